This is an optimization exercise on Yosys and OpenROAD, whose aim is small area, not a production implementation. The RTL was checked by simulation tests, not by an equivalence proof against the original design. Runs are listed by start time; runs that overlapped did not see each other's results, and the first one shown may already differ from the original design. Not every run is shown, and edits may drop behaviour that the tests do not exercise. The clock cells of runs 7 to 15 come from the design's own scripts or RTL, not from TritonCTS. The clock input has no modelled driver; a real chip could not lean on it and would need a root buffer or a full tree. Power and IR drop assume default switching activity.

`config.mk`:
```
export PLATFORM = sky130hd
export DESIGN_NAME = newspaper_vending_machine
export DESIGN_NICKNAME = newspaper_vending_machine
export VERILOG_FILES = /design/flow/design.v
export SDC_FILE = /design/flow/constraint.sdc
export NUM_CORES = 4
export LEC_CHECK = 0
export CAP_MARGIN = 20
export CORE_MARGIN = 2
export CORE_UTILIZATION = 40
export SLEW_MARGIN = 20
```
`constraint.sdc`:
```
create_clock -name core_clock -period 10.0 [get_ports {clk}]
set_input_delay 2.0000 -clock core_clock [delete_from_list [all_inputs] [get_ports {clk}]]
set_output_delay 2.0000 -clock core_clock [all_outputs]
set_load 0.01 [all_outputs]
```
`design.v`:
```
module newspaper_vending_machine(
    input wire clk,              
    input wire reset,            
    input wire coin5,             
    input wire coin10,            
    input wire coin15,            
    output reg newspaper,         
    output reg [4:0] led_amount   
);
    parameter S0  = 3'b000;    
    parameter S5  = 3'b001;    
    parameter S10 = 3'b010;    
    parameter S15 = 3'b011;    
    parameter S20 = 3'b100;    
    parameter S25 = 3'b101;    
    reg [2:0] state, next_state;
    parameter DEBOUNCE_TIME = 1_000;
    reg [9:0] debounce_counter5, debounce_counter10, debounce_counter15;
    reg coin5_sync1, coin5_sync2;
    reg coin10_sync1, coin10_sync2;
    reg coin15_sync1, coin15_sync2;
    reg reset_sync1, reset_sync2;
    reg coin5_prev, coin10_prev, coin15_prev;
    wire coin5_edge, coin10_edge, coin15_edge;
    reg coin5_stable, coin10_stable, coin15_stable;
    reg coin5_last, coin10_last, coin15_last;
    parameter DISPLAY_TIME = 20_000;
    reg [14:0] display_counter;
    reg displaying;
    always @(posedge clk) begin
        coin5_sync1  <= coin5;
        coin5_sync2  <= coin5_sync1;
        coin10_sync1 <= coin10;
        coin10_sync2 <= coin10_sync1;
        coin15_sync1 <= coin15;
        coin15_sync2 <= coin15_sync1;
        reset_sync1  <= reset;
        reset_sync2  <= reset_sync1;
    end
    always @(posedge clk) begin
        if (reset_sync2) begin
            debounce_counter5 <= 0;
            coin5_stable <= 0;
            coin5_last <= 0;
        end else begin
            if (coin5_sync2 != coin5_last) begin
                debounce_counter5 <= 0;
                coin5_last <= coin5_sync2;
            end else if (debounce_counter5 < DEBOUNCE_TIME) begin
                debounce_counter5 <= debounce_counter5 + 1;
            end else begin
                coin5_stable <= coin5_last;
            end
        end
    end
    always @(posedge clk) begin
        if (reset_sync2) begin
            debounce_counter10 <= 0;
            coin10_stable <= 0;
            coin10_last <= 0;
        end else begin
            if (coin10_sync2 != coin10_last) begin
                debounce_counter10 <= 0;
                coin10_last <= coin10_sync2;
            end else if (debounce_counter10 < DEBOUNCE_TIME) begin
                debounce_counter10 <= debounce_counter10 + 1;
            end else begin
                coin10_stable <= coin10_last;
            end
        end
    end
    always @(posedge clk) begin
        if (reset_sync2) begin
            debounce_counter15 <= 0;
            coin15_stable <= 0;
            coin15_last <= 0;
        end else begin
            if (coin15_sync2 != coin15_last) begin
                debounce_counter15 <= 0;
                coin15_last <= coin15_sync2;
            end else if (debounce_counter15 < DEBOUNCE_TIME) begin
                debounce_counter15 <= debounce_counter15 + 1;
            end else begin
                coin15_stable <= coin15_last;
            end
        end
    end
    always @(posedge clk) begin
        if (reset_sync2) begin
            coin5_prev  <= 0;
            coin10_prev <= 0;
            coin15_prev <= 0;
        end else begin
            coin5_prev  <= coin5_stable;
            coin10_prev <= coin10_stable;
            coin15_prev <= coin15_stable;
        end
    end
    assign coin5_edge  = coin5_stable  & ~coin5_prev;
    assign coin10_edge = coin10_stable & ~coin10_prev;
    assign coin15_edge = coin15_stable & ~coin15_prev;
    always @(posedge clk) begin
        if (reset_sync2)
            state <= S0;
        else
            state <= next_state;
    end
    always @(*) begin
        next_state = state;
        case (state)
            S0:  if (coin5_edge) next_state = S5;
                 else if (coin10_edge) next_state = S10;
                 else if (coin15_edge) next_state = S15;
            S5:  if (coin5_edge) next_state = S10;
                 else if (coin10_edge) next_state = S15;
                 else if (coin15_edge) next_state = S20;
            S10: if (coin5_edge) next_state = S15;
                 else if (coin10_edge) next_state = S20;
                 else if (coin15_edge) next_state = S25;
            S15, S20, S25:
                 if (!displaying) next_state = S0;
            default: next_state = S0;
        endcase
    end
    always @(posedge clk) begin
        if (reset_sync2) begin
            display_counter <= 0;
            displaying <= 0;
        end else begin
            if ((state == S15 || state == S20 || state == S25) && !displaying) begin
                displaying <= 1;
                display_counter <= 0;
            end else if (displaying) begin
                if (display_counter < DISPLAY_TIME)
                    display_counter <= display_counter + 1;
                else begin
                    displaying <= 0;
                    display_counter <= 0;
                end
            end
        end
    end
    always @(posedge clk) begin
        if (reset_sync2)
            newspaper <= 0;
        else
            newspaper <= displaying;
    end
    always @(*) begin
        case (state)
            S0:  led_amount = 5'b00000;
            S5:  led_amount = 5'b00001;
            S10: led_amount = 5'b00011;
            S15: led_amount = 5'b00111;
            S20: led_amount = 5'b01111;
            S25: led_amount = 5'b11111;
            default: led_amount = 5'b00000;
        endcase
    end
endmodule
```
`run.sh`:
```
#!/bin/bash
# synth_recipe.tcl (not shown) runs the flow's synth.tcl, then flattens the netlist and writes it again
# the make line also repeats each setting of config.mk as NAME=value (left out here)
make -C /OpenROAD-flow-scripts/flow DESIGN_CONFIG=/design/flow/config.mk WORK_HOME=/design/flow/orfs CLKGATE_MAP_FILE= SYNTH_SCRIPT=/design/flow/synth_recipe.tcl finish
```
==> results.txt, run 1 <==
core area=~6800 um2; slowest stage delay, CP=between 500 and 600 ps; Site Rows=30; min Tclk post-route=~3800 ps; post-synthesis net count=320; clock latency (worst-skew pair)=approximately 340 ps; worst vdd ir=approximately 0.080 mV; Routed Antenna Nets=0; port buffer count=10; H-tree levels=3; crit path max fanout=11; Power Dens Cells=between 150 and 200 nW/um2; Max Clock Freq=about 0.26 GHz; Syn Std Cell Area=2810 um2; Syn Area/Cell=~9.1 um2; number of buffers created by CTS=9; vias in the first global route=around 1,700; root buf cell=clkbuf_8; critical path's slowest cell=clkdlybuf4s50_1; post-synthesis sequential area ratio=a little under half; max-capacitance violation count=0; die area=between 7000 and 8000 um2; GR Overflow Total=0; static leakage=between 1 and 1.5 nW; Final Hold Viols=0; CP delay by family, top=buffers and inverters; RSZ-0062 raised after global routing=false; top cells by area, synth=dfxtp_1, nor2_1, xnor2_1, xor2_1, a21oi_1; Crit path required time=around 8000 ps; post-cts sizing count=0; initial antenna violation count=0; largest area contributor in the netlist=dfxtp_1; CP Class=register to output port; synth-to-layout area growth=10.9%; first-pass GRT wire length=between 7000 and 8000 um; Via Count=approximately 2,000; worst clock skew=roughly 8.3 ps; Initial DRC Count=79; Worst setup SP type=register; WP data arrival=1840 ps; final instance area=between 3000 and 4000 um2; CTS Hold Bufs=0; DRC=0; fillers=~670; drt first pass iters=6; hold crit path type=register to register; reg2reg path depth=5; pin count of the biggest net entering global routing=20; TNS Setup=0 ps; crit path buf inv count=1; clk sinks=67; clk buf depth=2; Initial Util=about 41%; Die Wd=87.9 um; Mapped Cells=between 300 and 400; Worst slew margin=59.7%; Clock Pin Slew Worst Setup and Hold Paths=roughly 70 ps; hold path depth=0; Die Ht=a little under 90 um; crit end category=output port; DP Area=2950 um2; Yosys top cell area share=a little under half; routability cong.=about 0.8; outcome=timing/DRC/antenna clean; WL final=between 4000 and 5000 um; crit-path cells=nand2_1 -> o21bai_2 -> clkdlybuf4s50_1; fin. max-slew vios=0; Ports=11; Crit path depth=3; post-synthesis cell type count=38; Worst Tran Pin Value=603 ps; diodes inserted=0; hpwl dp=a little under 3000 um; total track usage=about an eighth; Setup Buffers After CTS=0; Post-synth EDFFs=0; Top FF cell, synth=dfxtp_1; Ys Warns=1; CTS tree=yes; layout cells sized above 1=around 7.4%; drt wl/cell=between 10 and 15 um; Layout Nets=around 330; ys async rst share=0%; setup violators final=0; vias per inst=roughly 4.8; Tcrit/Tclk final=approximately two fifths; Seq cells post-synth=67
through the flow:
| step | hold WS [ps] | util, % | power, mW | setup slack [ps] | instances |
|---|---|---|---|---|---|
| final | 329 | 45.9 | 0.479 | 6160 | 419 |
| after global routing | 336 | 45.9 | 0.502 | 6020 | 419 |
| after CTS | 330 | 45.9 | 0.489 | 6140 | 419 |
| after detailed placement | 312 | 43.4 | 0.293 | 6520 | 403 |
| after global placement | 312 | 43.4 | 0.292 | 6560 | 403 |
| after floorplan | 310 | - | 0.290 | 7160 | 310 |
cell usage after synthesis, drive strengths merged (2+ instances only):
| cell type | n |
|---|---|
| a21boi | 3 |
| a21oi | 20 |
| a32oi | 2 |
| and3 | 7 |
| and4 | 2 |
| buf | 8 |
| clkbuf | 5 |
| dfxtp | 67 |
| ha | 5 |
| inv | 6 |
| mux2i | 5 |
| nand2 | 19 |
| nand2b | 7 |
| nand3 | 12 |
| nand4 | 11 |
| nor2 | 59 |
| nor2b | 5 |
| nor3 | 6 |
| o21ai | 10 |
| or2 | 2 |
| xnor2 | 21 |
| xor2 | 19 |
metal layers:
layer  share of wire, %  wire [um]  global-route usage, %
met1                 51       2250                   16.8
met2                 43       1910                   19.0
met3                4.6        206                   5.75
met4                1.6         72                   5.17
met5                  0          0                      0
power breakdown:
group	internal, mW	leakage (nW)	switching [mW]
Combinational	0.00525	0.465	0.00592
Sequential	0.271	0.544	0.00405
Clock	0.0888	0.0887	0.104
area by class of cell:
class / count / area, um2 / share of cell area, %
timing repair buffer: 10 / 100 / 3.21
inverter: 6 / 22.5 / 0.722
multi-input combinational: 224 / 1370 / 43.8
clock buffer: 9 / 124 / 3.97
clock inverter: 7 / 45.0 / 1.44
sequential: 67 / 1340 / 43.0
tap: 96 / 120 / 3.85
state kept, by name, indices dropped and copies added, names as in the netlist, 3 cells and up:
register	cells
debounce_counter10	10
debounce_counter5	10
debounce_counter15	10
display_counter	15
state	3
path summary, 6_finish.rpt:
check	start	slack [ps]	to
max	state[1]	6160	led_amount[2]
min	coin15_sync1	330	coin15_sync2
max reg2reg	state[1]	8410	state[0]
min reg2reg	coin15_sync1	330	coin15_sync2
layout by cell type, fill, tap and decap left out:
cell,netlist,layout
nand3b_1,1,1
o22a_1,1,1
nor2_1,59,59
a32oi_1,1,1
nand2b_1,7,7
nand4_1,11,11
clkinvlp_4,0,1
o21ai_0,9,9
clkbuf_8,1,9
or2_2,2,2
mux2i_1,5,5
clkdlybuf4s50_1,0,10
nand3_1,12,12
ha_1,5,5
nor2b_4,1,1
a21boi_0,3,3
o31ai_4,1,1
and4_2,1,1
o211ai_1,1,1
nor3_1,6,6
inv_1,6,6
clkinv_4,0,2
and2_1,1,1
xor2_1,19,19
o21ai_2,1,1
xnor2_1,21,21
o21bai_2,1,1
and4_1,1,1
nor4b_1,1,1
nor2b_1,4,4
o41a_1,1,1
o32ai_1,1,1
nand2_1,19,19
and3_1,7,7
a21oi_1,20,20
clkinv_2,0,4
a32oi_2,1,1
dfxtp_1,67,67
cells by family after synthesis:
group | synth area share, %
flip-flops | 47.7
adder cells (fa/ha/maj) | 2.22
buffers and inverters | 3.78
XOR/XNOR | 12.5
multiplexers | 1.78
AO/OA/AOI/OAI | 9.61
AND/OR/NAND/NOR | 22.5
==> inputs of run 2 (changes only) <==
==> design.v (replaced) <==
module newspaper_vending_machine(
    input wire clk,              
    input wire reset,            
    input wire coin5,             
    input wire coin10,            
    input wire coin15,            
    output reg newspaper,         
    output reg [4:0] led_amount   
);
    localparam [9:0]  DB_LOAD = 10'h2f9;
    localparam [9:0]  DB_INV  = 10'h2aa;
    localparam [14:0] DP_LOAD = 15'h2ecf;
    localparam [14:0] DP_INV  = 15'h2aaa;
    reg coin5_sync1, coin5_sync2;
    reg coin10_sync1, coin10_sync2;
    reg coin15_sync1, coin15_sync2;
    reg reset_sync1, reset_sync2;
    always @(posedge clk) begin
        coin5_sync1  <= coin5;
        coin5_sync2  <= coin5_sync1;
        coin10_sync1 <= coin10;
        coin10_sync2 <= coin10_sync1;
        coin15_sync1 <= coin15;
        coin15_sync2 <= coin15_sync1;
        reset_sync1  <= reset;
        reset_sync2  <= reset_sync1;
    end
    reg coin5_last, coin10_last, coin15_last;
    reg coin5_prev, coin10_prev, coin15_prev;
    reg [9:0] debounce_counter5, debounce_counter10, debounce_counter15;
    wire [9:0] q5  = debounce_counter5  ^ DB_INV;
    wire [9:0] q10 = debounce_counter10 ^ DB_INV;
    wire [9:0] q15 = debounce_counter15 ^ DB_INV;
    wire coin5_full  = &q5;
    wire coin10_full = &q10;
    wire coin15_full = &q15;
    wire [9:0] q5_next  = {q5[8:0],  ~(q5[9]  ^ q5[6])  | (&q5[8:0])};
    wire [9:0] q10_next = {q10[8:0], ~(q10[9] ^ q10[6]) | (&q10[8:0])};
    wire [9:0] q15_next = {q15[8:0], ~(q15[9] ^ q15[6]) | (&q15[8:0])};
    wire coin5_stable  = coin5_full  ? coin5_last  : coin5_prev;
    wire coin10_stable = coin10_full ? coin10_last : coin10_prev;
    wire coin15_stable = coin15_full ? coin15_last : coin15_prev;
    always @(posedge clk) begin
        if (reset_sync2 || (coin5_sync2 != coin5_last))
            debounce_counter5 <= DB_LOAD ^ DB_INV;
        else
            debounce_counter5 <= q5_next ^ DB_INV;
        if (reset_sync2 || (coin10_sync2 != coin10_last))
            debounce_counter10 <= DB_LOAD ^ DB_INV;
        else
            debounce_counter10 <= q10_next ^ DB_INV;
        if (reset_sync2 || (coin15_sync2 != coin15_last))
            debounce_counter15 <= DB_LOAD ^ DB_INV;
        else
            debounce_counter15 <= q15_next ^ DB_INV;
        if (reset_sync2) begin
            coin5_last  <= 1'b0;
            coin10_last <= 1'b0;
            coin15_last <= 1'b0;
            coin5_prev  <= 1'b0;
            coin10_prev <= 1'b0;
            coin15_prev <= 1'b0;
        end else begin
            coin5_last  <= coin5_sync2;
            coin10_last <= coin10_sync2;
            coin15_last <= coin15_sync2;
            coin5_prev  <= coin5_stable;
            coin10_prev <= coin10_stable;
            coin15_prev <= coin15_stable;
        end
    end
    wire coin5_edge  = coin5_full  & coin5_last  & ~coin5_prev;
    wire coin10_edge = coin10_full & coin10_last & ~coin10_prev;
    wire coin15_edge = coin15_full & coin15_last & ~coin15_prev;
    reg [2:0] state;
    reg [14:0] display_counter;
    wire [14:0] qd = display_counter ^ DP_INV;
    wire dp_a = &qd[13:1];
    wire displaying = ~(qd[14] & dp_a);
    wire [14:0] qd_next = {qd[13:0], ~(qd[14] ^ qd[13]) | dp_a};
    wire high = state[2] | (state[1] & state[0]);    
    wire [2:0] coin = coin5_edge ? 3'd1 : coin10_edge ? 3'd2 : coin15_edge ? 3'd3 : 3'd0;
    always @(posedge clk) begin
        if (reset_sync2)
            state <= 3'd0;
        else if (high) begin
            if (!displaying) state <= 3'd0;
        end else
            state <= state + coin;
    end
    always @(posedge clk) begin
        if (reset_sync2)
            display_counter <= {15{1'b1}} ^ DP_INV;
        else if (high && !displaying)
            display_counter <= DP_LOAD ^ DP_INV;
        else
            display_counter <= qd_next ^ DP_INV;
        if (reset_sync2)
            newspaper <= 1'b0;
        else
            newspaper <= displaying;
    end
    always @(*) begin
        case (state)
            3'd0: led_amount = 5'b00000;
            3'd1: led_amount = 5'b00001;
            3'd2: led_amount = 5'b00011;
            3'd3: led_amount = 5'b00111;
            3'd4: led_amount = 5'b01111;
            default: led_amount = 5'b11111;
        endcase
    end
endmodule
--- a/config.mk
+++ b/config.mk
@@ -5,6 +5,7 @@
 export SDC_FILE = /design/flow/constraint.sdc
 export NUM_CORES = 4
 export LEC_CHECK = 0
+export ABC_AREA = 1
 export CAP_MARGIN = 20
 export CORE_MARGIN = 2
 export CORE_UTILIZATION = 40
==> run 2 against run 1 <==
  * Final cell count decreased by 21%
  * Combinational power is 21% higher
  * Setup slack better by 250 ps
==> results.txt, run 2 <==
Top cell by count, worst path=nand2_1; Initial DRC Count=64; hold path depth=0; count leader, synth=dfxtp_1; r2r setup slk=8070 ps; GR Overflow Total=0; Post-synth EDFFs=0; most frequent cells in the layout=dfxtp_1, nor2_1, nand2_1, inv_1, nand3_1; Max Clock Freq=approximately 0.28 GHz; first-pass GRT wire length=just under 6000 um; diodes inserted=0; Seq cells post-synth=between 60 and 70; Syn Area/Cell=between 8 and 9 um2; crit path max fanout=5; Initial Util=roughly two fifths; core area=5110 um2; Power Dens Cells=around 210 nW/um2; number of buffers created by CTS=9; Layout Nets=around 270; H-tree levels=3; outcome=timing/DRC/antenna clean; fin cells=between 300 and 400; CTS Hold Bufs=0; top cells by count, synth=dfxtp_1, nor2_1, nand2_1, inv_1, nand3_1; routability cong.=slightly below 0.8; Seq. cell area=between 1000 and 1500 um2; setup violators final=0; crit path buf inv count=1; top cells by area, synth=dfxtp_1, nor2_1, nand2_1, inv_1, nand3_1; final instance area=around 2500 um2; max-capacitance violation count=0; CP delay by family, top=buffers and inverters; clk sinks=63; reg2reg path depth=10; Clock Pin Slew Worst Setup and Hold Paths=60 ps; Routed Antenna Nets=0; static leakage=about 1.1 nW; Worst setup SP type=register; RSZ-0062 raised after global routing=false; footprint of the multi-input gates=slightly above 700 um2; synth-to-layout area growth=19.6%; Syn Std Cell Area=2110 um2; clock latency (worst-skew pair)=approximately 340 ps; crit-path cells=nand2_1 -> nand2_1 -> clkdlybuf4s50_1; CTS tree=yes; worst vdd ir=around 0.096 mV; pin count of the biggest net entering global routing=14; Tcrit/Tclk final=35.9%; DRC=0; WL final=3210 um; RR Startpoint=debounce_counter10[6]; Via Count=roughly 1,400; worst clock skew=roughly 9 ps; critical path's slowest cell=clkdlybuf4s50_1; Worst Tran Pin Value=slightly below 600 ps; slowest stage delay, CP=slightly below 600 ps; largest area contributor in the netlist=dfxtp_1; initial antenna violation count=0; layout cells sized above 1=a little over a tenth; hold endpoint=coin5_sync2; Die Wd=about 77 um; most flop-heavy register=display_counter; fin. max-slew vios=0; die area=~5900 um2; Site Rows=26; fin worst setup slack=between 6000 and 7000 ps; Post-Place Cells=around 320; most common cell after layout, fill and taps aside=dfxtp_1; drt first pass iters=4; Setup Buffers After CTS=0; TNS Setup=0 ps; drt wl/cell=between 9 and 10 um; Top FF cell, synth=dfxtp_1; post-synthesis sequential area ratio=roughly three fifths; root buf cell=clkbuf_8; pre-CTS WS=about 6800 ps; Worst slew margin=between 60 and 70%; CP Class=register to output port; vias in the first global route=about 1,400; Die Ht=~77 um; post-cts sizing count=0; total track usage=a little over an eighth; ys async rst share=0%; port buffer count=10; Ys Warns=1; max reg flops=15; DP Area=between 2000 and 2500 um2; Final Hold Viols=0; WP data arrival=1590 ps; clk buf depth=2; Mapped Cells=240; post-synthesis cell type count=26; fillers=495; vias per inst=4.28; hold crit path type=register to register; Yosys top cell area share=59.8%; Ports=11; crit end category=output port; launch point of the worst hold path=coin5_sync1; min Tclk post-route=3590 ps; R2R Path End=state[1]; post-synthesis net count=247; Crit path required time=about 8000 ps; hpwl dp=around 2300 um
run 2: cell count changes after synthesis, moves of 5 or more:
cell      delta
inv_1       +25
mux2i_1      -5
nand4_1      -7
nor3_1       -6
nor2_1       -7
nand2b_1     -7
a21oi_1     -13
xnor2_1     -18
xor2_1      -18
o21ai_0      -6
and3_1       -7
nand2_1     +20
run 2: per-layer routing:
metal,vias up,part of all wire (%),GRT usage (%)
met5,-,0,0
met4,0,2.7,9.27
li1,773,-,-
met3,6,4.9,6.04
met2,23,42,18.3
met1,624,50,15.9
run 2: cell families (layout without fill, tap and decap cells):
| family | Yosys count | after routing | share of synthesized area (%) |
|---|---|---|---|
| adders and majority gates | 2 | 2 | 1.54 |
| and+or+nand+nor | 123 | 123 | 27.2 |
| DFF | 63 | 63 | 59.8 |
| buffers and inverters | 36 | 59 | 6.65 |
| xor gates and xnor gates | 4 | 4 | 1.66 |
| AOI/OAI and AO/OA | 12 | 12 | 3.15 |
run 2: worst reg2reg max path: cells and delay by family (launching register included):
| family | cells | cell delay [ps] |
|---|---|---|
| DFF | 1 | 370 |
| and+or+nand+nor | 7 | 700 |
| AOI/OAI and AO/OA | 1 | 130 |
| adders and majority gates | 2 | 650 |
run 2: cell type report:
cell class	count	area share, %
clock buffers	12	6.55
flip-flops and latches	63	50.0
repair buffers	10	3.97
clock inverters	4	3.03
well taps	70	3.47
inverters	33	4.91
multi-input cells	141	28.0
run 2: worst max-delay path by stage:
stage | start | to | slack (ps) | cells past startpoint
2_1_floorplan | state[1] | led_amount[2] | 7360 | 2
3_3_place_gp | state[1] | led_amount[2] | 6790 | 3
3_5_place_dp | state[1] | led_amount[2] | 6760 | 3
4_1_cts | state[1] | led_amount[2] | 6370 | 3
5_1_grt | state[1] | led_amount[2] | 6300 | 3
6_report | state[1] | led_amount[2] | 6410 | 3
run 2: metrics by stage:
step           hold slack [ps]  utilization, %  total power [mW]
6_report                   327            49.4             0.534
5_1_grt                    341            49.4             0.557
4_1_cts                    330            49.4             0.542
3_5_place_dp               312            44.6             0.283
3_3_place_gp               311            44.6             0.283
2_1_floorplan              310               -             0.279
run 2: where the power goes:
| group | switching [mW] | internal (mW) |
|---|---|---|
| Sequential | 0.00482 | 0.259 |
| Clock | 0.0957 | 0.161 |
| Combinational | 0.00781 | 0.00570 |
| Total | 0.108 | 0.425 |
==> inputs of run 3 (changes only) <==
--- a/config.mk
+++ b/config.mk
@@ -5,7 +5,6 @@
 export SDC_FILE = /design/flow/constraint.sdc
 export NUM_CORES = 4
 export LEC_CHECK = 0
-export ABC_AREA = 1
 export CAP_MARGIN = 20
 export CORE_MARGIN = 2
 export CORE_UTILIZATION = 40
==> run 3 against run 2 <==
  * Sequential cell count unchanged
  * Global-route usage up 0.82 points
  * Setup slack worse by 150 ps
  * Power down 7.1%
  * Cell area down 3.5%
  * First-iteration DRC count down 58%
  * Sequential share of layout area up 1.8 points
  * Routed wire length down 0.12%
  * Clock skew down 3.5 ps
  * Largest cell class unchanged
  * Sequential power about the same
  * Critical path type unchanged
  * Synthesized cell count down 20%
==> results.txt, run 3 <==
clock latency (worst-skew pair)=around 340 ps; largest area contributor in the netlist=dfxtp_1; WP data arrival=about 1700 ps; CTS tree=yes; Die Ht=~76 um; Final Hold Viols=0; RSZ-0062 raised after global routing=false; max-capacitance violation count=0; clk sinks=63; Worst setup SP type=register; Ports=11; hold crit path type=register to register; drt wl/cell=approximately 11 um; critical path's slowest cell=clkdlybuf4s50_1; post-synthesis cell type count=38; Max Clock Freq=~0.27 GHz; drt first pass iters=4; Site Rows=26; Routed Antenna Nets=0; total track usage=14.0%; launch point of the worst hold path=coin5_sync1; GR Overflow Total=0; diodes inserted=0; vias in the first global route=approximately 1,300; min Tclk post-route=~3700 ps; RR Startpoint=debounce_counter10[3]; die area=between 5000 and 6000 um2; H-tree levels=3; hpwl dp=around 2200 um; most frequent cells in the layout=dfxtp_1, nor2_1, nor2b_1, nand2b_1, nand2_1; Tcrit/Tclk final=between 30% and 40%; CP Class=register to output port; Setup Buffers After CTS=0; core area=~5000 um2; Post-synth EDFFs=0; Worst slew margin=between 60% and 70%; CTS Hold Bufs=0; R2R Path End=state[1]; outcome=timing/DRC/antenna clean; pre-CTS WS=~6600 ps; synth-to-layout area growth=18.2%; r2r setup slk=7670 ps; reg2reg path depth=6; Via Count=1,342; layout cells sized above 1=between 10% and 20%; crit-path cells=a21oi_1 -> inv_1 -> clkdlybuf4s50_1; Final Power=around 500 uW; fillers=roughly 470; crit path buf inv count=2; Clock Pin Slew Worst Setup and Hold Paths=~70 ps; crit path max fanout=6; routability cong.=0.718; TNS Setup=0 ps; clk buf depth=2; first-pass GRT wire length=5690 um; WL final=around 3200 um; Yosys top cell area share=61.3%; post-synthesis sequential area ratio=61.3%; Mapped Cells=between 150 and 200; number of buffers created by CTS=9; Ys Warns=1; hold slack=around 330 ps; fin. max-slew vios=0; ys async rst share=0%; DRC=0; fin worst setup slack=6260 ps; initial antenna violation count=0; worst vdd ir=about 0.12 mV; slowest stage delay, CP=520 ps; Seq cells post-synth=63; worst clock skew=between 5 and 6 ps; most flop-heavy register=display_counter; crit end category=output port; Syn Area/Cell=about 11 um2; Power Dens Cells=204 nW/um2; root buf cell=clkbuf_8; Initial Util=between 40% and 50%; Crit path required time=~8000 ps; hold path depth=0; hold endpoint=coin5_sync2; Worst Tran Pin Value=~570 ps; most common cell after layout, fill and taps aside=dfxtp_1; post-synthesis net count=roughly 200; setup violators final=0; static leakage=between 0.9 and 1 nW; post-cts sizing count=0; vias per inst=4.73; CP delay by family, top=buffers and inverters; Layout Nets=about 220; count leader, synth=dfxtp_1; Die Wd=about 76 um; top cells by count, synth=dfxtp_1, nor2_1, nor2b_1, nand2_1, nand2b_1; Top FF cell, synth=dfxtp_1; Syn Std Cell Area=between 2000 and 2500 um2; pin count of the biggest net entering global routing=22; Initial DRC Count=27; max reg flops=15; top cells by area, synth=dfxtp_1, nor2_1, nor2b_1, nand2b_1, nand2_1; port buffer count=10
[run 3: layout make-up]
| cell class | count | area [um2] | area share, % |
|---|---|---|---|
| multi-input cells | 121 | 767 | 31.5 |
| repair buffers | 11 | 108 | 4.42 |
| clock inverters | 6 | 60.1 | 2.47 |
| clock buffers | 10 | 138 | 5.66 |
| flip-flops and latches | 63 | 1260 | 51.9 |
| well taps | 70 | 87.6 | 3.60 |
| inverters | 3 | 11.3 | 0.463 |
[run 3: where the power goes]
part           internal (mW)  switching, mW
logic                0.00800        0.00858
clock network          0.120         0.0943
registers              0.259        0.00543
total                  0.387          0.108
[run 3: worst max path at each step]
stage | end | slack (ps) | cells past startpoint | startpoint
finish | led_amount[2] | 6260 | 3 | state[1]
global route | led_amount[2] | 6130 | 3 | state[1]
CTS | led_amount[2] | 6230 | 3 | state[1]
detailed placement | led_amount[2] | 6610 | 3 | state[1]
global placement | led_amount[2] | 6680 | 3 | state[1]
floorplan | led_amount[2] | 7230 | 2 | state[1]
[run 3: logic make-up (layout without fill, tap and decap cells)]
kind of cell	count (synthesis)	after routing	synth area share [%]
flip-flops	63	63	61.3
XOR/XNOR	7	7	2.98
buffers and inverters	8	30	1.46
AND/OR/NAND/NOR	92	92	25.7
AO/OA/AOI/OAI	19	19	6.51
multiplexers	1	1	0.486
adder cells (fa/ha/maj)	2	2	1.58
[run 3: per-stage QoR]
step	area [um2]	utilization (%)	std cells
6_report	2430	48.2	284
5_1_grt	2430	48.2	284
4_1_cts	2430	48.2	284
3_5_place_dp	2230	44.3	268
3_3_place_gp	2230	44.3	268
2_1_floorplan	2060	-	192
[run 3: metal layers]
| layer | share of wire, % | global-route usage (%) | vias up |
|---|---|---|---|
| met4 | 1.8 | 6.04 | 0 |
| met5 | 0 | 0 | - |
| met3 | 4.9 | 8.47 | 6 |
| li1 | - | - | 695 |
| met1 | 47 | 16.6 | 624 |
| met2 | 46 | 20.3 | 17 |
==> inputs of run 4 (changes only) <==
==> flow/run.sh (new file) <==
#!/bin/bash
# Standard ORFS layout, with a single-level clock tree (no dummy loads)
# and the smallest buffer on every input and output port.
set -e
export CTS_ARGS="-sink_clustering_enable -repair_clock_nets -dont_use_dummy_load -sink_clustering_size 100 -sink_clustering_max_diameter 500 -buf_list sky130_fd_sc_hd__clkbuf_16"
export BUFFER_PORTS_ARGS="-buffer_cell sky130_fd_sc_hd__buf_1"
bash standard.sh > standard.log 2>&1
==> standard.sh (new file) <==
#!/bin/bash
# synth_recipe.tcl (not shown) runs the flow's synth.tcl, then flattens the netlist and writes it again
# the make line also repeats each setting of config.mk as NAME=value (left out here)
make -C /OpenROAD-flow-scripts/flow DESIGN_CONFIG=/design/flow/config.mk WORK_HOME=/design/flow/orfs CLKGATE_MAP_FILE= SYNTH_SCRIPT=/design/flow/synth_recipe.tcl "${@:-finish}"
removed: run.sh
==> run 4 against run 3 <==
  * Power up 6.4%
  * Global-route usage up 0.70 points
  * Clock power up 14%
  * Utilization down 0.69 points
  * Via count up 0.45%
  * Critical endpoint unchanged
==> results.txt, run 4 <==
Ys Warns=1; setup violators final=0; clock latency (worst-skew pair)=320 ps; P_sw=between 100 and 150 uW; pin count of the biggest net entering global routing=38; Via Count=between 1,000 and 1,500; max-capacitance violation count=0; critical path's slowest cell=dfxtp_1; drt wl/cell=~12 um; hold crit path type=register to register; switching portion of total power=19.7%; Seq cells post-synth=63; Tcrit/Tclk final=about a third; total track usage=between 10% and 20%; diodes inserted=0; hpwl dp=2230 um; Initial DRC Count=43; static leakage=slightly above 0.9 nW; GR Overflow Total=0; top cells by count, synth=dfxtp_1, nor2_1, nor2b_1, nand2_1, nand2b_1; slowest stage delay, CP=roughly 360 ps; Worst slew margin=63.6%; min Tclk post-route=approximately 3300 ps; Setup Buffers After CTS=0; routability cong.=about 0.7; vias per inst=between 4 and 5; Routed Antenna Nets=0; Initial Util=between 40 and 50%; die area=around 5700 um2; Post-Place Cells=between 200 and 300; first-pass GRT wire length=about 5800 um; Layout Nets=216; fillers=between 400 and 500; Clock Pin Slew Worst Setup and Hold Paths=approximately 50 ps; met1 WL=1540 um; Worst Tran Pin Value=542 ps; Syn Std Cell Area=2060 um2; CP Class=register to output port; Seq pwr share=between 50% and 60%; crit path max fanout=6; largest area contributor in the netlist=dfxtp_1; core area=between 5000 and 6000 um2; TNS Setup=0 ps; Final Hold Viols=0; post-synthesis cell type count=38; DR WL met3=between 150 and 200 um; CTS tree=yes; number of buffers created by CTS=9; WP data arrival=~1300 ps; CP delay by family, top=flip-flops; Die Ht=around 76 um; Site Rows=26; layout cells sized above 1=under 10%; H-tree levels=3; Core Util, Final=47.5%; Crit path required time=roughly 8000 ps; final instance area=2400 um2; top cells by area, synth=dfxtp_1, nor2_1, nor2b_1, nand2b_1, nand2_1; hold slack=~320 ps; clk buf depth=2; port buffer count=10; crit-path cells=a21oi_1 -> inv_1 -> buf_1; RSZ-0062 raised after global routing=false; highest routed layer=met4; Max Clock Freq=between 0.2 and 0.3 GHz; Power Dens Cells=~220 nW/um2; max reg flops=15; Syn Area/Cell=between 10 and 15 um2; count leader, synth=dfxtp_1; initial antenna violation count=0; most flop-heavy register=display_counter; clk sinks=between 60 and 70; DRC=0; CTS Hold Bufs=0; DP Area=about 2200 um2; met2 wire length=around 1400 um; Die Wd=roughly 76 um; crit end category=output port; most frequent cells in the layout=dfxtp_1, nor2_1, nor2b_1, nand2b_1, nand2_1; worst clock skew=between 10 and 15 ps; worst vdd ir=0.161 mV; fin cells=277; Yosys top cell area share=between 60% and 70%; Mapped Cells=192; Ports=11; clock share of power=46.7%; synth-to-layout area growth=16.5%; post-cts sizing count=0; outcome=timing/DRC/antenna clean; Post-synth EDFFs=0; root buf cell=clkbuf_16; WL final=around 3300 um; vias in the first global route=between 1,000 and 1,500; ys async rst share=0%; Comb pwr share=3.1%; drt first pass iters=4; internal power=between 400 and 500 uW; Top FF cell, synth=dfxtp_1; Worst setup SP type=register; fin. max-slew vios=0; post-synthesis net count=between 150 and 200; crit path buf inv count=2; most common cell after layout, fill and taps aside=dfxtp_1; post-synthesis sequential area ratio=about three fifths
## run 4: cell counts after synthesis
Identical to the previous run, type by type.
## run 4: area by class of cell
class	instances	area, um2	share of cell area [%]
clock buffers	9	225	9.39
multi-input cells	121	767	32.0
flip-flops and latches	63	1260	52.6
inverters	3	11.3	0.470
repair buffers	11	45.0	1.88
well taps	70	87.6	3.65
## run 4: power by group through the flow
stage                     Combinational, mW  Sequential, mW  Clock, mW
after floorplan                      0.0134           0.268          0
after global placement               0.0165           0.269          0
after detailed placement             0.0167           0.269          0
after CTS                            0.0167           0.265      0.256
after global routing                 0.0188           0.265      0.265
final                                0.0165           0.265      0.246
## run 4: final timing paths
kind                         startpoint            end  slack (ps)  depth (start not counted)
setup / recovery               state[1]  led_amount[2]        6670                          3
hold / removal              coin5_sync1    coin5_sync2         320                          0
setup reg to reg  debounce_counter10[3]       state[1]        7700                          6
hold reg to reg             coin5_sync1    coin5_sync2         320                          0
## run 4: logic make-up after synthesis
group,after synthesis,share of synthesized area [%]
flops,63,61.3
simple gates,92,25.7
mux,1,0.486
compound gates,19,6.51
fa+ha+maj,2,1.58
xor+xnor,7,2.98
buf+inv,8,1.46
## run 4: through the flow
step                worst slack [ps]  power, mW
floorplan                       7230      0.282
global placement                7030      0.286
detailed placement              7010      0.286
CTS                             6660      0.537
global route                    6480      0.549
finish                          6670      0.527
## run 4: metal layers
layer,GRT usage [%],up-vias
met5,0,-
met4,9.94,0
met3,7.94,10
met2,20.6,25
met1,17.1,629
li1,-,684
==> inputs of run 5 (changes only) <==
==> flow/run.sh (replaced) <==
#!/bin/bash
# Standard ORFS layout, except: the clock is buffered by a single clock
# buffer (flow/cts_hook.tcl, run before CTS) and every input and output port
# gets the smallest buffer.  ORFS writes each step's log under orfs/logs.
set -e
export FLOW_CLKBUF=${FLOW_CLKBUF:-sky130_fd_sc_hd__clkbuf_8}
export PRE_CTS_TCL=$PWD/flow/cts_hook.tcl
export BUFFER_PORTS_ARGS="-buffer_cell sky130_fd_sc_hd__buf_1"
bash standard.sh > standard.log 2>&1
==> flow/cts_hook.tcl (new file) <==
# Clock tree: one clock buffer, placed at the centre of the registers,
# drives every clock pin.  Replaces TritonCTS's H-tree.
set block [ord::get_db_block]
set sx 0.0
set sy 0.0
set n 0
foreach it [[$block findNet clk] getITerms] {
  set b [[$it getInst] getBBox]
  set sx [expr {$sx + ([$b xMin] + [$b xMax]) / 2.0}]
  set sy [expr {$sy + ([$b yMin] + [$b yMax]) / 2.0}]
  incr n
}
set dbu [$block getDbUnitsPerMicron]
set x [expr {$sx / $n / $dbu}]
set y [expr {$sy / $n / $dbu}]
puts "clock buffer $::env(FLOW_CLKBUF) for $n sinks at ($x, $y)"
insert_buffer -buffer_cell $::env(FLOW_CLKBUF) -net clk -location [list $x $y] \
  -buffer_name clkbuf_root -net_name clknet_root
[$block findNet clknet_root] setSigType CLOCK
set_propagated_clock [all_clocks]
rename clock_tree_synthesis _tritoncts
proc clock_tree_synthesis {args} {
  puts "clock_tree_synthesis skipped: single clock buffer inserted"
}
==> run 5 against run 4 <==
  * The run now fails in clock tree synthesis
  * Area after synthesis did not move
  * Synthesized cell count unchanged
==> results.txt, run 5 <==
Die Ht=roughly 76 um; Seq cells post-synth=63; top cells by area, synth=dfxtp_1, nor2_1, nor2b_1, nand2b_1, nand2_1; count leader, synth=dfxtp_1; Post-synth EDFFs=0; top cells by count, synth=dfxtp_1, nor2_1, nor2b_1, nand2_1, nand2b_1; hpwl dp=between 2000 and 2500 um; Syn Area/Cell=about 11 um2; Ys Warns=1; ys async rst share=0%; outcome=did not finish; Error Message=Error: cts.tcl, 6 invalid command name "NULL"; Initial Util=40.8%; post-synthesis sequential area ratio=between 60% and 70%; routability cong.=between 0.6 and 0.7; Halt Stage=clock tree synthesis; port buffer count=10; largest area contributor in the netlist=dfxtp_1; DP Area=~2200 um2; post-synthesis cell type count=38; Mapped Cells=approximately 190; Site Rows=26; Ports=11; Syn Std Cell Area=roughly 2000 um2; Yosys top cell area share=roughly three fifths; Die Wd=75.7 um; post-synthesis net count=199; Top FF cell, synth=dfxtp_1
==> run 5: cell counts after synthesis <==
Identical to the previous run, type by type.
==> run 5: stage by stage <==
| stage | setup WS (ps) | cells | hold WS [ps] |
|---|---|---|---|
| after floorplan | 7230 | 192 | 310 |
| after global placement | 7030 | 268 | 313 |
| after detailed placement | 7010 | 268 | 314 |
==> run 5: worst max path at each step <==
stage | startpoint | end | slack (ps)
floorplan | state[1] | led_amount[2] | 7230
global placement | state[1] | led_amount[2] | 7030
detailed placement | state[1] | led_amount[2] | 7010
==> run 5: cell families after synthesis <==
kind of cell | count (synthesis) | share of synthesized area (%)
AOI/OAI and AO/OA | 19 | 6.51
xor gates and xnor gates | 7 | 2.98
adders and majority gates | 2 | 1.58
buffers and inverters | 8 | 1.46
DFF | 63 | 61.3
muxes | 1 | 0.486
and+or+nand+nor | 92 | 25.7
==> run 5: power groups by stage <==
stage,logic [mW],clock network (mW),registers [mW]
3_3_place_gp,0.0165,0,0.269
2_1_floorplan,0.0134,0,0.268
3_5_place_dp,0.0167,0,0.269
==> inputs of run 6 (changes only) <==
==> flow/run.sh (replaced) <==
#!/bin/bash
# Standard ORFS layout, except: the clock is buffered by a single clock
# buffer (flow/cts_hook.tcl, run before CTS) and every input and output port
# gets the smallest buffer.  ORFS writes each step's log under orfs/logs.
set -e
export FLOW_CLKBUF=${FLOW_CLKBUF:-sky130_fd_sc_hd__clkbuf_16}
export PRE_CTS_TCL=$PWD/flow/cts_hook.tcl
export BUFFER_PORTS_ARGS="-buffer_cell sky130_fd_sc_hd__buf_1"
bash standard.sh > standard.log 2>&1
==> run 6 against run 5 <==
  * Area after synthesis unchanged
  * Synthesized cell count unchanged
  * The flow again stops in clock tree synthesis
==> results.txt, run 6 <==
Post-synth EDFFs=0; Top FF cell, synth=dfxtp_1; Ports=11; Site Rows=26; Die Wd=approximately 76 um; Initial Util=about 41%; Mapped Cells=192; Syn Std Cell Area=slightly above 2000 um2; Halt Stage=clock tree synthesis; Ys Warns=1; hpwl dp=between 2000 and 2500 um; routability cong.=0.697; Error Message=Error: cts.tcl, 6 invalid command name "NULL"; largest area contributor in the netlist=dfxtp_1; outcome=did not finish; post-synthesis net count=a little under 200; post-synthesis sequential area ratio=around three fifths; ys async rst share=0%; count leader, synth=dfxtp_1; Die Ht=between 70 and 80 um; Yosys top cell area share=61.3%; top cells by count, synth=dfxtp_1, nor2_1, nor2b_1, nand2_1, nand2b_1; post-synthesis cell type count=38; port buffer count=10; Seq cells post-synth=63; Syn Area/Cell=10.7 um2; top cells by area, synth=dfxtp_1, nor2_1, nor2b_1, nand2b_1, nand2_1
-- run 6: cell counts after synthesis --
No cell type changed its count.
-- run 6: kinds of logic after synthesis --
kind of cell / Yosys count / share of synthesized area, %
XOR/XNOR: 7 / 2.98
AND/OR/NAND/NOR: 92 / 25.7
AO/OA/AOI/OAI: 19 / 6.51
adder cells (fa/ha/maj): 2 / 1.58
flip-flops: 63 / 61.3
buffers and inverters: 8 / 1.46
multiplexers: 1 / 0.486
-- run 6: worst min-delay path by stage --
stage	end	slack, ps	start
after floorplan	coin10_sync2	310	coin10_sync1
after global placement	coin5_sync2	310	coin5_sync1
after detailed placement	coin10_sync2	310	coin10_sync1
-- run 6: power groups by stage --
stage / clock [mW] / combinational, mW / sequential, mW
3_3_place_gp: 0 / 0.0165 / 0.269
2_1_floorplan: 0 / 0.0134 / 0.268
3_5_place_dp: 0 / 0.0167 / 0.269
-- run 6: stage by stage --
step	std cells	cell area (um2)	setup slack (ps)	utilization [%]	power, mW
3_3_place_gp	268	2170	7030	43.1	0.286
3_5_place_dp	268	2170	7010	43.1	0.286
2_1_floorplan	192	2060	7230	-	0.282
==> inputs of run 7 (changes only) <==
==> flow/run.sh (replaced) <==
#!/bin/bash
# Standard ORFS layout, except: the clock port drives a few clock buffers,
# one per cluster of registers (flow/cts_hook.tcl, run before CTS), and
# every input and output port gets the smallest buffer.  ORFS writes each step's log under orfs/logs.
set -e
export FLOW_CLKBUF=${FLOW_CLKBUF:-sky130_fd_sc_hd__clkbuf_16}
export FLOW_NCLK=${FLOW_NCLK:-2}
export PRE_CTS_TCL=$PWD/flow/cts_hook.tcl
export BUFFER_PORTS_ARGS="-buffer_cell sky130_fd_sc_hd__buf_1"
bash standard.sh > standard.log 2>&1
==> flow/cts_hook.tcl (replaced) <==
set block [ord::get_db_block]
set clknet [$block findNet clk]
set k $::env(FLOW_NCLK)
set pts {}
set its {}
foreach it [$clknet getITerms] {
  set b [[$it getInst] getBBox]
  lappend pts [list [expr {([$b xMin] + [$b xMax]) / 2.0}] [expr {([$b yMin] + [$b yMax]) / 2.0}]]
  lappend its $it
}
set n [llength $pts]
# initial centres: sinks sorted by x+y, evenly spaced
set order [lsort -real -indices [lmap p $pts {expr {[lindex $p 0] + [lindex $p 1]}}]]
set cen {}
for {set c 0} {$c < $k} {incr c} {
  lappend cen [lindex $pts [lindex $order [expr {int(($c + 0.5) * $n / $k)}]]]
}
# balanced k-means: each cluster takes at most ceil(n/k) sinks
set cap [expr {($n + $k - 1) / $k}]
for {set iter 0} {$iter < 30} {incr iter} {
  set pairs {}
  for {set i 0} {$i < $n} {incr i} {
    set p [lindex $pts $i]
    for {set c 0} {$c < $k} {incr c} {
      set q [lindex $cen $c]
      lappend pairs [list [expr {abs([lindex $p 0] - [lindex $q 0]) + abs([lindex $p 1] - [lindex $q 1])}] $i $c]
    }
  }
  set pairs [lsort -real -index 0 $pairs]
  set asg [lrepeat $n -1]
  set cnt [lrepeat $k 0]
  foreach pr $pairs {
    lassign $pr d i c
    if {[lindex $asg $i] >= 0 || [lindex $cnt $c] >= $cap} { continue }
    lset asg $i $c
    lset cnt $c [expr {[lindex $cnt $c] + 1}]
  }
  set new {}
  for {set c 0} {$c < $k} {incr c} {
    set sx 0.0; set sy 0.0; set m 0
    for {set i 0} {$i < $n} {incr i} {
      if {[lindex $asg $i] == $c} {
        set sx [expr {$sx + [lindex $pts $i 0]}]
        set sy [expr {$sy + [lindex $pts $i 1]}]
        incr m
      }
    }
    lappend new [list [expr {$sx / max($m, 1)}] [expr {$sy / max($m, 1)}]]
  }
  set cen $new
}
set master [[ord::get_db] findMaster $::env(FLOW_CLKBUF)]
for {set c 0} {$c < $k} {incr c} {
  set inst [odb::dbInst_create $block $master clkbuf_$c]
  set net [odb::dbNet_create $block clknet_$c]
  $net setSigType CLOCK
  for {set i 0} {$i < $n} {incr i} {
    if {[lindex $asg $i] == $c} {
      set it [lindex $its $i]
      $it disconnect
      $it connect $net
    }
  }
  [$inst findITerm A] connect $clknet
  [$inst findITerm X] connect $net
  $inst setLocation [expr {int([lindex $cen $c 0])}] [expr {int([lindex $cen $c 1])}]
  $inst setPlacementStatus PLACED
  puts "clock buffer clkbuf_$c ($::env(FLOW_CLKBUF)): [lindex $cnt $c] sinks at [lindex $cen $c]"
}
set_propagated_clock [all_clocks]
rename clock_tree_synthesis _tritoncts
proc clock_tree_synthesis {args} {
  puts "clock_tree_synthesis skipped: clock buffers inserted by flow/cts_hook.tcl"
}
==> run 7 against run 6 <==
  * Synthesized cell count stayed put
  * Area after synthesis stayed put
  * The run now finishes clean
==> results.txt, run 7 <==
outcome=timing/DRC/antenna clean; CTS Hold Bufs=0; Crit path required time=~8000 ps; Yosys top cell area share=around three fifths; hpwl dp=2230 um; Final Hold Viols=0; crit-path cells=a21oi_1 -> inv_1 -> buf_1; DRC=0; clock share of power=25.5%; Routed Antenna Nets=0; Power Dens Cells=169 nW/um2; internal power=303 uW; Post-Place Cells=around 270; TNS Setup=0 ps; core area=approximately 5000 um2; first-pass GRT wire length=roughly 5500 um; Layout Nets=approximately 210; Site Rows=26; crit end category=output port; Worst Tran Pin Value=around 540 ps; worst clock skew=7.31 ps; slowest stage delay, CP=~380 ps; initial antenna violation count=0; crit path from=state[1]; hold slack=~340 ps; RSZ-0062 raised after global routing=false; setup violators final=0; Worst setup SP type=register; routability cong.=~0.70; Seq cells post-synth=63; hold crit path type=register to register; most frequent cells in the layout=dfxtp_1, nor2_1, nor2b_1, nand2b_1, nand2_1; Setup Buffers After CTS=0; total track usage=11.7%; synth-to-layout area growth=7.96%; Max Clock Freq=0.312 GHz; post-synthesis net count=slightly below 200; drt wl/cell=between 10 and 15 um; max reg flops=15; CP Class=register to output port; RR Startpoint=debounce_counter10[3]; Clock Pin Slew Worst Setup and Hold Paths=approximately 110 ps; top cells by count, synth=dfxtp_1, nor2_1, nor2b_1, nand2_1, nand2b_1; Via Count=between 1,000 and 1,500; count leader, synth=dfxtp_1; P_sw=a little over 70 uW; GR Overflow Total=0; Post-synth EDFFs=0; Core Util, Final=approximately 44%; reg2reg path depth=6; post-cts sizing count=0; WP data arrival=between 1000 and 1500 ps; busiest layer in global routing=met2; pin count of the biggest net entering global routing=38; Worst slew margin=between 60% and 70%; diodes inserted=0; port buffer count=10; WL final=~3000 um; R2R Path End=state[1]; worst vdd ir=roughly 0.11 mV; met2 Usage GRT=a little over a fifth; Initial Util=approximately 41%; Syn Std Cell Area=a little over 2000 um2; fin cells=270; most common cell after layout, fill and taps aside=dfxtp_1; crit path max fanout=6; Die Wd=between 70 and 80 um; Syn Area/Cell=10.7 um2; max-capacitance violation count=0; vias in the first global route=1,238; GRT met3 Usage=0.926%; fin. max-slew vios=0; Mapped Cells=between 150 and 200; ys async rst share=0%; largest area contributor in the netlist=dfxtp_1; r2r setup slk=7690 ps; Tcrit/Tclk final=between 30% and 40%; top cells by area, synth=dfxtp_1, nor2_1, nor2b_1, nand2b_1, nand2_1; Top FF cell, synth=dfxtp_1; crit path to=led_amount[2]; min Tclk post-route=between 3000 and 4000 ps; met1 usage in global routing=between 10% and 20%; switching portion of total power=slightly below 20%; most flop-heavy register=display_counter; critical path's slowest cell=dfxtp_1; post-synthesis cell type count=38; drt first pass iters=4; Ports=11; clock latency (worst-skew pair)=between 150 and 200 ps; Seq pwr share=70.1%; layout cells sized above 1=about 5.0%; Initial DRC Count=36; Die Ht=approximately 76 um; Ys Warns=1; static leakage=about 0.84 nW; launch point of the worst hold path=coin10_sync1; die area=5740 um2; Comb pwr share=under 10%; vias per inst=just under 5; post-synthesis sequential area ratio=~61%
[run 7: cell counts after synthesis]
Identical to the previous run, type by type.
[run 7: worst min path at each step]
stage | to | slack (ps) | depth (start not counted)
5_1_grt | coin15_sync2 | 350 | 0
6_report | coin10_sync2 | 340 | 0
4_1_cts | coin10_sync2 | 340 | 0
2_1_floorplan | coin10_sync2 | 310 | 0
3_3_place_gp | coin5_sync2 | 310 | 0
3_5_place_dp | coin10_sync2 | 310 | 0
[run 7: final cells by class]
class | instances | area (um2)
buffer | 2 | 50.0
fill | 491 | 2820
inverter | 3 | 11.3
multi-input combinational | 121 | 767
sequential | 63 | 1260
tap | 70 | 87.6
timing repair buffer | 11 | 45.0
[run 7: kinds of logic (layout without fill, tap and decap cells)]
group                      count (synthesis)  count (layout)  synth area share (%)
and+or+nand+nor                           92              92                  25.7
DFF                                       63              63                  61.3
AOI/OAI and AO/OA                         19              19                  6.51
buffers and inverters                      8              16                  1.46
xor gates and xnor gates                   7               7                  2.98
adders and majority gates                  2               2                  1.58
muxes                                      1               1                 0.486
[run 7: per-stage QoR]
stage                     setup WS (ps)  power [mW]  area (um2)
after global routing               6610       0.392        2220
after global placement             7030       0.286        2170
after floorplan                    7230       0.282        2060
final                              6800       0.376        2220
after detailed placement           7010       0.286        2170
after CTS                          6800       0.382        2220
[run 7: critical path: cells and delay by family, from the launching register on]
family                 cells  cell delay (ps)
AO/OA/AOI/OAI              1              330
flip-flops                 1              380
buffers and inverters      2              330
[run 7: power by group through the flow]
| stage | Combinational (mW) | Sequential, mW | Clock, mW |
|---|---|---|---|
| floorplan | 0.0134 | 0.268 | 0 |
| global placement | 0.0165 | 0.269 | 0 |
| detailed placement | 0.0167 | 0.269 | 0 |
| CTS | 0.0167 | 0.264 | 0.102 |
| global route | 0.0188 | 0.265 | 0.108 |
| finish | 0.0164 | 0.264 | 0.0958 |
[run 7: routing by layer]
layer	vias to the layer above	part of all wire (%)
met5	-	0
met1	622	50
met2	6	47
met4	0	0.95
li1	671	-
met3	2	2.0
==> inputs of run 8 (changes only) <==
==> flow/run.sh (replaced) <==
#!/bin/bash
# Standard ORFS layout, except:
#  - after the standard synthesis, the logic between the registers is mapped
#    again for area (flow/remap.py; registers and their names are kept);
#  - the clock port drives a few clock buffers, one per cluster of registers
#    (flow/cts_hook.tcl, run before CTS), instead of TritonCTS's tree;
#  - every input and output port gets the smallest buffer.
# ORFS writes each step's log under orfs/logs; the others go to *.log here.
set -e
export FLOW_CLKBUF=${FLOW_CLKBUF:-sky130_fd_sc_hd__clkbuf_16}
export FLOW_NCLK=${FLOW_NCLK:-2}
export PRE_CTS_TCL=$PWD/flow/cts_hook.tcl
export BUFFER_PORTS_ARGS="-buffer_cell sky130_fd_sc_hd__buf_1"
R=orfs/results/$FLOW_PLATFORM/newspaper_vending_machine/base
bash standard.sh synth > standard_synth.log 2>&1
cp $R/1_2_yosys.v $R/1_2_yosys_standard.v
python3 flow/remap.py $R/1_2_yosys_standard.v remap_out.v orfs/objects/$FLOW_PLATFORM/newspaper_vending_machine/base/abc.constr > remap.log 2>&1
cp remap_out.v $R/1_2_yosys.v
rm -f $R/1_synth.odb
bash standard.sh > standard.log 2>&1
==> flow/remap.py (new file) <==
#!/usr/bin/env python3
# Re-maps the combinational logic of the standard synthesis netlist for
# area.  The registers (dfxtp instances) are kept as they are, with their
# names; every other cell is replaced by its liberty function and the logic
# between the registers and ports is mapped again by ABC with a few area
# scripts.  The smallest result is written out.
# usage: remap.py in.v out.v abc.constr
import os, re, subprocess, sys
IN, OUT, CONSTR = sys.argv[1:4]
FLOW = os.environ['FLOW_HOME']
LIB = FLOW + '/platforms/sky130hd/lib/sky130_fd_sc_hd__tt_025C_1v80.lib'
YOSYS = os.environ.get('FLOW_YOSYS', FLOW + '/../tools/install/yosys/bin/yosys')
lib = open(LIB).read()
dont = sorted(set(re.findall(r'sky130_fd_sc_hd__\w+', open(FLOW + '/platforms/sky130hd/config.mk').read())))
net = open(IN).read()
used = set(re.findall(r'^\s*(sky130_fd_sc_hd__\w+)\s', net, re.M))
models = []
for cell in sorted(used):
    if cell.startswith('sky130_fd_sc_hd__df'):
        continue
    i = lib.index('cell ("%s")' % cell)
    j = lib.find('\n    cell (', i + 10)
    body = lib[i:j if j > 0 else len(lib)]
    ins, outs = [], []
    for name, pb in re.findall(r'(?<![_\w])pin \("(\w+)"\) \{(.*?)\n        \}', body, re.S):
        d = re.search(r'direction : "(\w+)"', pb).group(1)
        f = re.search(r'function : "([^"]*)"', pb)
        if d == 'input':
            ins.append(name)
        else:
            if not f:
                sys.exit('no function for %s/%s' % (cell, name))
            outs.append((name, f.group(1)))
    s = 'module %s(%s);\n' % (cell, ', '.join(ins + [o for o, _ in outs]))
    s += ''.join('  input %s;\n' % p for p in ins)
    for o, f in outs:
        e = re.sub(r'\)\s+\(', ') & (', f.replace('!', '~'))
        s += '  output %s;\n  assign %s = %s;\n' % (o, o, e)
    models.append(s + 'endmodule\n')
open('remap_models.v', 'w').write('\n'.join(models))
scripts = {
    'nf': '&get -n\n&st\n&dch\n&nf -R 1000 -p\n&put\n',
    'nf3': '&get -n\n&st\n&dch\n&nf -R 1000 -p\n&st\n&syn2\n&dch\n&nf -R 1000 -p\n&st\n&dch -f\n&nf -R 1000 -p\n&put\n',
    'amap': 'strash\ndch\namap\n',
    'amapm': 'strash\ndch\namap -m -F 4 -A 8\n',
    'speed': open(FLOW + '/scripts/abc_speed.script').read(),
}
best = None
for name, scr in scripts.items():
    open('remap_%s.abc' % name, 'w').write(scr)
    ys = '\n'.join([
        'read_liberty -lib %s' % LIB,
        'read_verilog remap_models.v',
        'read_verilog %s' % IN,
        'hierarchy -top %s' % os.environ['FLOW_TOP'],
        'flatten', 'techmap', 'opt -fast', 'opt_clean',
        'abc -liberty %s %s -constr %s -script remap_%s.abc' % (LIB, ' '.join('-dont_use ' + c for c in dont), CONSTR, name),
        'opt_clean',
        'write_verilog -noattr -noexpr -nohex -nodec remap_%s.v' % name,
        'stat -liberty %s' % LIB, ''])
    open('remap_%s.ys' % name, 'w').write(ys)
    with open('remap_%s.log' % name, 'w') as log:
        r = subprocess.run([YOSYS, '-s', 'remap_%s.ys' % name], stdout=log, stderr=subprocess.STDOUT)
    txt = open('remap_%s.log' % name).read()
    m = re.findall(r'Chip area for module .*?: ([\d.]+)', txt)
    if r.returncode or not m:
        print('remap %s: failed' % name)
        continue
    area = float(m[-1])
    print('remap %s: area %.2f' % (name, area))
    if best is None or area < best[0]:
        best = (area, name)
m = re.findall(r'Chip area for module .*?: ([\d.]+)', open(os.environ.get('FLOW_SYNTH_LOG', '/dev/null')).read()) if os.environ.get('FLOW_SYNTH_LOG') else []
if best is None:
    sys.exit('remap: no script succeeded')
print('remap: using %s (%.2f)' % (best[1], best[0]))
open(OUT, 'w').write(open('remap_%s.v' % best[1]).read())
==> run 8 against run 7 <==
  * Utilization increased by 0.12 points
  * Hold slack improved by 2.3 ps
  * Fmax decreased by 0.16%
  * Power decreased by 1.7%
  * Clock skew decreased by 5.4 ps
  * Largest cell class unchanged
  * Register-to-register slack got worse by 120 ps
  * Final cell count decreased by 5.2%
  * Still clean
  * Sequential cell count unchanged
  * Routed wire length decreased by 11%
  * Area after synthesis decreased by 8.1%
  * Largest power group unchanged
  * Sequential share of layout area increased by 4.9 points
  * Clock power increased by 0.7%
==> results.txt, run 8 <==
outcome=timing/DRC/antenna clean; Syn Area/Cell=9.95 um2; launch point of the worst hold path=coin15_sync1; port buffer count=10; max reg flops=15; layout cells sized above 1=less than 1%; Setup Buffers After CTS=0; most frequent cells in the layout=dfxtp_1, nor2_1, clkinv_1; die area=5290 um2; Die Ht=around 73 um; vias per inst=approximately 4.8; Max Clock Freq=0.312 GHz; Mapped Cells=190; fin. max-slew vios=0; Worst Tran Pin Value=roughly 730 ps; worst vdd ir=between 0.08 and 0.09 mV; DRC=0; Layout Nets=209; R2R Path End=state[1]; initial antenna violation count=0; hpwl dp=1930 um; Seq. cell area=1260 um2; most flop-heavy register=display_counter; Initial DRC Count=25; post-synthesis net count=around 200; most common cell after layout, fill and taps aside=dfxtp_1; Final Power=about 370 uW; Final Hold Viols=0; CTS Hold Bufs=0; Power Dens Cells=181 nW/um2; WL final=2710 um; RR Startpoint=debounce_counter5[6]; footprint of the multi-input gates=554 um2; Die Wd=around 73 um; Comb pwr share=~2.7%; Routed Antenna Nets=0; Initial Util=40.8%; Site Rows=25; routability cong.=between 0.7 and 0.8; crit path max fanout=8; worst clock skew=around 1.9 ps; diodes inserted=0; reg2reg path depth=10; switching portion of total power=around a fifth; Ys Warns=1; vias in the first global route=1,153; Worst slew margin=51.7%; pin count of the biggest net entering global routing=33; hold path depth=0; TNS Setup=0 ps; Syn Std Cell Area=1890 um2; Worst setup SP type=register; clock share of power=a little over a quarter; Tcrit/Tclk final=approximately a third; min Tclk post-route=3210 ps; crit end category=output port; RSZ-0062 raised after global routing=false; fillers=461; pre-CTS WS=7020 ps; hold crit path type=register to register; DP Area=2000 um2; fin worst setup slack=around 6800 ps; Clock Pin Slew Worst Setup and Hold Paths=about 110 ps; internal power=approximately 300 uW; r2r setup slk=approximately 7600 ps; final instance area=2050 um2; core area=4630 um2; Ports=11; drt first pass iters=4; drt wl/cell=around 11 um; max-capacitance violation count=0; CP Class=register to output port; first-pass GRT wire length=roughly 4700 um; static leakage=between 0.7 and 0.8 nW; GR Overflow Total=0; Crit path required time=approximately 8000 ps; Via Count=around 1,200; setup violators final=0; clock latency (worst-skew pair)=approximately 170 ps; synth-to-layout area growth=8.21%; post-cts sizing count=0; total track usage=around 10%; WP data arrival=about 1200 ps; hold endpoint=coin15_sync2; Seq pwr share=a little over 70%; P_sw=around 70 uW
-- run 8: cell types whose count changed in the layout (fill, tap and decap cells not counted), moves of 4 or more --
cell	delta
nand3b_1	-5
o21ai_0	+4
clkinv_1	+20
nand3_1	+4
nor2_1	+9
nor2b_1	-11
a21oi_1	+4
nand2b_1	-5
-- run 8: metrics by stage --
step	utilization [%]	hold WS [ps]	cells
CTS	44.2	342	256
global route	44.2	349	256
global placement	43.1	310	254
detailed placement	43.1	315	254
floorplan	-	310	190
finish	44.2	339	256
-- run 8: routing by layer --
metal	global-route usage, %	part of all wire [%]	wire length, um	vias up
li1	-	-	-	654
met1	14.1	52	1410	569
met2	18.7	44	1200	10
met3	0.552	1.8	50	4
met4	1.44	1.6	43	0
met5	0	0	0	-
-- run 8: worst max-delay path by stage --
| stage | start | to | slack [ps] |
|---|---|---|---|
| 3_3_place_gp | state[1] | led_amount[2] | 7050 |
| 3_5_place_dp | state[1] | led_amount[2] | 7020 |
| 5_1_grt | state[1] | led_amount[2] | 6660 |
| 4_1_cts | state[1] | led_amount[2] | 6790 |
| 2_1_floorplan | state[2] | led_amount[2] | 7100 |
| 6_report | state[1] | led_amount[2] | 6790 |
-- run 8: layout make-up --
type	count	area share, %
Inverter	20	3.67
Timing Repair Buffer	10	1.83
Multi-Input combinational cell	107	27.1
Buffer	2	2.45
Tap cell	54	3.30
Sequential cell	63	61.7
-- run 8: power groups by stage --
stage | sequential, mW | clock (mW) | combinational [mW]
4_1_cts | 0.263 | 0.101 | 0.0102
3_3_place_gp | 0.269 | 0 | 0.0100
2_1_floorplan | 0.268 | 0 | 0.00782
3_5_place_dp | 0.269 | 0 | 0.0102
6_report | 0.263 | 0.0965 | 0.0100
5_1_grt | 0.264 | 0.109 | 0.0118
-- run 8: worst max-delay path, stage by stage, from the launching register on --
cell and delay, ps:
dfxtp_1 330, clkinv_1 160, a22oi_1 360, buf_1 190
==> inputs of run 9 (changes only) <==
==> design.v (replaced) <==
module newspaper_vending_machine(
    input wire clk,              
    input wire reset,            
    input wire coin5,             
    input wire coin10,            
    input wire coin15,            
    output reg newspaper,         
    output reg [4:0] led_amount   
);
    localparam [9:0]  DB_LOAD = 10'h2f9;
    localparam [9:0]  DB_INV  = 10'h2aa;
    localparam [9:0]  DB_FULL = 10'h3b7;
    localparam [9:0]  DB_LAST = 10'h1df;
    localparam [14:0] DP_LOAD = 15'h2ecf;
    localparam [14:0] DP_INV  = 15'h2aaa;
    reg coin5_sync1, coin5_sync2;
    reg coin10_sync1, coin10_sync2;
    reg coin15_sync1, coin15_sync2;
    reg reset_sync1, reset_sync2;
    always @(posedge clk) begin
        coin5_sync1  <= coin5;
        coin5_sync2  <= coin5_sync1;
        coin10_sync1 <= coin10;
        coin10_sync2 <= coin10_sync1;
        coin15_sync1 <= coin15;
        coin15_sync2 <= coin15_sync1;
        reset_sync1  <= reset;
        reset_sync2  <= reset_sync1;
    end
    reg coin5_last, coin10_last, coin15_last;
    reg coin5_prev, coin10_prev, coin15_prev;
    reg [9:0] debounce_counter5, debounce_counter10, debounce_counter15;
    wire [9:0] q5  = debounce_counter5  ^ DB_INV;
    wire [9:0] q10 = debounce_counter10 ^ DB_INV;
    wire [9:0] q15 = debounce_counter15 ^ DB_INV;
    wire coin5_full  = &(q5 | ~DB_FULL);
    wire coin10_full = &(q10 | ~DB_FULL);
    wire coin15_full = &(q15 | ~DB_FULL);
    wire [9:0] q5_next  = {q5[8:0],  ~(q5[9]  ^ q5[6])  | (&(q5 | ~DB_LAST))};
    wire [9:0] q10_next = {q10[8:0], ~(q10[9] ^ q10[6]) | (&(q10 | ~DB_LAST))};
    wire [9:0] q15_next = {q15[8:0], ~(q15[9] ^ q15[6]) | (&(q15 | ~DB_LAST))};
    wire coin5_stable  = coin5_full  ? coin5_last  : coin5_prev;
    wire coin10_stable = coin10_full ? coin10_last : coin10_prev;
    wire coin15_stable = coin15_full ? coin15_last : coin15_prev;
    always @(posedge clk) begin
        if (coin5_sync2 != coin5_last)
            debounce_counter5 <= DB_LOAD ^ DB_INV;
        else
            debounce_counter5 <= q5_next ^ DB_INV;
        if (coin10_sync2 != coin10_last)
            debounce_counter10 <= DB_LOAD ^ DB_INV;
        else
            debounce_counter10 <= q10_next ^ DB_INV;
        if (coin15_sync2 != coin15_last)
            debounce_counter15 <= DB_LOAD ^ DB_INV;
        else
            debounce_counter15 <= q15_next ^ DB_INV;
        if (reset_sync2) begin
            coin5_last  <= 1'b0;
            coin10_last <= 1'b0;
            coin15_last <= 1'b0;
            coin5_prev  <= 1'b0;
            coin10_prev <= 1'b0;
            coin15_prev <= 1'b0;
        end else begin
            coin5_last  <= coin5_sync2;
            coin10_last <= coin10_sync2;
            coin15_last <= coin15_sync2;
            coin5_prev  <= coin5_stable;
            coin10_prev <= coin10_stable;
            coin15_prev <= coin15_stable;
        end
    end
    wire coin5_edge  = coin5_full  & coin5_last  & ~coin5_prev;
    wire coin10_edge = coin10_full & coin10_last & ~coin10_prev;
    wire coin15_edge = coin15_full & coin15_last & ~coin15_prev;
    reg [14:0] display_counter;
    wire [14:0] qd = display_counter ^ DP_INV;
    wire dp_a = &qd[13:1];
    wire displaying = ~(qd[14] & dp_a);
    wire [14:0] qd_next = {qd[13:0], ~(qd[14] ^ qd[13]) | dp_a};
    localparam [2:0] A0 = 3'd1;
    localparam [2:0] A1 = 3'd3;
    localparam [2:0] A2 = 3'd0;
    localparam [2:0] A3 = 3'd2;
    localparam [2:0] A4 = 3'd4;
    localparam [2:0] A5 = 3'd6;
    reg [2:0] state, state_next;
    reg high;    
    always @(*) begin
        high = 1'b0;
        case (state)
            A0: state_next = coin5_edge ? A1 : coin10_edge ? A2 : coin15_edge ? A3 : A0;
            A1: state_next = coin5_edge ? A2 : coin10_edge ? A3 : coin15_edge ? A4 : A1;
            A2: state_next = coin5_edge ? A3 : coin10_edge ? A4 : coin15_edge ? A5 : A2;
            default: begin
                high = 1'b1;
                state_next = displaying ? state : A0;
            end
        endcase
        case (state)
            A0: led_amount = 5'b00000;
            A1: led_amount = 5'b00001;
            A2: led_amount = 5'b00011;
            A3: led_amount = 5'b00111;
            A4: led_amount = 5'b01111;
            default: led_amount = 5'b11111;
        endcase
    end
    wire start = high & ~displaying;
    always @(posedge clk) begin
        if (reset_sync2)
            state <= A0;
        else
            state <= state_next;
    end
    always @(posedge clk) begin
        if (reset_sync2)
            display_counter <= {15{1'b1}} ^ DP_INV;
        else
            display_counter <= (qd_next & ~(~DP_LOAD & {15{start}})) ^ DP_INV;
        if (reset_sync2)
            newspaper <= 1'b0;
        else
            newspaper <= displaying;
    end
endmodule
==> run 9 against run 8 <==
  * Sequential share of layout area is 1.8 points higher
  * Sequential cell count is the same
  * Utilization increased by 1.2 points
  * Cell area is 2.8% lower
  * Register-to-register slack better by 290 ps
  * Global-route usage increased by 0.96 points
  * Final cell count shrank 3.9%
  * Hold slack worse by 0.93 ps
  * Die area decreased by 2.8%
  * Power grew 4.0%
  * Sequential power increased by 4%
  * Setup slack improved by 76 ps
  * Critical endpoint unchanged
  * Highest routed layer unchanged
==> results.txt, run 9 <==
outcome=timing/DRC/antenna clean; post-synthesis net count=roughly 190; drt wl/cell=between 10 and 15 um; highest routed layer=met4; setup violators final=0; Initial DRC Count=64; crit path max fanout=4; drt first pass iters=4; CTS Hold Bufs=0; crit path from=state[1]; vias in the first global route=between 1,000 and 1,500; pin count of the biggest net entering global routing=33; crit end category=output port; Ports=11; r2r setup slk=slightly below 8000 ps; pre-CTS WS=between 7000 and 8000 ps; initial antenna violation count=0; DR WL met3=78 um; vias per inst=4.86; Site Rows=24; Syn Area/Cell=just over 10 um2; met1 WL=between 1000 and 1500 um; WL final=around 2800 um; post-cts sizing count=0; core area=between 4000 and 5000 um2; Crit path required time=8000 ps; max reg flops=15; WP data arrival=between 1000 and 1500 ps; Max Clock Freq=approximately 0.32 GHz; Die Wd=71.7 um; Routed Antenna Nets=0; routability cong.=0.809; Mapped Cells=182; Seq. cell area=1260 um2; Worst slew margin=between 50% and 60%; most frequent cells in the layout=dfxtp_1, nor2_1, clkinv_1, nand2_1, buf_1; launch point of the worst hold path=coin5_sync1; max-capacitance violation count=0; Via Count=1,195; fin. max-slew vios=0; footprint of the multi-input gates=between 500 and 600 um2; diodes inserted=0; fin worst setup slack=~6900 ps; Setup Buffers After CTS=0; met2 wire length=1300 um; Worst setup SP type=register; synth-to-layout area growth=8.32%; TNS Setup=0 ps; GR Overflow Total=0; min Tclk post-route=3130 ps; static leakage=about 0.76 nW; RR Startpoint=debounce_counter5[1]; DRC=0; Worst Tran Pin Value=around 720 ps; Clock Pin Slew Worst Setup and Hold Paths=between 100 and 150 ps; Layout Nets=approximately 200; Initial Util=41.9%; first-pass GRT wire length=4990 um; most flop-heavy register=display_counter; CP Class=register to output port; Tcrit/Tclk final=between 30% and 40%; die area=~5100 um2; most common cell after layout, fill and taps aside=dfxtp_1; hpwl dp=about 2100 um; Power Dens Cells=193 nW/um2; worst clock skew=slightly below 7 ps; slowest stage delay, CP=slightly below 400 ps; total track usage=11.3%; layout cells sized above 1=roughly 1.0%; Syn Std Cell Area=between 1500 and 2000 um2; Die Ht=between 70 and 80 um; Final Power=around 380 uW; worst vdd ir=between 0.1 and 0.15 mV; fillers=just over 400; port buffer count=10; critical path's slowest cell=dfxtp_1; crit-path cells=clkinv_1 -> o21ai_0 -> buf_1; Final Hold Viols=0; RSZ-0062 raised after global routing=false; hold crit path type=register to register; Ys Warns=1; clock latency (worst-skew pair)=approximately 170 ps
[run 9: metal layers]
metal  track usage [%]  vias to the layer above
met1              14.7                      536
met2              20.0                       15
met4              3.56                        0
met5                 0                        -
met3             0.985                        9
li1                  -                      635
[run 9: final cells by class]
type / count / area share (%)
inverters: 15 / 2.83
flip-flops and latches: 63 / 63.4
well taps: 52 / 3.27
multi-input cells: 104 / 26.1
repair buffers: 10 / 1.89
plain buffers: 2 / 2.52
[run 9: final timing paths]
check                  end  cells past startpoint
min            coin5_sync2                      0
min reg2reg    coin5_sync2                      0
max reg2reg       state[2]                      7
max          led_amount[2]                      3
[run 9: power breakdown]
group	total [mW]	internal, mW	switching [mW]	leakage (nW)
clock	0.0950	0.0372	0.0579	0.0246
sequential	0.273	0.265	0.00866	0.519
combinational	0.0161	0.00693	0.00918	0.218
[run 9: stage by stage]
stage | cells | util [%] | hold WS (ps) | instance area, um2
6_report | 246 | 45.3 | 338 | 1990
5_1_grt | 246 | 45.3 | 349 | 1990
4_1_cts | 246 | 45.3 | 338 | 1990
3_5_place_dp | 244 | 44.2 | 312 | 1940
3_3_place_gp | 244 | 44.2 | 313 | 1940
2_1_floorplan | 182 | - | 310 | 1840
[run 9: worst max-delay path, delay by kind of cell, from the launching register on]
kind	cells	cell delay, ps
buffers and inverters	2	330
AO/OA/AOI/OAI	1	240
flip-flops	1	390
==> inputs of run 10 (changes only) <==
--- a/flow/run.sh
+++ b/flow/run.sh
@@ -7,8 +7,8 @@
 #  - every input and output port gets the smallest buffer.
 # ORFS writes each step's log under orfs/logs; the others go to *.log here.
 set -e
-export FLOW_CLKBUF=${FLOW_CLKBUF:-sky130_fd_sc_hd__clkbuf_16}
-export FLOW_NCLK=${FLOW_NCLK:-2}
+export FLOW_CLKBUF=${FLOW_CLKBUF:-sky130_fd_sc_hd__clkbuf_8}
+export FLOW_NCLK=${FLOW_NCLK:-3}
 export PRE_CTS_TCL=$PWD/flow/cts_hook.tcl
 export BUFFER_PORTS_ARGS="-buffer_cell sky130_fd_sc_hd__buf_1"
 R=orfs/results/$FLOW_PLATFORM/newspaper_vending_machine/base
--- a/flow/remap.py
+++ b/flow/remap.py
@@ -43,6 +43,9 @@
     'nf3': '&get -n\n&st\n&dch\n&nf -R 1000 -p\n&st\n&syn2\n&dch\n&nf -R 1000 -p\n&st\n&dch -f\n&nf -R 1000 -p\n&put\n',
     'amap': 'strash\ndch\namap\n',
     'amapm': 'strash\ndch\namap -m -F 4 -A 8\n',
+    'amap3': 'strash\ndch\namap\n' * 3,
+    'amap5': 'strash\ndch\namap\n' * 5,
+    'amapm3': 'strash\ndch\namap -m -F 4 -A 8\n' * 3,
     'speed': open(FLOW + '/scripts/abc_speed.script').read(),
 }
 best = None
@@ -70,7 +73,6 @@
     print('remap %s: area %.2f' % (name, area))
     if best is None or area < best[0]:
         best = (area, name)
-m = re.findall(r'Chip area for module .*?: ([\d.]+)', open(os.environ.get('FLOW_SYNTH_LOG', '/dev/null')).read()) if os.environ.get('FLOW_SYNTH_LOG') else []
 if best is None:
     sys.exit('remap: no script succeeded')
 print('remap: using %s (%.2f)' % (best[1], best[0]))
--- a/config.mk
+++ b/config.mk
@@ -7,5 +7,6 @@
 export LEC_CHECK = 0
 export CAP_MARGIN = 20
 export CORE_MARGIN = 2
-export CORE_UTILIZATION = 40
+export CORE_UTILIZATION = 70
+export PLACE_DENSITY = 0.85
 export SLEW_MARGIN = 20
==> run 10 against run 9 <==
  * Critical endpoint unchanged
  * Utilization grew 33 points
  * Sequential share of layout area grew 1.5 points
  * Sequential power is essentially flat
  * Critical path type unchanged
  * First-iteration DRC count shrank 52%
  * Power shrank 4.4%
  * Critical path depth is the same
  * Register-to-register slack gained 100 ps
  * Routed wire length shrank 3.1%
  * Still clean
==> results.txt, run 10 <==
outcome=timing/DRC/antenna clean; Worst Tran Pin Value=roughly 670 ps; reg2reg path depth=8; Routed Antenna Nets=0; RSZ-0062 raised after global routing=false; setup violators final=0; Max Clock Freq=between 0.3 and 0.4 GHz; pin count of the biggest net entering global routing=22; Initial Util=about 74%; Final Hold Viols=0; total track usage=19.0%; Site Rows=18; Setup Buffers After CTS=0; Syn Area/Cell=approximately 10 um2; clock latency (worst-skew pair)=roughly 170 ps; most frequent cells in the layout=dfxtp_1, nor2_1; vias in the first global route=1,049; Layout Nets=~200; final instance area=roughly 1900 um2; CP Class=register to output port; initial antenna violation count=0; first-pass GRT wire length=approximately 4300 um; CTS Hold Bufs=0; synth-to-layout area growth=6.37%; DP Area=approximately 1900 um2; Worst slew margin=a little under three fifths; TNS Setup=0 ps; die area=between 3000 and 4000 um2; worst clock skew=between 8 and 9 ps; Clock Pin Slew Worst Setup and Hold Paths=110 ps; crit end category=output port; critical path's slowest cell=dfxtp_1; Syn Std Cell Area=1830 um2; Tcrit/Tclk final=31.2%; routability cong.=around 0.69; drt wl/cell=approximately 12 um; R2R Path End=state[0]; max-capacitance violation count=0; Mapped Cells=177; post-cts sizing count=0; most common cell after layout, fill and taps aside=dfxtp_1; r2r setup slk=slightly below 8000 ps; Ports=11; hpwl dp=between 1500 and 2000 um; Power Dens Cells=~190 nW/um2; fin cells=220; static leakage=0.757 nW; layout cells sized above 1=around 1.6%; hold endpoint=coin10_sync2; Ys Warns=1; DRC=0; crit path max fanout=4; Crit path required time=roughly 8000 ps; hold path depth=0; GR Overflow Total=0; crit-path cells=clkinv_1 -> o21ai_0 -> buf_1; most flop-heavy register=display_counter; core area=~2500 um2; RR Startpoint=debounce_counter5[8]; WP data arrival=roughly 1100 ps; WL final=roughly 2700 um; fin. max-slew vios=0; hold crit path type=register to register; slowest stage delay, CP=390 ps; max reg flops=15; launch point of the worst hold path=coin10_sync1; Die Wd=~55 um; min Tclk post-route=between 3000 and 4000 ps; Via Count=~1,200; Post-Place Cells=217; worst vdd ir=0.193 mV; vias per inst=about 5.5; post-synthesis net count=~180; Initial DRC Count=31; diodes inserted=0; drt first pass iters=4; Die Ht=between 50 and 60 um; Worst setup SP type=register; port buffer count=10
[run 10: report_power, final]
group	switching [mW]	leakage (nW)	total, mW	internal [mW]
sequential	0.00749	0.519	0.270	0.263
clock	0.0559	0.0216	0.0839	0.0281
combinational	0.00740	0.217	0.0134	0.00595
total	0.0707	0.757	0.368	0.297
[run 10: per-stage QoR]
stage | util (%) | power [mW] | setup slack (ps) | hold slack (ps)
after floorplan | - | 0.284 | 7210 | 310
after global placement | 76.8 | 0.288 | 7170 | 313
after detailed placement | 76.8 | 0.290 | 7080 | 313
after CTS | 78.4 | 0.370 | 6870 | 335
after global routing | 78.4 | 0.380 | 6770 | 343
final | 78.4 | 0.368 | 6880 | 332
[run 10: worst max-delay path, delay by kind of cell (launching register included)]
kind                   cells  cell delay [ps]
AOI/OAI and AO/OA          1              240
buffers and inverters      2              320
DFF                        1              390
[run 10: how the worst max path moves through the flow]
| stage | startpoint | depth (start not counted) | end |
|---|---|---|---|
| finish | state[1] | 3 | led_amount[2] |
| global route | state[1] | 3 | led_amount[2] |
| CTS | state[1] | 3 | led_amount[2] |
| detailed placement | state[1] | 3 | led_amount[2] |
| global placement | state[1] | 3 | led_amount[2] |
| floorplan | state[1] | 2 | led_amount[2] |
[run 10: routing by layer]
metal | track usage (%) | vias to the layer above | share of wire, %
li1 | - | 624 | -
met1 | 23.7 | 555 | 48
met2 | 35.9 | 22 | 46
met3 | 1.61 | 5 | 4.1
met4 | 3.25 | 0 | 1.4
met5 | 0 | - | 0
[run 10: cell type report]
class	count	area, um2
flip-flops and latches	63	1260
well taps	30	37.5
inverters	10	37.5
fillers	174	534
plain buffers	3	41.3
repair buffers	10	37.5
multi-input cells	104	528
==> inputs of run 11 (changes only) <==
--- a/design.v
+++ b/design.v
@@ -76,30 +76,32 @@
     wire coin15_edge = coin15_full & coin15_last & ~coin15_prev;
     reg [14:0] display_counter;
     wire [14:0] qd = display_counter ^ DP_INV;
-    wire dp_a = &qd[13:1];
-    wire displaying = ~(qd[14] & dp_a);
+    wire dp_a = &qd[13:1];       
     wire [14:0] qd_next = {qd[13:0], ~(qd[14] ^ qd[13]) | dp_a};
+    wire displaying;
     localparam [2:0] A0 = 3'd1;
-    localparam [2:0] A1 = 3'd3;
-    localparam [2:0] A2 = 3'd0;
-    localparam [2:0] A3 = 3'd2;
-    localparam [2:0] A4 = 3'd4;
+    localparam [2:0] A0S = 3'd2;
+    localparam [2:0] A1 = 3'd0;
+    localparam [2:0] A2 = 3'd4;
+    localparam [2:0] A3 = 3'd5;
+    localparam [2:0] A4 = 3'd7;
     localparam [2:0] A5 = 3'd6;
     reg [2:0] state, state_next;
     reg high;    
+    wire started = (state == A0S);
     always @(*) begin
         high = 1'b0;
         case (state)
-            A0: state_next = coin5_edge ? A1 : coin10_edge ? A2 : coin15_edge ? A3 : A0;
+            A0, A0S, 3'd3: state_next = coin5_edge ? A1 : coin10_edge ? A2 : coin15_edge ? A3 : A0;
             A1: state_next = coin5_edge ? A2 : coin10_edge ? A3 : coin15_edge ? A4 : A1;
             A2: state_next = coin5_edge ? A3 : coin10_edge ? A4 : coin15_edge ? A5 : A2;
             default: begin
                 high = 1'b1;
-                state_next = displaying ? state : A0;
+                state_next = displaying ? state : A0S;
             end
         endcase
         case (state)
-            A0: led_amount = 5'b00000;
+            A0, A0S, 3'd3: led_amount = 5'b00000;
             A1: led_amount = 5'b00001;
             A2: led_amount = 5'b00011;
             A3: led_amount = 5'b00111;
@@ -107,21 +109,19 @@
             default: led_amount = 5'b11111;
         endcase
     end
-    wire start = high & ~displaying;
     always @(posedge clk) begin
         if (reset_sync2)
             state <= A0;
         else
             state <= state_next;
     end
+    assign displaying = ~dp_a | started;
     always @(posedge clk) begin
         if (reset_sync2)
             display_counter <= {15{1'b1}} ^ DP_INV;
         else
-            display_counter <= (qd_next & ~(~DP_LOAD & {15{start}})) ^ DP_INV;
-        if (reset_sync2)
-            newspaper <= 1'b0;
-        else
-            newspaper <= displaying;
+            display_counter <= (qd_next & ~(~DP_LOAD & {15{started}})) ^ DP_INV;
     end
+    always @(*)
+        newspaper = ~(qd[14] & dp_a);
 endmodule
--- a/flow/run.sh
+++ b/flow/run.sh
@@ -7,8 +7,8 @@
 #  - every input and output port gets the smallest buffer.
 # ORFS writes each step's log under orfs/logs; the others go to *.log here.
 set -e
-export FLOW_CLKBUF=${FLOW_CLKBUF:-sky130_fd_sc_hd__clkbuf_8}
-export FLOW_NCLK=${FLOW_NCLK:-3}
+export FLOW_CLKBUF=${FLOW_CLKBUF:-sky130_fd_sc_hd__clkbuf_16}
+export FLOW_NCLK=${FLOW_NCLK:-2}
 export PRE_CTS_TCL=$PWD/flow/cts_hook.tcl
 export BUFFER_PORTS_ARGS="-buffer_cell sky130_fd_sc_hd__buf_1"
 R=orfs/results/$FLOW_PLATFORM/newspaper_vending_machine/base
--- a/flow/remap.py
+++ b/flow/remap.py
@@ -46,6 +46,9 @@
     'amap3': 'strash\ndch\namap\n' * 3,
     'amap5': 'strash\ndch\namap\n' * 5,
     'amapm3': 'strash\ndch\namap -m -F 4 -A 8\n' * 3,
+    'amapx': 'strash\ndch -x\namap\n',
+    'amapx3': 'strash\ndch -x\namap\n' * 3,
+    'amapx5': 'strash\ndch -x\namap\n' * 5,
     'speed': open(FLOW + '/scripts/abc_speed.script').read(),
 }
 best = None
--- a/config.mk
+++ b/config.mk
@@ -7,6 +7,5 @@
 export LEC_CHECK = 0
 export CAP_MARGIN = 20
 export CORE_MARGIN = 2
-export CORE_UTILIZATION = 70
-export PLACE_DENSITY = 0.85
+export CORE_UTILIZATION = 40
 export SLEW_MARGIN = 20
==> run 11 against run 10 <==
  * Combinational power decreased by 3%
  * Hold slack better by 4.1 ps
  * Synthesized cell count is 3.4% higher
  * Area after synthesis fell by 1.0%
  * Sequential share of layout area shrank 1.6 points
  * Still clean
==> results.txt, run 11 <==
Power Dens Cells=~190 nW/um2; Initial Util=approximately 42%; most frequent cells in the layout=dfxtp_1, nor2_1, nand2_1, clkinv_1, buf_1; max reg flops=15; Die Wd=between 70 and 80 um; diodes inserted=0; crit path max fanout=4; Via Count=approximately 1,200; routability cong.=0.785; max-capacitance violation count=0; first-pass GRT wire length=around 4600 um; Initial DRC Count=just under 60; Crit path required time=around 8000 ps; CTS Hold Bufs=0; most flop-heavy register=display_counter; port buffer count=10; total track usage=approximately a tenth; Max Clock Freq=around 0.26 GHz; drt wl/cell=around 11 um; DP Area=~1900 um2; Final Hold Viols=0; footprint of the multi-input gates=~520 um2; crit end category=output port; Routed Antenna Nets=0; layout cells sized above 1=under 10%; fin worst setup slack=6200 ps; initial antenna violation count=0; core area=about 4400 um2; Die Ht=71.2 um; Ys Warns=1; RR Startpoint=display_counter[1]; WP data arrival=between 1500 and 2000 ps; Tcrit/Tclk final=a little under two fifths; WL final=around 2600 um; Core Util, Final=45.0%; GR Overflow Total=0; outcome=timing/DRC/antenna clean; hpwl dp=approximately 1900 um; vias in the first global route=approximately 1,100; clock latency (worst-skew pair)=about 170 ps; Syn Std Cell Area=1810 um2; pin count of the biggest net entering global routing=32; most common cell after layout, fill and taps aside=dfxtp_1; Setup Buffers After CTS=0; fin. max-slew vios=0; Layout Nets=a little over 200; DRC=0; post-synthesis net count=between 150 and 200; drt first pass iters=4; fillers=415; final instance area=roughly 2000 um2; Site Rows=24; Ports=11; hold crit path type=register to register; setup violators final=0; Clock Pin Slew Worst Setup and Hold Paths=~100 ps; CP Class=register to output port; launch point of the worst hold path=reset_sync1; min Tclk post-route=approximately 3800 ps; post-cts sizing count=0; Syn Area/Cell=roughly 10 um2; synth-to-layout area growth=8.44%; vias per inst=around 4.8; pre-CTS WS=between 6000 and 7000 ps; Worst slew margin=57.8%; worst vdd ir=between 0.1 and 0.15 mV; die area=5070 um2; crit path from=display_counter[1]; RSZ-0062 raised after global routing=false; worst clock skew=about 4.9 ps; Mapped Cells=183; static leakage=around 0.76 nW; Seq. cell area=1240 um2; Worst setup SP type=register; TNS Setup=0 ps; Worst Tran Pin Value=approximately 630 ps
run 11: cell type report:
cell class	count	area share, %
Timing Repair Buffer	10	1.91
Buffer	2	2.55
Inverter	12	2.30
Tap cell	52	3.32
Multi-Input combinational cell	109	26.6
Sequential cell	62	63.3
run 11: stage by stage:
step | std cells | total power [mW] | hold slack (ps)
final | 247 | 0.373 | 336
after global routing | 247 | 0.392 | 347
after CTS | 247 | 0.377 | 340
after detailed placement | 245 | 0.285 | 313
after global placement | 245 | 0.284 | 312
after floorplan | 183 | 0.280 | 310
run 11: worst max-delay path, stage by stage, from the launching register on:
cell and delay, ps:
dfxtp_1 320, nand4b_1 170, or4_1 470, nor4_1 440
nand2_1 100, buf_1 140
run 11: metal layers:
| metal | GRT usage (%) | routed length [um] | up-vias |
|---|---|---|---|
| li1 | - | - | 646 |
| met1 | 16.4 | 1410 | 522 |
| met2 | 16.2 | 1080 | 10 |
| met3 | 0.703 | 77 | 3 |
| met4 | 1.89 | 46 | 0 |
| met5 | 0 | 0 | - |
run 11: final timing paths:
path | endpoint | slack [ps] | depth (start not counted)
setup / recovery | newspaper | 6200 | 5
hold / removal | reset_sync2 | 340 | 0
setup reg to reg | state[0] | 7960 | 6
hold reg to reg | reset_sync2 | 340 | 0
run 11: power breakdown:
group | internal (mW) | switching (mW)
Sequential | 0.258 | 0.00735
Combinational | 0.00533 | 0.00769
Clock | 0.0372 | 0.0575
Total | 0.301 | 0.0726
==> inputs of run 12 (changes only) <==
--- a/flow/run.sh
+++ b/flow/run.sh
@@ -2,12 +2,14 @@
 # Standard ORFS layout, except:
 #  - after the standard synthesis, the logic between the registers is mapped
 #    again for area (flow/remap.py; registers and their names are kept);
-#  - the clock port drives a few clock buffers, one per cluster of registers
-#    (flow/cts_hook.tcl, run before CTS), instead of TritonCTS's tree;
+#  - the clock port drives one small inverter that drives a few clock
+#    inverters, one per cluster of registers (flow/cts_hook.tcl, run before
+#    CTS), instead of TritonCTS's tree;
 #  - every input and output port gets the smallest buffer.
 # ORFS writes each step's log under orfs/logs; the others go to *.log here.
 set -e
-export FLOW_CLKBUF=${FLOW_CLKBUF:-sky130_fd_sc_hd__clkbuf_16}
+export FLOW_CLKROOT=${FLOW_CLKROOT-sky130_fd_sc_hd__clkinv_4}
+export FLOW_CLKBUF=${FLOW_CLKBUF:-sky130_fd_sc_hd__clkinv_8}
 export FLOW_NCLK=${FLOW_NCLK:-2}
 export PRE_CTS_TCL=$PWD/flow/cts_hook.tcl
 export BUFFER_PORTS_ARGS="-buffer_cell sky130_fd_sc_hd__buf_1"
--- a/flow/cts_hook.tcl
+++ b/flow/cts_hook.tcl
@@ -1,3 +1,10 @@
+# Clock tree: FLOW_NCLK clock drivers (FLOW_CLKBUF), each placed at the
+# centre of a cluster of registers (k-means on the placed positions) and
+# driving that cluster's clock pins.  If FLOW_CLKROOT is set (an inverter),
+# the clock port drives one such inverter, placed at the centre of all the
+# registers, and the cluster drivers (inverters too) hang from it, so every
+# register sees the clock through two inversions.  Replaces TritonCTS's
+# H-tree and its dummy loads.
 set block [ord::get_db_block]
 set clknet [$block findNet clk]
 set k $::env(FLOW_NCLK)
@@ -49,7 +56,25 @@
   }
   set cen $new
 }
+set src $clknet
+if {[info exists ::env(FLOW_CLKROOT)] && $::env(FLOW_CLKROOT) ne ""} {
+  set sx 0.0
+  set sy 0.0
+  foreach p $pts {
+    set sx [expr {$sx + [lindex $p 0]}]
+    set sy [expr {$sy + [lindex $p 1]}]
+  }
+  set root [odb::dbInst_create $block [[ord::get_db] findMaster $::env(FLOW_CLKROOT)] clkroot]
+  set src [odb::dbNet_create $block clknet_root]
+  $src setSigType CLOCK
+  [$root findITerm A] connect $clknet
+  [$root findITerm Y] connect $src
+  $root setLocation [expr {int($sx / $n)}] [expr {int($sy / $n)}]
+  $root setPlacementStatus PLACED
+  puts "clock root $::env(FLOW_CLKROOT) at [expr {$sx / $n}] [expr {$sy / $n}]"
+}
 set master [[ord::get_db] findMaster $::env(FLOW_CLKBUF)]
+set out [expr {[$master findMTerm X] ne "NULL" ? "X" : "Y"}]
 for {set c 0} {$c < $k} {incr c} {
   set inst [odb::dbInst_create $block $master clkbuf_$c]
   set net [odb::dbNet_create $block clknet_$c]
@@ -61,13 +86,19 @@
       $it connect $net
     }
   }
-  [$inst findITerm A] connect $clknet
-  [$inst findITerm X] connect $net
+  [$inst findITerm A] connect $src
+  [$inst findITerm $out] connect $net
   $inst setLocation [expr {int([lindex $cen $c 0])}] [expr {int([lindex $cen $c 1])}]
   $inst setPlacementStatus PLACED
   puts "clock buffer clkbuf_$c ($::env(FLOW_CLKBUF)): [lindex $cnt $c] sinks at [lindex $cen $c]"
 }
 set_propagated_clock [all_clocks]
+# cts.tcl runs repair_clock_inverters after this hook; it would clone the
+# clock inverters next to every register, so it is skipped too.
+rename repair_clock_inverters _repair_clock_inverters
+proc repair_clock_inverters {args} {
+  puts "repair_clock_inverters skipped: clock tree built by flow/cts_hook.tcl"
+}
 rename clock_tree_synthesis _tritoncts
 proc clock_tree_synthesis {args} {
   puts "clock_tree_synthesis skipped: clock buffers inserted by flow/cts_hook.tcl"
==> run 12 against run 11 <==
  * Global-route usage unchanged
  * Synthesized cell count unchanged
  * Critical path depth unchanged
  * Largest power group unchanged
  * Sequential power about the same
  * Power decreased by 3.4%
  * Fmax decreased by 0.69%
  * Sequential share of layout area increased by 0.28 points
  * Routed wire length decreased by 0.73%
  * Hold slack got worse by 0.92 ps
==> results.txt, run 12 <==
RR Startpoint=display_counter[1]; Via Count=roughly 1,200; port buffer count=10; crit path max fanout=4; Worst Tran Pin Value=between 600 and 700 ps; fin worst setup slack=6170 ps; Crit path required time=approximately 8000 ps; internal power=275 uW; hold slack=approximately 340 ps; max-capacitance violation count=0; Initial Util=about two fifths; Routed Antenna Nets=0; die area=about 5100 um2; clock share of power=a little under a quarter; CTS Hold Bufs=0; static leakage=about 0.75 nW; initial antenna violation count=0; Worst setup SP type=register; Syn Area/Cell=slightly below 10 um2; crit end category=output port; routability cong.=0.785; Final Power=between 300 and 400 uW; vias per inst=around 4.8; r2r setup slk=7960 ps; hpwl dp=roughly 1900 um; DRC=0; drt wl/cell=between 10 and 15 um; core area=between 4000 and 5000 um2; most flop-heavy register=display_counter; fin cells=between 200 and 250; drt first pass iters=4; Comb pwr share=3.6%; most frequent cells in the layout=dfxtp_1, nor2_1, nand2_1, clkinv_1, buf_1; footprint of the multi-input gates=522 um2; most common cell after layout, fill and taps aside=dfxtp_1; GRT met3 Usage=0.703%; Die Ht=about 70 um; total track usage=10.5%; outcome=timing/DRC/antenna clean; worst clock skew=~4.8 ps; Power Dens Cells=185 nW/um2; Final Hold Viols=0; CP Class=register to output port; vias in the first global route=between 1,000 and 1,500; busiest layer in global routing=met2; met2 Usage GRT=between 10% and 20%; Syn Std Cell Area=around 1800 um2; Mapped Cells=approximately 180; Worst slew margin=a little under three fifths; worst vdd ir=0.0794 mV; clock latency (worst-skew pair)=190 ps; first-pass GRT wire length=about 4700 um; post-synthesis net count=around 190; layout cells sized above 1=under 10%; Ys Warns=1; Layout Nets=between 200 and 250; P_sw=roughly 86 uW; fin. max-slew vios=0; GR Overflow Total=0; pre-CTS WS=between 6000 and 7000 ps; synth-to-layout area growth=7.96%; crit path from=display_counter[1]; Setup Buffers After CTS=0; Die Wd=between 70 and 80 um; max reg flops=15; Tcrit/Tclk final=around two fifths; RSZ-0062 raised after global routing=false; Site Rows=24; Ports=11; Initial DRC Count=slightly below 60; reg2reg path depth=6; met1 usage in global routing=roughly 16%; switching portion of total power=23.8%; R2R Path End=state[0]; setup violators final=0; TNS Setup=0 ps; hold crit path type=register to register; WL final=2590 um; fillers=approximately 420; Post-Place Cells=around 250; Seq pwr share=approximately 74%; Seq. cell area=between 1000 and 1500 um2; WP data arrival=1830 ps; min Tclk post-route=between 3000 and 4000 ps; diodes inserted=0; Max Clock Freq=approximately 0.26 GHz; post-cts sizing count=0; pin count of the biggest net entering global routing=32; Clock Pin Slew Worst Setup and Hold Paths=roughly 100 ps; crit path to=newspaper
run 12: final cells by class:
cell class	count	share of cell area, %
Multi-Input combinational cell	109	26.7
Timing Repair Buffer	10	1.92
Tap cell	52	3.33
Inverter	15	4.42
Sequential cell	62	63.6
run 12: layer usage:
layer / routed length, um / up-vias
li1: - / 647
met1: 1370 / 527
met2: 1130 / 11
met3: 78 / 2
met4: 17 / 0
met5: 0 / -
run 12: worst min path at each step:
stage,start,endpoint,slack (ps),cells after the start
floorplan,coin10_sync1,coin10_sync2,310,0
global route,coin5_sync1,coin5_sync2,350,0
detailed placement,coin10_sync1,coin10_sync2,310,0
finish,reset_sync1,reset_sync2,340,0
global placement,coin10_sync1,coin10_sync2,310,0
CTS,coin5_sync1,coin5_sync2,340,0
run 12: stage by stage:
step / cell area (um2) / util, %
2_1_floorplan: 1810 / -
3_3_place_gp: 1910 / 43.9
3_5_place_dp: 1910 / 43.9
4_1_cts: 1950 / 44.8
5_1_grt: 1950 / 44.8
6_report: 1950 / 44.8
run 12: power groups by stage:
stage               Combinational [mW]  Sequential, mW  Clock, mW
finish                          0.0130           0.266     0.0818
global route                    0.0155           0.268     0.0975
CTS                             0.0132           0.266     0.0892
detailed placement              0.0131           0.271          0
global placement                0.0130           0.271          0
floorplan                       0.0104           0.269          0
run 12: worst max-delay path, stage by stage (launching register included):
cell and delay [ps]:
dfxtp_1 320, nand4b_1 170, or4_1 470, nor4_1 440
nand2_1 100, buf_1 140
==> inputs of run 13 (changes only) <==
--- a/flow/run.sh
+++ b/flow/run.sh
@@ -8,7 +8,10 @@
 #  - every input and output port gets the smallest buffer.
 # ORFS writes each step's log under orfs/logs; the others go to *.log here.
 set -e
-export FLOW_CLKROOT=${FLOW_CLKROOT-sky130_fd_sc_hd__clkinv_4}
+# keep every temporary file inside the work folder
+mkdir -p tmp
+export TMPDIR=$PWD/tmp
+export FLOW_CLKROOT=${FLOW_CLKROOT-sky130_fd_sc_hd__clkinv_2}
 export FLOW_CLKBUF=${FLOW_CLKBUF:-sky130_fd_sc_hd__clkinv_8}
 export FLOW_NCLK=${FLOW_NCLK:-2}
 export PRE_CTS_TCL=$PWD/flow/cts_hook.tcl
==> run 13 against run 12 <==
  * Largest power group unchanged
  * Utilization fell by 0.086 points
  * Area after synthesis did not move
  * Routed wire length barely moved
  * Sequential cell count did not move
  * Sequential share of layout area rose by 0.12 points
  * Hold slack improved by 2.7 ps
  * Cell area fell by 0.19%
  * Still clean on timing, DRC and antenna
  * Critical path depth did not move
  * Register-to-register slack barely moved
==> results.txt, run 13 <==
outcome=timing/DRC/antenna clean; fillers=roughly 420; Layout Nets=roughly 200; min Tclk post-route=3920 ps; Die Ht=71.2 um; core area=4350 um2; Power Dens Cells=185 nW/um2; port buffer count=10; drt first pass iters=4; initial antenna violation count=0; post-synthesis net count=188; Setup Buffers After CTS=0; hold crit path type=register to register; static leakage=0.750 nW; Ports=11; Syn Area/Cell=roughly 9.9 um2; Max Clock Freq=0.255 GHz; DRC=0; Syn Std Cell Area=approximately 1800 um2; drt wl/cell=~10 um; TNS Setup=0 ps; RSZ-0062 raised after global routing=false; total track usage=around a tenth; die area=5070 um2; Routed Antenna Nets=0; Core Util, Final=approximately 45%; Site Rows=24; Post-Place Cells=245; max reg flops=15; Final Hold Viols=0; GR Overflow Total=0; setup violators final=0; routability cong.=slightly below 0.8; fin. max-slew vios=0; Tcrit/Tclk final=just under 40%; most flop-heavy register=display_counter; max-capacitance violation count=0; Ys Warns=1; layout cells sized above 1=about 1.5%; first-pass GRT wire length=approximately 4600 um; crit end category=output port; Initial Util=approximately two fifths; most frequent cells in the layout=dfxtp_1, nor2_1, nand2_1, clkinv_1, buf_1; vias per inst=4.82; Die Wd=71.2 um; Initial DRC Count=59; pin count of the biggest net entering global routing=32; Mapped Cells=183; most common cell after layout, fill and taps aside=dfxtp_1; vias in the first global route=1,083; hpwl dp=1920 um; fin cells=248; CTS Hold Bufs=0; Worst Tran Pin Value=between 600 and 700 ps; diodes inserted=0; clock latency (worst-skew pair)=between 200 and 300 ps; Via Count=around 1,200; WL final=about 2600 um; Crit path required time=roughly 8000 ps; crit path max fanout=4; worst clock skew=5.21 ps; post-cts sizing count=0; Clock Pin Slew Worst Setup and Hold Paths=110 ps; synth-to-layout area growth=7.75%; WP data arrival=1920 ps; worst vdd ir=slightly above 0.09 mV; Worst slew margin=a little under three fifths; Worst setup SP type=register; CP Class=register to output port
run 13: path summary, 6_finish.rpt:
path	from	endpoint	slack [ps]	cells past startpoint
min	reset_sync1	reset_sync2	340	0
max reg2reg	display_counter[1]	state[0]	7960	6
min reg2reg	reset_sync1	reset_sync2	340	0
max	display_counter[1]	newspaper	6080	5
run 13: through the flow:
| step | hold slack [ps] | setup slack, ps | cell area, um2 | power, mW |
|---|---|---|---|---|
| 4_1_cts | 342 | 6020 | 1950 | 0.366 |
| 3_3_place_gp | 312 | 6400 | 1910 | 0.284 |
| 6_report | 338 | 6080 | 1950 | 0.360 |
| 2_1_floorplan | 310 | 6550 | 1810 | 0.280 |
| 3_5_place_dp | 313 | 6360 | 1910 | 0.285 |
| 5_1_grt | 348 | 5890 | 1950 | 0.379 |
run 13: metal layers:
metal	share of wire (%)	global-route usage (%)	wire length (um)	vias up
li1	-	-	-	650
met1	54	15.9	1390	528
met2	42	16.7	1080	13
met3	3.2	0.703	83	4
met4	1.5	1.89	38	0
met5	0	0	0	-
run 13: power by group:
part | leakage (nW) | switching, mW | internal, mW
Clock | 0.0177 | 0.0716 | 0.00916
Combinational | 0.222 | 0.00768 | 0.00533
Sequential | 0.510 | 0.00737 | 0.258
run 13: layout make-up:
cell class	count	area [um2]	share of cell area [%]
Multi-Input combinational cell	109	522	26.8
Timing Repair Buffer	10	37.5	1.93
Tap cell	52	65.1	3.34
Inverter	15	82.6	4.24
Sequential cell	62	1240	63.7
run 13: worst max-delay path: stages, from the launching register on:
cell,delay (ps)
dfxtp_1,320
nand4b_1,170
or4_1,470
nor4_1,440
nand2_1,100
buf_1,140
==> inputs of run 14 (changes only) <==
--- a/design.v
+++ b/design.v
@@ -7,11 +7,11 @@
     output reg newspaper,         
     output reg [4:0] led_amount   
 );
-    localparam [9:0]  DB_LOAD = 10'h2f9;
+    localparam [9:0]  DB_LOAD = 10'h328;
     localparam [9:0]  DB_INV  = 10'h2aa;
-    localparam [9:0]  DB_FULL = 10'h3b7;
-    localparam [9:0]  DB_LAST = 10'h1df;
-    localparam [14:0] DP_LOAD = 15'h2ecf;
+    localparam [9:0]  DB_FULL = 10'h3fb;
+    localparam [9:0]  DB_LAST = 10'h1ff;
+    localparam [14:0] DP_LOAD = 15'h4273;
     localparam [14:0] DP_INV  = 15'h2aaa;
     reg coin5_sync1, coin5_sync2;
     reg coin10_sync1, coin10_sync2;
@@ -36,9 +36,9 @@
     wire coin5_full  = &(q5 | ~DB_FULL);
     wire coin10_full = &(q10 | ~DB_FULL);
     wire coin15_full = &(q15 | ~DB_FULL);
-    wire [9:0] q5_next  = {q5[8:0],  ~(q5[9]  ^ q5[6])  | (&(q5 | ~DB_LAST))};
-    wire [9:0] q10_next = {q10[8:0], ~(q10[9] ^ q10[6]) | (&(q10 | ~DB_LAST))};
-    wire [9:0] q15_next = {q15[8:0], ~(q15[9] ^ q15[6]) | (&(q15 | ~DB_LAST))};
+    wire [9:0] q5_next  = {q5[8:0],  ~(q5[9]  ^ q5[2])  | (&(q5 | ~DB_LAST))};
+    wire [9:0] q10_next = {q10[8:0], ~(q10[9] ^ q10[2]) | (&(q10 | ~DB_LAST))};
+    wire [9:0] q15_next = {q15[8:0], ~(q15[9] ^ q15[2]) | (&(q15 | ~DB_LAST))};
     wire coin5_stable  = coin5_full  ? coin5_last  : coin5_prev;
     wire coin10_stable = coin10_full ? coin10_last : coin10_prev;
     wire coin15_stable = coin15_full ? coin15_last : coin15_prev;
@@ -77,7 +77,7 @@
     reg [14:0] display_counter;
     wire [14:0] qd = display_counter ^ DP_INV;
     wire dp_a = &qd[13:1];       
-    wire [14:0] qd_next = {qd[13:0], ~(qd[14] ^ qd[13]) | dp_a};
+    wire [14:0] qd_next = {qd[13:0], ~(qd[14] ^ qd[7]) | dp_a};
     wire displaying;
     localparam [2:0] A0 = 3'd1;
     localparam [2:0] A0S = 3'd2;
@@ -86,13 +86,14 @@
     localparam [2:0] A3 = 3'd5;
     localparam [2:0] A4 = 3'd7;
     localparam [2:0] A5 = 3'd6;
+    localparam [2:0] AX = 3'd3;    
     reg [2:0] state, state_next;
     reg high;    
     wire started = (state == A0S);
     always @(*) begin
         high = 1'b0;
         case (state)
-            A0, A0S, 3'd3: state_next = coin5_edge ? A1 : coin10_edge ? A2 : coin15_edge ? A3 : A0;
+            A0, A0S, AX: state_next = coin5_edge ? A1 : coin10_edge ? A2 : coin15_edge ? A3 : A0;
             A1: state_next = coin5_edge ? A2 : coin10_edge ? A3 : coin15_edge ? A4 : A1;
             A2: state_next = coin5_edge ? A3 : coin10_edge ? A4 : coin15_edge ? A5 : A2;
             default: begin
@@ -101,7 +102,7 @@
             end
         endcase
         case (state)
-            A0, A0S, 3'd3: led_amount = 5'b00000;
+            A0, A0S, AX: led_amount = 5'b00000;
             A1: led_amount = 5'b00001;
             A2: led_amount = 5'b00011;
             A3: led_amount = 5'b00111;
==> run 14 against run 13 <==
  * Still clean
  * Critical path depth up 2
  * Area after synthesis down 0.28%
  * Via count down 0.42%
  * Cell area down 0.26%
  * Synthesized cell count up 0.55%
  * Utilization down 0.11 points
  * First-iteration DRC count up 36%
  * Clock power up 2.8%
  * Final cell count up 0.40%
  * Sequential power about the same
  * Die area down 0.27%
==> results.txt, run 14 <==
Ports=11; Routed Antenna Nets=0; first-pass GRT wire length=4690 um; reg2reg path depth=7; initial antenna violation count=0; vias in the first global route=1,082; Layout Nets=204; switching portion of total power=between 20% and 30%; drt first pass iters=4; post-synthesis net count=approximately 190; max reg flops=15; Initial DRC Count=80; R2R Path End=state[1]; Crit path required time=about 8000 ps; pin count of the biggest net entering global routing=32; outcome=timing/DRC/antenna clean; Worst slew margin=about 52%; Worst Tran Pin Value=714 ps; total track usage=between 10 and 15%; DRC=0; diodes inserted=0; Comb pwr share=~3.0%; most frequent cells in the layout=dfxtp_1, nor2_1, nand2_1, clkinv_1, buf_1; internal power=~270 uW; Tcrit/Tclk final=33.7%; RR Startpoint=debounce_counter10[0]; hold path depth=0; worst clock skew=between 6 and 7 ps; WP data arrival=between 1000 and 1500 ps; Die Wd=~71 um; clock latency (worst-skew pair)=between 200 and 300 ps; Syn Std Cell Area=~1800 um2; fin. max-slew vios=0; min Tclk post-route=between 3000 and 4000 ps; GR Overflow Total=0; CTS Hold Bufs=0; drt wl/cell=about 11 um; Final Power=around 360 uW; setup violators final=0; Setup Buffers After CTS=0; Clock Pin Slew Worst Setup and Hold Paths=120 ps; Ys Warns=1; Initial Util=about two fifths; clock share of power=a little under a quarter; crit path max fanout=3; CP Class=register to output port; port buffer count=10; most flop-heavy register=display_counter; max-capacitance violation count=0; crit end category=output port; hold slack=between 300 and 400 ps; Power Dens Cells=around 190 nW/um2; WL final=around 2600 um; hpwl dp=between 1500 and 2000 um; hold endpoint=reset_sync2; RSZ-0062 raised after global routing=false; Core Util, Final=between 40% and 50%; vias per inst=around 4.8; routability cong.=~0.78; core area=4350 um2; Final Hold Viols=0; synth-to-layout area growth=7.77%; worst vdd ir=between 0.08 and 0.09 mV; Via Count=between 1,000 and 1,500; TNS Setup=0 ps; Mapped Cells=184; Seq pwr share=74.0%; layout cells sized above 1=around 1.5%; DP Area=between 1500 and 2000 um2; r2r setup slk=~8000 ps; most common cell after layout, fill and taps aside=dfxtp_1; Die Ht=71.1 um; crit path from=display_counter[13]; Worst setup SP type=register; Max Clock Freq=between 0.2 and 0.3 GHz; launch point of the worst hold path=reset_sync1; hold crit path type=register to register; Syn Area/Cell=around 9.8 um2; P_sw=~88 uW; post-cts sizing count=0; die area=about 5000 um2; static leakage=approximately 0.76 nW; Site Rows=24; final instance area=between 1500 and 2000 um2
run 14: cell type report:
cell class	instances	area [um2]
Fill cell	431	2410
Sequential cell	62	1240
Multi-Input combinational cell	105	498
Inverter	20	101
Tap cell	52	65.1
Timing Repair Buffer	10	37.5
run 14: routing by layer:
| layer | track usage (%) | share of wire [%] | up-vias |
|---|---|---|---|
| li1 | - | - | 635 |
| met1 | 16.0 | 53 | 528 |
| met2 | 17.3 | 42 | 25 |
| met3 | 1.28 | 4.2 | 2 |
| met4 | 1.05 | 0.64 | 0 |
| met5 | 0 | 0 | - |
run 14: how the worst max path moves through the flow:
stage | end | depth (start not counted)
after floorplan | newspaper | 6
after global placement | newspaper | 7
after detailed placement | newspaper | 7
after CTS | newspaper | 7
after global routing | newspaper | 7
final | newspaper | 7
run 14: metrics by stage:
step	cells	setup slack [ps]
global placement	246	7010
detailed placement	246	6980
CTS	249	6620
global route	249	6450
finish	249	6630
floorplan	184	7130
run 14: worst max-delay path, cell delays in order (launching register included):
cell	delay, ps
dfxtp_1	330
nor3_1	180
nand4_1	120
nor2_1	110
nand2_1	90
clkinv_1	70
nand2_1	50
buf_1	120
run 14: power groups by stage:
| stage | Clock [mW] | Sequential (mW) | Combinational [mW] |
|---|---|---|---|
| global route | 0.0961 | 0.268 | 0.0130 |
| floorplan | 0 | 0.270 | 0.00844 |
| CTS | 0.0880 | 0.267 | 0.0108 |
| global placement | 0 | 0.272 | 0.0106 |
| detailed placement | 0 | 0.272 | 0.0108 |
| finish | 0.0831 | 0.266 | 0.0107 |
==> inputs of run 15 (changes only) <==
--- a/design.v
+++ b/design.v
@@ -43,15 +43,15 @@
     wire coin10_stable = coin10_full ? coin10_last : coin10_prev;
     wire coin15_stable = coin15_full ? coin15_last : coin15_prev;
     always @(posedge clk) begin
-        if (coin5_sync2 != coin5_last)
+        if (reset_sync2 || (coin5_sync2 != coin5_last))
             debounce_counter5 <= DB_LOAD ^ DB_INV;
         else
             debounce_counter5 <= q5_next ^ DB_INV;
-        if (coin10_sync2 != coin10_last)
+        if (reset_sync2 || (coin10_sync2 != coin10_last))
             debounce_counter10 <= DB_LOAD ^ DB_INV;
         else
             debounce_counter10 <= q10_next ^ DB_INV;
-        if (coin15_sync2 != coin15_last)
+        if (reset_sync2 || (coin15_sync2 != coin15_last))
             debounce_counter15 <= DB_LOAD ^ DB_INV;
         else
             debounce_counter15 <= q15_next ^ DB_INV;
==> run 15 against run 14 <==
  * First-iteration DRC count shrank 31%
  * Clock power shrank 1%
  * Hold slack gained 4.6 ps
  * Register-to-register slack is essentially flat
  * Utilization grew 0.37 points
  * Fmax grew 0.53%
  * Power shrank 2.6%
  * Clock skew shrank 3.8 ps
  * Critical path type unchanged
  * Final cell count shrank 0.80%
  * Via count grew 3.0%
  * Global-route usage grew 0.86 points
  * Still clean on timing, DRC and antenna
==> results.txt, run 15 <==
Crit path required time=approximately 8000 ps; drt wl/cell=11.4 um; Die Ht=between 70 and 80 um; outcome=timing/DRC/antenna clean; most common cell after layout, fill and taps aside=dfxtp_1; DRC=0; RR Startpoint=reset_sync2; hold endpoint=coin15_sync2; worst clock skew=around 2.8 ps; setup violators final=0; fillers=approximately 410; most frequent cells in the layout=dfxtp_1, nor2_1, nand2_1, clkinv_1, buf_1; Syn Std Cell Area=approximately 1800 um2; pin count of the biggest net entering global routing=32; TNS Setup=0 ps; Final Hold Viols=0; routability cong.=about 0.84; pre-CTS WS=between 6000 and 7000 ps; final instance area=1960 um2; min Tclk post-route=roughly 3300 ps; Layout Nets=roughly 200; fin worst setup slack=roughly 6700 ps; CP Class=register to output port; R2R Path End=display_counter[3]; drt first pass iters=4; layout cells sized above 1=1.54%; vias per inst=4.96; Die Wd=71.4 um; Worst Tran Pin Value=approximately 700 ps; WP data arrival=approximately 1400 ps; Via Count=1,226; CTS Hold Bufs=0; total track usage=11.6%; Power Dens Cells=approximately 180 nW/um2; Routed Antenna Nets=0; r2r setup slk=8100 ps; WL final=2810 um; crit path max fanout=3; static leakage=around 0.76 nW; Syn Area/Cell=between 9 and 10 um2; Initial Util=a little over two fifths; Mapped Cells=between 150 and 200; post-synthesis net count=187; crit end category=output port; max-capacitance violation count=0; hold slack=approximately 340 ps; GR Overflow Total=0; post-cts sizing count=0; Setup Buffers After CTS=0; Clock Pin Slew Worst Setup and Hold Paths=about 110 ps; worst vdd ir=0.0660 mV; Initial DRC Count=55; DP Area=approximately 1900 um2; initial antenna violation count=0; hold crit path type=register to register; Final Power=351 uW; die area=5100 um2; hpwl dp=2050 um; core area=between 4000 and 5000 um2; Worst setup SP type=register; RSZ-0062 raised after global routing=false; most flop-heavy register=display_counter; max reg flops=15; Ys Warns=1; Ports=11; fin. max-slew vios=0; Worst slew margin=53.1%; port buffer count=10; diodes inserted=0; vias in the first global route=1,203; Tcrit/Tclk final=33.5%; Site Rows=24; first-pass GRT wire length=5050 um; synth-to-layout area growth=7.70%; hold path depth=0; reg2reg path depth=3; clock latency (worst-skew pair)=approximately 280 ps; launch point of the worst hold path=coin15_sync1; Max Clock Freq=around 0.3 GHz
[run 15: critical path, cell delays in order, from the launching register on]
cell and delay [ps]:
dfxtp_1 330, nor3_1 180, nand4_1 110, nor2_1 110, nand2_1 90, clkinv_1 70
nand2_1 50, buf_1 130
[run 15: final cells by class]
| cell class | instances | area, um2 | share of cell area, % |
|---|---|---|---|
| Tap cell | 52 | 65.1 | 3.32 |
| Multi-Input combinational cell | 105 | 522 | 26.6 |
| Inverter | 18 | 93.8 | 4.79 |
| Timing Repair Buffer | 10 | 37.5 | 1.92 |
| Sequential cell | 62 | 1240 | 63.3 |
[run 15: how the worst max path moves through the flow]
stage	startpoint	endpoint	slack, ps	cells after the start
final	display_counter[13]	newspaper	6650	7
after global routing	display_counter[13]	newspaper	6520	7
after CTS	display_counter[13]	newspaper	6650	7
after detailed placement	display_counter[13]	newspaper	7000	7
after global placement	display_counter[13]	newspaper	6990	7
after floorplan	display_counter[13]	newspaper	7130	6
[run 15: report_power, final]
part | internal (mW) | switching [mW] | total, mW
logic | 0.00326 | 0.00531 | 0.00857
clock network | 0.00917 | 0.0729 | 0.0821
registers | 0.255 | 0.00493 | 0.260
[run 15: per-stage QoR]
stage	utilization [%]	std cells
2_1_floorplan	-	182
3_3_place_gp	44.1	244
3_5_place_dp	44.1	244
4_1_cts	45.0	247
5_1_grt	45.0	247
6_report	45.0	247
[run 15: metal layers]
layer | up-vias | GRT usage (%) | wire (um)
met5 | - | 0 | 0
met4 | 0 | 2.31 | 24
met3 | 2 | 0.703 | 79
met2 | 16 | 21.2 | 1350
met1 | 572 | 15.1 | 1350
li1 | 636 | - | -

separate check: timing with driven ports:
The results above use ideal ports. As a check the final layouts listed here were re-extracted and re-timed, cells and wires unchanged.
Step 1 assumes that a clkbuf_16 drives the clock port and a buf_2 every other input.
Step 2 times the ports against the registers' clock, not the clock port: input delays grow and output delays shrink by t, the midpoint of the rising clock arrivals with the driver on.
a / b / c = ideal ports / drivers / drivers and shift; a / b = the first two.
| run | t (ns) | slack for setup (ns) | worst setup path after step 2 | worst slew at a driven data input, ns |
|---|---|---|---|---|
| run 1 | 0.364 | 6.161 / 6.132 / 6.497 | register to output | 0.03 |
| run 2 | 0.363 | 6.415 / 6.387 / 6.751 | register to output | 0.03 |
| run 3 | 0.359 | 6.261 / 6.234 / 6.594 | register to output | 0.03 |
| run 4 | 0.348 | 6.666 / 6.635 / 6.983 | register to output | 0.03 |
| run 7 | 0.209 | 6.798 / 6.754 / 6.963 | register to output | 0.03 |
| run 8 | 0.213 | 6.792 / 6.746 / 6.959 | register to output | 0.03 |
| run 9 | 0.208 | 6.868 / 6.825 / 7.034 | register to output | 0.03 |
| run 10 | 0.208 | 6.882 / 6.837 / 7.045 | register to output | 0.03 |
| run 11 | 0.210 | 6.196 / 6.150 / 6.360 | register to output | 0.03 |
| run 12 | 0.222 | 6.170 / 6.136 / 6.358 | register to output | 0.03 |
| run 13 | 0.307 | 6.076 / 6.048 / 6.355 | register to output | 0.03 |
| run 14 | 0.317 | 6.632 / 6.606 / 6.922 | register to output | 0.03 |
| run 15 | 0.312 | 6.650 / 6.620 / 6.933 | register to output | 0.03 |
After both steps setup and hold are still met in every run listed.
